Background: an optimization exercise with open tools, aiming at small area. Do not read the settings as production practice. At most, simulation tests tie the RTL to the original design; equivalence was not proved. Runs are listed by start time; runs that overlapped did not see each other's results, and the first one shown may already differ from the original design. Some runs may be left out. An edit can pass the tests and still lose a function that they never use. No functional check of the RTL was part of run 3. In runs 9 and 11 the design's own scripts or RTL, not TritonCTS, make the clock network. The clock port is modelled as an ideal driver, which makes a skipped or thinned clock tree look cheaper than it is; a real chip needs a root buffer or a tree. Power figures rest on the tool's default switching activity, not on a simulated workload.

File: flow/design.v
`timescale 1ns / 1ps
module Zmija(
input clk50, reset, up, down, left, right,
output [9:0] yCount,
output [9:0] xCount,
output VGA_hSync,
output VGA_vSync,
output VGA_R,
output VGA_G,
output VGA_B
 );
    parameter H_DISPLAY = 640;
    parameter H_FRONT_PORCH = 27;
    parameter H_SYNC_WIDTH = 96;
    parameter H_BACK_PORCH = 37;
    parameter H_TOTAL = 800;
    parameter V_DISPLAY = 485;
    parameter V_FRONT_PORCH = 8;
    parameter V_SYNC_WIDTH = 2;
    parameter V_BACK_PORCH = 26;
    parameter V_TOTAL = 521;
    parameter TIMER_MAX = 61799;
    reg [9:0] hCount, vCount;
    reg [5:0] k_s;
    reg [4:0] k_r;
    reg [9:0] hCount_next, vCount_next;
    reg hSync, vSync;
    reg hSync_next, vSync_next;
    reg red_value, green_value;
    wire blue_value = 1'b0;
    reg [5:0] x1, x2, x3, x4;
    reg [4:0] y1, y2, y3, y4;
    reg [5:0] apple_x1,apple_x2;
    reg [4:0] apple_y1,apple_y2;
    reg game_over;
    reg [31:0] timer_1;
    reg b;
    reg [1:0] direction;
    reg [1:0] controll;
    reg clk25;
    wire pix_en = ~clk25;
    always @(posedge clk50 or posedge reset) begin
        if (reset)
            clk25 <= 1'b0;
        else
            clk25 <= ~clk25;
    end
    always @(posedge clk50 or posedge reset) begin
        if(reset) begin
            vCount <= 0;
            hCount <= 0;
            vSync <= 1'b0;
            hSync <= 1'b0;
        end
        else begin
            vCount <= vCount_next;
            hCount <= hCount_next;
            vSync <= vSync_next;
            hSync <= hSync_next;
        end
    end
    always @(posedge clk50 or posedge reset) begin
        if(reset)
            hCount_next <= 0;
        else if (pix_en) begin
            if (hCount == H_TOTAL - 1)
                hCount_next <= 0;
            else
                hCount_next <= hCount + 1;
        end
    end
    always @(posedge clk50 or posedge reset) begin
        if(reset)
            vCount_next <= 0;
        else if (pix_en) begin
            if (hCount == H_TOTAL - 1) begin
                if(vCount == V_TOTAL - 1)
                    vCount_next <= 0;
                else
                    vCount_next <= vCount + 1;
            end
        end
    end
    always @(posedge clk50 or posedge reset) begin
        if(reset)
            controll<=0;
        else if (pix_en) begin
            if(up) begin
                if(direction != 1)
                    controll <= 3;
            end
            else if(left) begin
                if(direction != 0)
                    controll <= 2;
            end
            else if(down) begin
                if(direction != 3)
                    controll <= 1;
            end
            else if(right) begin
                if(direction != 2)
                    controll <= 0;
            end
        end
    end
    always @(posedge clk50) begin
      if (pix_en) begin
        k_s <= hCount [9:4];
        k_r <= vCount [9:4];
        if (reset)
        begin
            x1 <= 4;
            x2 <= 3;
            x3 <= 2;
            x4 <= 1;
            y1 <= 1;
            y2 <= 1;
            y3 <= 1;
            y4 <= 1;
            game_over<=0;
            apple_x1 <=32;
            apple_y1 <= 3;
            apple_x2 <=5 ;
            apple_y2 <= 25;
            direction <=0;
            red_value <= 0;
            green_value <= 0;
            timer_1 <= 0;
            b <= 0;
        end
        else
        begin
        if(x1==0 || x1 == 37 || y1==0 || y1==29 || game_over==1)
        begin
            game_over<=1;
            red_value<=0;
            green_value<=0;
        end
        else
        begin
        if(k_r < 30 && hCount [3:0]==0)
        begin 
                green_value <= 0;
                red_value<=0;
        end
        else if(k_s < 38 && vCount [3:0]==0)  
        begin
                green_value <= 0;
                red_value<=0;
        end
        else if((k_r == y1)&&(k_s==x1))
        begin
                green_value<=1;
                red_value<=0;
        end
        else if(k_r == y2 && k_s==x2)
        begin
                green_value<=1;
                red_value<=0;
        end
        else if(k_r == y3 && k_s==x3)
        begin
                green_value<=1;
                red_value<=0;
        end
        else if(k_r == y4 && k_s==x4)
        begin
                green_value<=1;
                red_value<=0;
        end
        else if(k_r== apple_y1 && k_s == apple_x1)
                red_value<=1;
        else if(k_r== apple_y2 && k_s == apple_x2)
                red_value<=1;
        else
        begin
                green_value<=0;
                red_value<=0;
        end
        end
        if(x1 == apple_x1 && y1==apple_y1)
                apple_x1<=45;
        if(x1 == apple_x2 && y1==apple_y2)
                apple_x2<=45;
        case(direction)
            0: begin
                if(b)
                begin
                    x1<=x1+1;
                    x2<=x1;
                    y2<=y1;
                    x3<=x2;
                    y3<=y2;
                    x4<=x3;
                    y4<=y3;
                end
            end
            1:begin
                if(b)
                begin
                    y1<=y1+1;
                    x2<=x1;
                    y2<=y1;
                    x3<=x2;
                    y3<=y2;
                    x4<=x3;
                    y4<=y3;
                end
            end
            2:begin
                if(b)
                begin
                    x1<=x1-1;
                    x2<=x1;
                    y2<=y1;
                    x3<=x2;
                    y3<=y2;
                    x4<=x3;
                    y4<=y3;
                end
            end
            3:begin
                if(b)
                begin
                    y1<=y1-1;
                    x2<=x1;
                    y2<=y1;
                    x3<=x2;
                    y3<=y2;
                    x4<=x3;
                    y4<=y3;
                end
            end
        endcase
            if(k_s== 0 && k_r<30)
                red_value <= 1;
            else if(k_s== 37 && k_r<30)
                red_value <= 1;
            else if(k_s<40 && k_r==0)
                red_value <= 1;
            else if(k_s<40 && k_r==29)
                red_value <= 1;
        if(timer_1==TIMER_MAX)
        begin
            timer_1 <= 0;
            b <= 1;
            direction<=controll;
        end
        else begin
            timer_1 <= timer_1+1;
            b <= 0;
        end
        end
      end
    end
    always @(posedge clk50) begin
      if (pix_en) begin
        hSync_next <= (hCount >= (H_DISPLAY + H_FRONT_PORCH) && hCount <= (H_DISPLAY + H_FRONT_PORCH + H_SYNC_WIDTH - 1));
        vSync_next <= (vCount >= (V_DISPLAY + V_FRONT_PORCH) && vCount <= (V_DISPLAY + V_FRONT_PORCH + V_SYNC_WIDTH - 1));
      end
    end
    assign xCount = hCount;
    assign yCount = vCount;
    assign VGA_hSync = ~hSync;
    assign VGA_vSync = ~vSync;
    assign VGA_R = red_value;
    assign VGA_B = blue_value;
    assign VGA_G = green_value;
endmodule
File: flow/run.sh
#!/bin/bash
# synth_recipe.tcl (not shown) runs the flow's synth.tcl, then flattens the netlist and writes it again
# the make line also repeats each setting of config.mk as NAME=value (left out here)
make -C /OpenROAD-flow-scripts/flow DESIGN_CONFIG=/design/flow/config.mk WORK_HOME=/design/flow/orfs CLKGATE_MAP_FILE= SYNTH_SCRIPT=/design/flow/synth_recipe.tcl finish
File: flow/config.mk
export PLATFORM = sky130hd
export DESIGN_NAME = Zmija
export DESIGN_NICKNAME = Zmija
export VERILOG_FILES = /design/flow/design.v
export SDC_FILE = /design/flow/constraint.sdc
export NUM_CORES = 4
export LEC_CHECK = 0
export CAP_MARGIN = 20
export CORE_MARGIN = 2
export CORE_UTILIZATION = 40
export SLEW_MARGIN = 20
File: flow/constraint.sdc
create_clock -name core_clock -period 20.0 [get_ports {clk50}]
set_input_delay 4.0000 -clock core_clock [delete_from_list [all_inputs] [get_ports {clk50}]]
set_output_delay 4.0000 -clock core_clock [all_outputs]
set_load 0.01 [all_outputs]
==> out/results.tsv, run 1 <==
stage	metric	value	unit
detailed_routing	drt_iter0_markers	280	
floorplan	coreArea	17400	µm²
floorplan	start_util	0.411	
critical_path	reg2reg_depth	5	
clock_tree	clock_latency	0.42	ns
clock_tree	hold_buffers	0	
grt	grt_max_degree	56	
logic_synthesis	synth_xor_area_frac	0.118	
floorplan	num_rows	48	
power_and_ir_drop	p_per_area	79.9	nW/µm²
detailed_routing	routedWlPerCell	15.8	µm
detailed_routing	drc_errors	0	
floorplan	die_y	138	µm
hold_path	holdCritStartpoint	vSync_next	
logic_synthesis	ys_types	51	
logic_synthesis	synthMuxAreaShare	0.00438	
finish	design_area	8220	µm²
logic_synthesis	ys_top_cells_by_count	edfxtp_1 (97), xnor2_1 (73), nor2_1 (60)	
logic_synthesis	synth_compound_area_frac	0.0524	
critical_path	crit_required	20.12	ns
grt	track_usage	0.164	
sta	finalMaxSlewViolations	0	
logic_synthesis	synth_ff_type	edfxtp_1	
grt	antenna_found_initial	0	
critical_path	crit_path_end_kind	flop	
logic_synthesis	ys_ff_latch	142	
logic_synthesis	synth_top_family_by_area	simple AND/OR/NAND/NOR gates	
floorplan	ios	31	
sta	hold_viol_final	0	
power_and_ir_drop	peakVddDrop	0.0773	mV
logic_synthesis	ys_warn_count	1	
placed_design	dpl_cell_area	7630	µm²
floorplan	die_w	138	µm
detailed_routing	vias	4676	
logic_synthesis	synth.area.top_cells	edfxtp_1 (41%), dfrtp_1 (16%), xnor2_1 (9.0%), nor2_1 (3.2%), xor2_1 (2.8%)	
sta	rsz0062_at_grt	false	
clock_tree	clockBufferDepth	2	
critical_path	cp_cell_sequence	clkdlybuf4s50_1 -> buf_4 -> o21ai_0 -> inv_1 -> buf_16	
logic_synthesis	syn_inst	641	
critical_path	arrival	5.92	ns
logic_synthesis	seq_area_frac_synth	0.566	
grt	grt_pass1_vias	4764	
sta	tightest_slew	0.856	ns
critical_path	worstPathMaxFanout	48	
sta	finalSetupViolations	0	
sta	fin_tns_setup	0	ns
status	status	complete, no violations	
critical_path	r2r_start	timer_1[26]	
finish	antenna_cells	0	
clock_tree	clk_pin_slew	0.06	ns
detailed_routing	vias_per_cell	5.18	
logic_synthesis	syn-num-nets	665	
sta	period_share	0.290	
sta	clock_skew	0.00990	ns
placed_design	dp_hpwl	9.82	mm
clock_tree	cts_tree	done	
sta	fin_crit	5.80	ns
critical_path	r2r_slack	16.92	ns
logic_synthesis	async_flop_share	0.317	
critical_path	path_class	in2reg	
hold_path	hold_class	reg2reg	
critical_path	crit_buf_inv	4	
critical_path	cpMaxStageDelayCell	inv_1	
flow_run	maxCapViolations	0	
placed_design	place_congestion	0.839	
sta	fin_hold_ws	0.350	ns
critical_path	critPathLaunchType	input pin	
floorplan	die-area	18900	µm²
detailed_routing	drt-pass1-iter-count	7	
sta	slew_headroom	0.430	
logic_synthesis	synth_top_cell_area_share	0.408	
critical_path	crit_path_max_incr_delay	0.53	ns
critical_path	crit_family	buffers and inverters	
placed_design	io_buffer_count	29	
logic_synthesis	synth.cell_area	7140	µm²
hold_path	hold_end	vSync	
clock_tree	clockRootBuffer	clkbuf_16	
detailed_routing	ant_nets	0	
clock_tree	cts_resized	0	
logic_synthesis	synth-simple-area-share	0.189	
clock_tree	cts_sinks	142	
logic_synthesis	synth_edf_count	97	
logic_synthesis	synth_adder_area_share	0.0336	
finish	syn_to_final_growth	15.0	%
critical_path	r2r-end	direction[0]	
clock_tree	htreeDepth	4	
logic_synthesis	yosysMostFrequentCell	edfxtp_1	
power_and_ir_drop	leakage	0.00304	µW
logic_synthesis	synth_top_cell_by_area	edfxtp_1	
logic_synthesis	synth.avg_cell_area	11.1	µm²
hold_path	worstHoldPathCells	0	
grt	grt-ovfl-total	0	
finish	layout-drive-gt1-share	0.0678	
finish	post-route-util	0.473	
clock_tree	post_cts.repair.setup_buffers	0	
detailed_routing	routed_wl	14.3	mm
clock_tree	cts_buffers	17	
sta	fmax	172	MHz
finish	nets	689	
grt	grt_first_pass_wirelength	23.9	mm
[how the worst max path moves through the flow]
stage | start | to | cells after the start
5_1_grt | reset | y4[2] | 5
3_3_place_gp | reset | x4[0] | 4
4_1_cts | reset | direction[0] | 4
2_1_floorplan | reset | x1[0] | 3
3_5_place_dp | reset | direction[0] | 4
6_report | reset | y4[1] | 5
[layout make-up]
| type | count | area (µm²) |
|---|---|---|
| repair buffers | 34 | 348 |
| multi-input cells | 439 | 2840 |
| fillers | 1573 | 9140 |
| well taps | 225 | 282 |
| inverters | 31 | 116 |
| clock buffers | 22 | 518 |
| clock inverters | 10 | 70.1 |
| flip-flops and latches | 142 | 4040 |
[sequential cells by signal, summed over array words and instances, names as in the netlist, 2 cells and up]
name and flops:
controll 2, direction 2, hCount 10, hCount_next 10
k_r 5, k_s 6, timer_1 32, vCount 10
vCount_next 10, x1 6, x2 6, x3 6
x4 6, y1 5, y2 5, y3 5
y4 5
[where the power goes]
group / switching (µW) / total, µW / internal [µW]
Clock: 122 / 307 / 185
Sequential: 5.70 / 325 / 320
Combinational: 13.5 / 24.1 / 10.6
[kinds of logic (layout without fill, tap and decap cells)]
| family | count (synthesis) | in the layout |
|---|---|---|
| multiplexers | 3 | 3 |
| XOR/XNOR | 96 | 96 |
| other | 1 | 1 |
| AO/OA/AOI/OAI | 60 | 60 |
| flip-flops | 142 | 142 |
| adder cells (fa/ha/maj) | 18 | 18 |
| AND/OR/NAND/NOR | 261 | 261 |
| buffers and inverters | 60 | 97 |
[cells in the final DEF, fill, tap and decap left out, drive strengths merged, types with 3 or more instances in the layout]
cell type,netlist,routed
o31ai,5,5
nor2b,29,29
or4,7,7
nand2,45,45
nand4,21,21
nor4b,3,3
edfxtp,97,97
xor2,23,23
or3,6,6
nor4,15,15
inv,30,35
clkdlybuf4s50,0,29
ha,16,16
clkbuf,20,22
clkinv,1,4
nor2,60,60
nand3,24,24
xnor2,73,73
o21ai,20,20
nor3,19,19
or2,8,8
and3,7,7
and2,7,7
a21oi,14,14
dfrtp,45,45
and4,4,4
a21o,6,6
a31oi,4,4
buf,9,5
[metrics by stage]
step / setup WS (ns) / power [µW] / std cells
after floorplan: 13.41 / 349 / 641
final: 14.20 / 656 / 903
after global placement: 13.55 / 354 / 870
after CTS: 14.00 / 662 / 903
after global routing: 14.03 / 679 / 903
after detailed placement: 13.56 / 356 / 871
[routing by layer]
metal / vias to the layer above / part of all wire / wire, µm / global-route usage
met3: 17 / 0.031 / 445 / 0.0353
met5: - / 0 / 0 / 0
met2: 76 / 0.49 / 6970 / 0.262
li1: 2311 / - / - / -
met1: 2272 / 0.47 / 6640 / 0.218
met4: 0 / 0.015 / 217 / 0.0682
==> run 2, diff against run 1 <==
==> flow/design.v (replaced) <==
`timescale 1ns / 1ps
module Zmija(
input clk50, reset, up, down, left, right,
output [9:0] yCount,
output [9:0] xCount,
output VGA_hSync,
output VGA_vSync,
output VGA_R,
output VGA_G,
output VGA_B
 );
    reg        ph;           
    reg  [9:0] h, v;         
    reg  [6:0] lc;           
    reg  [1:0] tp;           
    reg        b;            
    reg  [5:0] x1;           
    reg  [4:0] y1;
    reg  [1:0] m1, m2, m3;   
    reg  [1:0] direction, controll;
    reg        game_over, e1, e2;
    reg        red_value, green_value;
    wire en   = ~ph;
    wire hend = h[9] & h[8] & (&h[4:0]);           
    wire vend = v[9] & v[3];                       
    wire hadv = ph & hend;                         
    wire lc77 = lc[6] & lc[3] & lc[2] & lc[0];      
    wire fire = lc77 & (&h[2:0]) & ~h[5] &
                (h[9] == tp[1]) & (h[4] == tp[1]) & (h[7] == ~tp[1]) &
                (h[8] == tp[0]) & (h[3] == tp[0]) & (h[6] == ~tp[0]);
    always @(posedge clk50 or posedge reset) begin
        if (reset) begin
            ph <= 1'b0;
            h  <= 10'd0;
            v  <= 10'd0;
            lc <= 7'd0;
            tp <= 2'd0;
            b  <= 1'b0;
        end else begin
            ph <= ~ph;
            h  <= hadv ? 10'd0 : h + {9'd0, ph};
            v  <= (hadv & vend) ? 10'd0 : v + {9'd0, hadv};
            lc <= (ph & fire) ? 7'd0 : lc + {6'd0, hadv};
            tp <= tp + {1'b0, ph & fire};
            b  <= ph & fire;
        end
    end
    always @(posedge clk50 or posedge reset) begin
        if (reset)
            controll <= 2'd0;
        else if (en) begin
            if (up) begin
                if (direction != 2'd1) controll <= 2'd3;
            end else if (left) begin
                if (direction != 2'd0) controll <= 2'd2;
            end else if (down) begin
                if (direction != 2'd3) controll <= 2'd1;
            end else if (right) begin
                if (direction != 2'd2) controll <= 2'd0;
            end
        end
    end
    wire [5:0] cs = h[9:4];        
    wire [4:0] cr = v[8:4];        
    wire       h0 = (h[3:0] == 4'd0);
    wire       hz = h0 & (h[9:4] == 6'd0);
    wire on_border = (x1 == 6'd0) | (x1 == 6'd37) | (y1 == 5'd0) | (y1 == 5'd29);
    wire active    = ~game_over & ~on_border;
    wire [5:0] dx = cs - x1;
    wire [4:0] dy = cr - y1;
    wire head  = (dx == 6'd0) & (dy == 5'd0);
    wire near = (dx[5:2] == {4{dx[2]}}) & (dy[4:2] == {3{dy[2]}});
    function [2:0] bx; input [1:0] d; bx = (d == 2'd0) ? 3'b111 : (d == 2'd2) ? 3'b001 : 3'b000; endfunction
    function [2:0] by; input [1:0] d; by = (d == 2'd1) ? 3'b111 : (d == 2'd3) ? 3'b001 : 3'b000; endfunction
    wire [2:0] ox2 = bx(m1),        oy2 = by(m1);
    wire [2:0] ox3 = ox2 + bx(m2),  oy3 = oy2 + by(m2);
    wire [2:0] ox4 = ox3 + bx(m3),  oy4 = oy3 + by(m3);
    wire seg2 = (dx[2:0] == ox2) & (dy[2:0] == oy2);
    wire seg3 = (dx[2:0] == ox3) & (dy[2:0] == oy3);
    wire seg4 = (dx[2:0] == ox4) & (dy[2:0] == oy4);
    wire snake = head | (near & (seg2 | seg3 | seg4));
    wire apple = ((cr == 5'd3)  & (cs == (e1 ? 6'd45 : 6'd32))) |
                 ((cr == 5'd25) & (cs == (e2 ? 6'd45 : 6'd5)));
    wire r2 = (cs < 6'd38) & (v[3:0] == 4'd0);
    wire rows = (cr < 5'd30);
    wire rowe = (cr == 5'd0) | (cr == 5'd29);
    wire bord  = (rows & ((cs == 6'd0) | (cs == 6'd37))) | ((cs < 6'd40) & rowe);
    wire bordl = (rows & ((cs == 6'd1) | (cs == 6'd38))) | ((cs < 6'd41) & rowe);
    wire paint = active & ~r2;
    wire green_n = ~h0 & paint & (snake | (apple & green_value));
    wire red_n   = h0 ? (hz ? ((lc == 7'd0) & ~b) : bordl)
                      : (bord | (paint & ~snake & apple));
    always @(posedge clk50 or posedge reset) begin
        if (reset) begin
            x1 <= 6'd4;
            y1 <= 5'd1;
            m1 <= 2'd0;
            m2 <= 2'd0;
            m3 <= 2'd0;
            direction <= 2'd0;
            game_over <= 1'b0;
            e1 <= 1'b0;
            e2 <= 1'b0;
            red_value <= 1'b0;
            green_value <= 1'b0;
        end else begin
            if (en) begin
                red_value <= red_n;
                green_value <= green_n;
                if (on_border) game_over <= 1'b1;
                if (x1 == 6'd32 && y1 == 5'd3) e1 <= 1'b1;
                if (x1 == 6'd5 && y1 == 5'd25) e2 <= 1'b1;
                if (fire) direction <= controll;
            end
            if (b) begin
                case (direction)
                    2'd0: x1 <= x1 + 6'd1;
                    2'd1: y1 <= y1 + 5'd1;
                    2'd2: x1 <= x1 - 6'd1;
                    2'd3: y1 <= y1 - 5'd1;
                endcase
                m1 <= direction;
                m2 <= m1;
                m3 <= m2;
            end
        end
    end
    assign xCount = h;
    assign yCount = v;
    assign VGA_hSync = ~((h >= 10'd668) & (h <= 10'd763));
    assign VGA_vSync = ~(hz ? ((v == 10'd494) | (v == 10'd495)) : ((v == 10'd493) | (v == 10'd494)));
    assign VGA_R = red_value;
    assign VGA_G = green_value;
    assign VGA_B = 1'b0;
endmodule
==> run 2 against run 1 <==
Count of clock-buffer cells in the layout shrank 11. Synthesized area shrank 42%. Final cell count shrank 30%. Design area shrank 42%. Largest cell class is now multi-input combinational cells. Highest routed layer unchanged.
==> out/results.tsv, run 2 <==
stage	metric	value	unit	change
status	status	complete, no violations		
floorplan	start_util	0.408		-0.00337
sta	fmax	157	MHz	-8.6%
grt	grt-ovfl-total	0		unchanged
floorplan	ios	31		unchanged
logic_synthesis	yosysMostFrequentCell	dfrtp_1		
clock_tree	post_cts.repair.setup_buffers	0		unchanged
sta	fin_crit	6.35	ns	+0.546 ns
floorplan	num_rows	37		-23%
critical_path	crit_family	simple AND/OR/NAND/NOR gates		
flow_run	maxCapViolations	0		unchanged
finish	layout-drive-gt1-share	0.0771		+0.00923
grt	antenna_found_initial	0		unchanged
sta	fin_tns_setup	0	ns	unchanged
grt	track_usage	0.183		+0.0184
finish	layout_common_cells	dfrtp_1 (55), nor2_1 (48), nand2_1 (36), ha_1 (31), inv_1 (30)		
logic_synthesis	ys_types	64		+25%
critical_path	crit_path_end_kind	primary output		
detailed_routing	drt-pass1-iter-count	4		-3
detailed_routing	ant_nets	0		unchanged
logic_synthesis	synth_top_cell_by_area	dfrtp_1		
floorplan	coreArea	10200	µm²	-41%
critical_path	path_class	reg2out		
logic_synthesis	async_flop_share	1.00		+0.683
hold_path	hold_class	reg2reg		
placed_design	dp_hpwl	7.03	mm	-28%
logic_synthesis	synth.area.top_cells	dfrtp_1 (33%), ha_1 (9.3%), xor2_1 (5.7%), xnor2_1 (5.5%), nor2_1 (4.3%)		
sta	slew_headroom	0.375		-0.0546
logic_synthesis	synth_edf_count	0		-100%
logic_synthesis	synth_top_cell_area_share	0.331		-0.0767
grt	grt_first_pass_wirelength	16.5	mm	-31%
critical_path	crit_path_max_incr_delay	0.61	ns	+0.08 ns
critical_path	crit_buf_inv	1		-3
finish	fillers	1018		-35%
clock_tree	cts_resized	0		unchanged
logic_synthesis	ys_top_cells_by_count	dfrtp_1 (55), nor2_1 (48), nand2_1 (36)		
placed_design	place_ws	14.00	ns	+0.446 ns
placed_design	io_buffer_count	29		unchanged
clock_tree	cts_buffers	9		-8
critical_path	cpMaxStageDelayCell	or4_1		
grt	grt_max_degree	58		+3.6%
critical_path	worstPathMaxFanout	8		-83%
sta	tightest_slew	0.930	ns	+0.0747 ns
sta	clock_skew	0.00948	ns	-0.000424 ns
clock_tree	clockBufferDepth	2		unchanged
sta	finalMaxSlewViolations	0		unchanged
finish	layout_commonest_cell	dfrtp_1		
grt	grt_pass1_vias	3390		-29%
floorplan	die_w	106	µm	-23%
sta	rsz0062_at_grt	false		
floorplan	die_y	106	µm	-23%
sta	hold_viol_final	0		unchanged
finish	syn_to_final_growth	15.1	%	about the same
clock_tree	hold_buffers	0		unchanged
sta	fin_ws	13.65	ns	-0.546 ns
sta	finalSetupViolations	0		unchanged
critical_path	cp_cell_sequence	or4_1 -> o21ai_0 -> xnor2_1 -> nand3_1 -> clkdlybuf4s50_1		
clock_tree	cts_sinks	57		-60%
clock_tree	clock_latency	0.33	ns	-0.09 ns
logic_synthesis	syn_inst	464		-28%
critical_path	arrival	2.35	ns	-3.57 ns
critical_path	critPathLaunchType	flop		
detailed_routing	drt_iter0_markers	148		-47%
detailed_routing	drc_errors	0		unchanged
logic_synthesis	ys_ff_latch	57		-60%
logic_synthesis	synth.cell_area	4160	µm²	-42%
clock_tree	cts_tree	done		
clock_tree	clk_pin_slew	0.07	ns	about the same
clock_tree	htreeDepth	3		-1
finish	nets	531		-23%
critical_path	crit_required	16.00	ns	-4.12 ns
logic_synthesis	seq_area_frac_synth	0.344		-0.222
detailed_routing	vias	3334		-29%
sta	period_share	0.317		+0.0273
placed_design	place_congestion	0.840		+0.14%
logic_synthesis	ys_warn_count	1		unchanged
detailed_routing	routed_wl	9.39	mm	-34%
floorplan	die-area	11200	µm²	-41%
finish	antenna_cells	0		unchanged
detailed_routing	routedWlPerCell	14.9	µm	-5.5%
logic_synthesis	synth.avg_cell_area	8.96	µm²	-20%
detailed_routing	vias_per_cell	5.30		+2.4%
logic_synthesis	syn-num-nets	507		-24%
logic_synthesis	synth_ff_type	dfrtp_1		
clock_tree	clockRootBuffer	clkbuf_8		
finish	top_regs	h: 10 flops, v: 10 flops, lc: 7 flops		
-- run 2: through the flow --
stage / area (µm²) / hold WS [ns] / cells / utilization
detailed placement: 4550 / 0.474 / 613 / 0.447
global route: 4780 / 0.515 / 629 / 0.470
floorplan: 4160 / 0.429 / 464 / -
CTS: 4780 / 0.489 / 629 / 0.470
global placement: 4550 / 0.477 / 613 / 0.447
finish: 4780 / 0.489 / 629 / 0.470
-- run 2: cells by family after synthesis --
| logic type | Yosys count | share of synthesized area |
|---|---|---|
| buffers and inverters | 50 | 0.0491 |
| AND/OR/NAND/NOR | 184 | 0.228 |
| XOR/XNOR | 56 | 0.123 |
| multiplexers | 5 | 0.0144 |
| adder cells (fa/ha/maj) | 37 | 0.122 |
| flip-flops | 57 | 0.344 |
| other | 1 | 0.000902 |
| AO/OA/AOI/OAI | 74 | 0.118 |
-- run 2: path summary, 6_finish.rpt --
| kind | depth (start not counted) | end | slack [ns] | from |
|---|---|---|---|---|
| min | 1 | game_over | 0.49 | game_over |
| max in group asynchronous | 3 | red_value | 15.32 | reset |
| min in group asynchronous | 3 | x1[3] | 4.20 | reset |
| max reg2reg | 13 | green_value | 16.48 | m1[0] |
| max | 5 | VGA_vSync | 13.65 | h[1] |
| min reg2reg | 1 | game_over | 0.49 | game_over |
-- run 2: worst register-to-register path, stage by stage (launching register included) --
cell and delay, ns:
dfrtp_1 0.52, nor2b_4 0.28, xnor2_2 0.11, ha_1 0.33
inv_1 0.07, fa_1 0.50, xnor2_1 0.14, nor4_1 0.33
nor2b_1 0.24, nand2_1 0.07, nor2_1 0.19, a211oi_4 0.08
o41ai_2 0.38, a2bb2oi_1 0.21
-- run 2: final cells by class --
type / instances / area (µm²) / share of cell area
inverter: 32 / 120 / 0.0251
clock buffer: 11 / 151 / 0.0317
multi-input combinational: 357 / 2530 / 0.529
sequential: 57 / 1430 / 0.299
timing repair buffer: 31 / 305 / 0.0638
tap: 136 / 170 / 0.0356
clock inverter: 5 / 77.6 / 0.0162
-- run 2: layer usage --
| layer | vias up | part of all wire | GRT usage |
|---|---|---|---|
| met1 | 1608 | 0.49 | 0.252 |
| met4 | 0 | 0.018 | 0.0611 |
| met3 | 14 | 0.022 | 0.0258 |
| met2 | 44 | 0.47 | 0.296 |
| li1 | 1668 | - | - |
| met5 | - | 0 | 0 |
Power of run 2 is not shown: the default activity estimate is doubtful for this run.
==> run 3, diff against run 2 <==
--- a/flow/design.v
+++ b/flow/design.v
@@ -30,3 +30,3 @@
                 (h[8] == tp[0]) & (h[3] == tp[0]) & (h[6] == ~tp[0]);
-    always @(posedge clk50 or posedge reset) begin
+    always @(posedge clk50) begin
         if (reset) begin
@@ -47,3 +47,3 @@
     end
-    always @(posedge clk50 or posedge reset) begin
+    always @(posedge clk50) begin
         if (reset)
@@ -92,3 +92,3 @@
                       : (bord | (paint & ~snake & apple));
-    always @(posedge clk50 or posedge reset) begin
+    always @(posedge clk50) begin
         if (reset) begin
--- a/flow/config.mk
+++ b/flow/config.mk
@@ -7,5 +7,7 @@
 export LEC_CHECK = 0
+export ABC_AREA = 1
 export CAP_MARGIN = 20
 export CORE_MARGIN = 2
-export CORE_UTILIZATION = 40
+export CORE_UTILIZATION = 60
+export CTS_BUF_LIST = sky130_fd_sc_hd__clkbuf_4
 export SLEW_MARGIN = 20
==> run 3 against run 2 <==
Core utilization is 23 points higher. Die area is 34% lower. Non-clock buffer count down 2. Critical endpoint unchanged. First-iteration DRC count up 91%. Register-to-register slack improved by 0.62 ns. Clock skew increased by 0.017 ns. Largest cell class unchanged. Global-route usage is 9.9 points higher. Sequential share of layout area shrank 4.6 points. Routed wire length rose by 4.3%. Synthesized cell count up 27%. Via count grew 18%. Highest routed layer unchanged. Still clean.
==> out/results.tsv, run 3 <==
stage	metric	value	unit	change
status	status	complete, no violations		
grt	grt_max_degree	20		-66%
placed_design	io_buffer_count	29		unchanged
sta	fmax	153	MHz	-3.1%
sta	clock_skew	0.0267	ns	+0.0172 ns
floorplan	start_util	0.630		+0.222
grt	track_usage	0.282		+0.0993
clock_tree	clock_latency	0.41	ns	+0.08 ns
detailed_routing	drt-pass1-iter-count	5		+1
clock_tree	clockRootBuffer	clkbuf_4		
detailed_routing	wl_met1	4.54	mm	-0.66%
flow_run	maxCapViolations	0		unchanged
sta	tightest_slew	0.761	ns	-0.170 ns
clock_tree	cts_buffers	9		unchanged
logic_synthesis	synth_top_cell_area_share	0.282		-0.0490
finish	nets	660		+24%
sta	fin_ws	13.45	ns	-0.201 ns
detailed_routing	wl_met2	4.49	mm	+0.88%
detailed_routing	drt_iter0_markers	283		+91%
logic_synthesis	seq_area_frac_synth	0.282		-0.0617
floorplan	ios	31		unchanged
power_and_ir_drop	p_sw	51.8	µW	
power_and_ir_drop	p_total	209	µW	
placed_design	place_congestion	0.929		+11%
logic_synthesis	async_flop_share	0		-1.00
placed_design	dp_hpwl	7.57	mm	+7.7%
logic_synthesis	synth.cell_area	4050	µm²	-2.7%
critical_path	cp_cell_sequence	nor4_1 -> a21oi_1 -> or2_2 -> nand3_1 -> clkdlybuf4s50_1		
clock_tree	hold_buffers	0		unchanged
detailed_routing	vias_per_cell	5.61		+5.9%
finish	layout_commonest_cell	nand2_1		
power_and_ir_drop	swShare	0.248		
hold_path	worstHoldPathCells	2		+1
power_and_ir_drop	pwr-share-clk	0.400		
clock_tree	post_cts.repair.setup_buffers	0		unchanged
finish	antenna_cells	0		unchanged
sta	rsz0062_at_grt	false		
clock_tree	clockBufferDepth	2		unchanged
logic_synthesis	ys_ff_latch	57		unchanged
sta	slew_headroom	0.488		+0.113
grt	grt_pass1_vias	3555		+4.9%
power_and_ir_drop	peakVddDrop	0.0386	mV	
finish	syn_to_final_growth	11.7	%	
sta	period_share	0.328		+0.0101
critical_path	crit_path_end_kind	primary output		
power_and_ir_drop	p_seq_frac	0.555		
logic_synthesis	yosysMostFrequentCell	nand2_1		
logic_synthesis	synth_edf_count	0		unchanged
logic_synthesis	synth_top_cell_by_area	dfxtp_1		
finish	final_cells	699		+11%
clock_tree	cts_resized	0		unchanged
sta	hold_viol_final	0		unchanged
floorplan	die_y	86.1	µm	-19%
finish	layout-drive-gt1-share	0.0482		-0.0288
power_and_ir_drop	p_int	157	µW	
power_and_ir_drop	leakage	0.00204	µW	
hold_path	hold_class	reg2reg		
critical_path	reg2reg_depth	20		+7
logic_synthesis	synth.avg_cell_area	6.88	µm²	-23%
critical_path	cpMaxStageDelayCell	nor4_1		
detailed_routing	ant_nets	0		unchanged
detailed_routing	routedWlPerCell	14.0	µm	-6.1%
clock_tree	clk_pin_slew	0.10	ns	+0.03 ns
clock_tree	cts_tree	done		
logic_synthesis	ys_top_cells_by_count	nand2_1 (92), inv_1 (90), nor2_1 (77)		
critical_path	crit_required	16.00	ns	about the same
detailed_routing	wl_met3	542	µm	+160%
floorplan	die-area	7410	µm²	-34%
grt	antenna_found_initial	0		unchanged
critical_path	path_class	reg2out		
grt	grt_first_pass_wirelength	16.6	mm	+0.75%
logic_synthesis	syn_inst	588		+27%
logic_synthesis	syn-num-nets	631		+24%
critical_path	critPathLaunchType	flop		
logic_synthesis	synth_ff_type	dfxtp_1		
detailed_routing	routed_wl	9.80	mm	+4.3%
logic_synthesis	ys_types	43		-33%
critical_path	arrival	2.55	ns	+0.20 ns
finish	top_regs	h: 10 flops, v: 10 flops, lc: 7 flops		
placed_design	post-place-cells	683		+11%
floorplan	coreArea	6420	µm²	-37%
placed_design	place_ws	13.62	ns	-0.383 ns
power_and_ir_drop	p_per_area	46.3	nW/µm²	
logic_synthesis	ys_warn_count	1		unchanged
clock_tree	cts_sinks	57		unchanged
grt	grt-ovfl-total	0		unchanged
sta	fin_crit	6.55	ns	+0.201 ns
sta	fin_tns_setup	0	ns	unchanged
sta	finalMaxSlewViolations	0		unchanged
critical_path	crit_family	simple AND/OR/NAND/NOR gates		
floorplan	die_w	86.1	µm	-19%
critical_path	crit_path_max_incr_delay	0.66	ns	+0.05 ns
detailed_routing	drc_errors	0		unchanged
finish	layout_common_cells	nand2_1 (92), inv_1 (90), nor2_1 (77), dfxtp_1 (57), a21oi_1 (37)		
critical_path	worstPathMaxFanout	7		-1
logic_synthesis	synth.area.top_cells	dfxtp_1 (28%), ha_1 (9.6%), nand2_1 (8.5%), inv_1 (8.4%), nor2_1 (7.1%)		
power_and_ir_drop	combPwrFrac	0.045		
critical_path	worst-path-stages	5		unchanged
critical_path	crit_buf_inv	1		unchanged
floorplan	num_rows	29		-22%
clock_tree	htreeDepth	3		unchanged
sta	finalSetupViolations	0		unchanged
detailed_routing	vias	3923		+18%
finish	fillers	585		-43%
detailed_routing	routed.top_layer	met4		
## run 3: cell types whose count changed in the layout (fill, tap and decap cells not counted), moves of 13 or more
cell | previous run | this run
xnor2_1 | 26 | 13
nand2_1 | 36 | 92
nor2_1 | 48 | 77
dfrtp_1 | 55 | 0
a21oi_1 | 17 | 37
dfxtp_1 | 0 | 57
inv_1 | 30 | 90
## run 3: power groups by stage
stage	registers [µW]	clock network, µW	logic, µW
finish	116	83.7	9.40
global route	116	90.2	10.5
CTS	116	84.1	9.44
detailed placement	119	0	9.42
global placement	118	0	9.30
floorplan	118	0	5.46
## run 3: logic make-up (layout without fill, tap and decap cells)
logic type | Yosys count | in the layout | synth area share
flops | 57 | 57 | 0.282
buf+inv | 108 | 142 | 0.102
compound gates | 99 | 99 | 0.140
fa+ha+maj | 37 | 37 | 0.126
xor+xnor | 37 | 37 | 0.0820
simple gates | 249 | 249 | 0.268
other cells | 1 | 1 | 0.000927
## run 3: layout make-up
type,instances,area (µm²),share of cell area
well taps,77,96.3,0.0213
clock inverters,6,58.8,0.0130
flip-flops and latches,57,1140,0.253
clock buffers,10,75.1,0.0166
inverters,97,364,0.0806
multi-input cells,423,2490,0.552
repair buffers,29,290,0.0643
## run 3: worst register-to-register path, stage by stage, from the launching register on
cell	delay, ns
dfxtp_1	0.43
inv_2	0.13
nor2_4	0.14
nand2_2	0.09
nand2_2	0.08
inv_1	0.04
ha_1	0.29
inv_1	0.06
fa_1	0.55
xor2_1	0.15
nand2_1	0.07
nor3_1	0.17
nand2_1	0.08
nor2_1	0.09
nand2_1	0.06
nand2_1	0.07
nand2_1	0.07
nand3_1	0.07
nand2_1	0.05
nand2_1	0.07
a21oi_2	0.05
## run 3: worst paths after layout
kind                            startpoint         to  slack [ns]
worst max-delay path                  h[3]  VGA_vSync       13.45
worst min-delay path             game_over  game_over        0.49
worst max register to register       m1[0]  red_value       17.10
worst min register to register   game_over  game_over        0.49
## run 3: per-stage QoR
step	util	area, µm²	hold WS, ns
floorplan	-	4050	0.444
global placement	0.682	4380	0.477
detailed placement	0.682	4380	0.484
CTS	0.703	4520	0.501
global route	0.703	4520	0.549
finish	0.703	4520	0.494
## run 3: metal layers
layer	global-route usage	vias up
met3	0.0510	21
met2	0.462	131
met4	0.0952	0
met5	0	-
li1	-	1986
met1	0.374	1785
==> run 4, diff against run 3 <==
--- a/flow/design.v
+++ b/flow/design.v
@@ -72,11 +72,14 @@
     wire near = (dx[5:2] == {4{dx[2]}}) & (dy[4:2] == {3{dy[2]}});
-    function [2:0] bx; input [1:0] d; bx = (d == 2'd0) ? 3'b111 : (d == 2'd2) ? 3'b001 : 3'b000; endfunction
-    function [2:0] by; input [1:0] d; by = (d == 2'd1) ? 3'b111 : (d == 2'd3) ? 3'b001 : 3'b000; endfunction
-    wire [2:0] ox2 = bx(m1),        oy2 = by(m1);
-    wire [2:0] ox3 = ox2 + bx(m2),  oy3 = oy2 + by(m2);
-    wire [2:0] ox4 = ox3 + bx(m3),  oy4 = oy3 + by(m3);
-    wire seg2 = (dx[2:0] == ox2) & (dy[2:0] == oy2);
-    wire seg3 = (dx[2:0] == ox3) & (dy[2:0] == oy3);
-    wire seg4 = (dx[2:0] == ox4) & (dy[2:0] == oy4);
-    wire snake = head | (near & (seg2 | seg3 | seg4));
+    wire [6:0] X1, Y1;
+    genvar i;
+    generate for (i = 0; i < 7; i = i + 1) begin : dec
+        assign X1[i] = (dx[2:0] == ((i + 5) % 8));
+        assign Y1[i] = (dy[2:0] == ((i + 5) % 8));
+    end endgenerate
+    function [6:0] shx; input [6:0] X; input [1:0] d; shx = (d == 2'd0) ? {X[5:0],1'b0} : (d == 2'd2) ? {1'b0,X[6:1]} : X; endfunction
+    function [6:0] shy; input [6:0] X; input [1:0] d; shy = (d == 2'd1) ? {X[5:0],1'b0} : (d == 2'd3) ? {1'b0,X[6:1]} : X; endfunction
+    wire [6:0] X2 = shx(X1, m1), Y2 = shy(Y1, m1);
+    wire [6:0] X3 = shx(X2, m2), Y3 = shy(Y2, m2);
+    wire [6:0] X4 = shx(X3, m3), Y4 = shy(Y3, m3);
+    wire snake = head | (near & ((X2[3]&Y2[3]) | (X3[3]&Y3[3]) | (X4[3]&Y4[3])));
     wire apple = ((cr == 5'd3)  & (cs == (e1 ? 6'd45 : 6'd32))) |
==> run 4 against run 3 <==
Highest routed layer unchanged. Sequential share of layout area increased by 0.59 points. Critical endpoint unchanged. Die area decreased by 2.8%. Sequential cell count unchanged. Power increased by 8.2%. Combinational power increased by about 40%. Clock power increased by 15%. Synthesized area decreased by 3.0%. Routed wire length decreased by 1.7%. Worst setup slack improved by 0.11 ns. Sequential power about the same. Via count increased by 1.0%.
==> out/results.tsv, run 4 <==
stage	metric	value	unit	change
finish	layout_common_cells	nand2_1 (128), inv_1 (89), nor2_1 (82), dfxtp_1 (57), a21oi_1 (46)		
floorplan	die_y	84.9	µm	-1.4%
placed_design	place_ws	14.05	ns	+0.431 ns
floorplan	ios	31		unchanged
grt	grt_use_met1	0.393		+0.0195
sta	fin_crit	6.44	ns	-0.111 ns
finish	antenna_cells	0		unchanged
logic_synthesis	synth_ff_type	dfxtp_1		
grt	grt_pass1_vias	3782		+6.4%
power_and_ir_drop	peakVddDrop	0.0359	mV	-7.0%
sta	period_share	0.322		-0.00553
critical_path	crit_required	16.00	ns	about the same
sta	finalMaxSlewViolations	0		unchanged
finish	layout-drive-gt1-share	0.0427		-0.00558
hold_path	holdCritStartpoint	e1		
grt	track_usage	0.290		+0.00799
flow_run	maxCapViolations	0		unchanged
hold_path	hold_end	e1		
critical_path	r2r_slack	16.98	ns	-0.12 ns
critical_path	critPathLaunchType	flop		
floorplan	die_w	84.9	µm	-1.4%
critical_path	cp-startpoint	h[1]		
logic_synthesis	async_flop_share	0		unchanged
logic_synthesis	synth_top_cell_by_area	dfxtp_1		
finish	layout_commonest_cell	nand2_1		
detailed_routing	vias	3963		+1.0%
logic_synthesis	yosysMostFrequentCell	nand2_1		
power_and_ir_drop	leakage	0.00201	µW	-1.6%
finish	fillers	600		+2.6%
finish	final-seq-area	1140	µm²	unchanged
clock_tree	clockBufferDepth	2		unchanged
logic_synthesis	ys_ff_latch	57		unchanged
sta	finalSetupViolations	0		unchanged
placed_design	post-place-cells	694		+1.6%
sta	fin_tns_setup	0	ns	unchanged
detailed_routing	routedWlPerCell	13.6	µm	-3.2%
clock_tree	clk_pin_slew	0.10	ns	about the same
detailed_routing	vias_per_cell	5.58		-0.55%
status	status	complete, no violations		
finish	top_regs	h: 10 flops, v: 10 flops, lc: 7 flops		
clock_tree	cts_sinks	57		unchanged
clock_tree	clock_latency	0.42	ns	about the same
clock_tree	cts_tree	done		
clock_tree	hold_buffers	0		unchanged
hold_path	hold_class	reg2reg		
sta	hold_viol_final	0		unchanged
critical_path	reg2reg_depth	17		-15%
critical_path	path_class	reg2out		
detailed_routing	drt-pass1-iter-count	4		-1
finish	multiInputGateArea	2390	µm²	-4.2%
placed_design	io_buffer_count	29		unchanged
clock_tree	htreeDepth	3		unchanged
finish	final_cells	710		+1.6%
sta	clock_skew	0.0232	ns	-0.00355 ns
logic_synthesis	ys_top_cells_by_count	nand2_1 (128), inv_1 (89), nor2_1 (82)		
detailed_routing	drt_iter0_markers	220		-22%
clock_tree	cts_buffers	9		unchanged
logic_synthesis	synth_edf_count	0		unchanged
logic_synthesis	synth.area.top_cells	dfxtp_1 (29%), nand2_1 (12%), inv_1 (8.5%), ha_1 (8.0%), nor2_1 (7.8%)		
logic_synthesis	syn_inst	597		+1.5%
grt	antenna_found_initial	0		unchanged
sta	fin_hold_ws	0.486	ns	-0.00823 ns
grt	grt_first_pass_wirelength	17.1	mm	+2.8%
clock_tree	cts_resized	0		unchanged
critical_path	arrival	2.44	ns	-0.11 ns
floorplan	num_rows	29		unchanged
grt	top_usage_layer	met2		
sta	slew_headroom	0.411		-0.0775
logic_synthesis	syn-num-nets	632		+0.16%
logic_synthesis	synth_top_cell_area_share	0.291		+0.00863
logic_synthesis	ys_types	45		+4.7%
critical_path	worstPathMaxFanout	5		-2
placed_design	dp_hpwl	7.59	mm	+0.25%
grt	met3_usage	0.0506		-0.000427
detailed_routing	drc_errors	0		unchanged
finish	nets	663		+0.45%
floorplan	start_util	0.618		-0.0117
grt	grt_use_met2	0.476		+0.0137
hold_path	worstHoldPathCells	2		unchanged
grt	grt-ovfl-total	0		unchanged
critical_path	r2r-end	green_value		
placed_design	place_congestion	0.908		-2.2%
power_and_ir_drop	p_per_area	51.2	nW/µm²	+11%
floorplan	coreArea	6350	µm²	-1.1%
logic_synthesis	seq_area_frac_synth	0.291		+0.00863
logic_synthesis	synth.avg_cell_area	6.57	µm²	-4.4%
sta	fmax	155	MHz	+1.7%
clock_tree	post_cts.repair.setup_buffers	0		unchanged
sta	fin_ws	13.56	ns	+0.111 ns
logic_synthesis	ys_warn_count	1		unchanged
clock_tree	clockRootBuffer	clkbuf_4		
detailed_routing	routed_wl	9.63	mm	-1.7%
logic_synthesis	synth.cell_area	3930	µm²	-3.0%
detailed_routing	ant_nets	0		unchanged
finish	syn_to_final_growth	12.5	%	
critical_path	r2r_start	h[4]		
sta	tightest_slew	0.876	ns	+0.115 ns
critical_path	crit_path_end_kind	primary output		
floorplan	die-area	7200	µm²	-2.8%
finish	post-route-util	0.695		-0.00812
grt	grt_max_degree	18		-10%
sta	rsz0062_at_grt	false		
-- run 4: cell types whose count changed in the layout (fill, tap and decap cells not counted), sizes merged, moves of 3 or more --
cell and change:
ha -6, a21oi +7, nand3 +9, xnor2 -7, nand2 +34, a31oi -3, inv -4, xor2 -11
nor3 -7, nor2 +3, o21ai -8
-- run 4: per-stage QoR --
stage,total power [µW],instance area [µm²]
after floorplan,128,3930
after global placement,132,4260
after detailed placement,132,4260
after CTS,227,4410
after global routing,234,4410
final,226,4410
-- run 4: how the worst max path moves through the flow --
stage,to,cells after the start,slack (ns)
2_1_floorplan,VGA_vSync,7,14.72
3_3_place_gp,v[8],4,14.08
3_5_place_dp,VGA_vSync,7,14.05
4_1_cts,VGA_vSync,7,13.57
5_1_grt,VGA_vSync,7,13.43
6_report,VGA_vSync,7,13.56
-- run 4: cells by family after synthesis --
family          Yosys count  share of synthesized area
buf+inv                 100                      0.101
simple gates            292                      0.318
other cells               1                   0.000955
flops                    57                      0.291
fa+ha+maj                29                      0.100
xor+xnor                 19                     0.0443
mux                       1                    0.00255
compound gates           98                      0.142
-- run 4: critical path, cell delays in order, from the launching register on --
cell and delay, ns:
dfxtp_1 0.37, nor4_1 0.57, inv_1 0.12, nor2_1 0.20, inv_1 0.08, nand3_1 0.07, nand4_1 0.11, clkdlybuf4s50_1 0.52
-- run 4: routing by layer --
metal	up-vias	wire [µm]
met4	0	138
met3	15	603
li1	2021	-
met1	1790	4540
met2	137	4350
met5	-	0
-- run 4: final cells by class --
cell class | instances | share of cell area
flip-flops and latches | 57 | 0.259
clock buffers | 10 | 0.0170
clock inverters | 6 | 0.0187
inverters | 91 | 0.0774
repair buffers | 29 | 0.0658
multi-input cells | 440 | 0.541
well taps | 77 | 0.0218
-- run 4: power by group --
group | leakage, µW | total [µW] | switching, µW | internal, µW
Combinational | 0.00146 | 13.2 | 7.80 | 5.42
Sequential | 0.000461 | 116 | 1.59 | 115
Clock | 0.0000862 | 96.5 | 45.0 | 51.5
==> run 5, diff against run 4 <==
==> flow/flow/run.sh (new file) <==
#!/bin/bash
# Standard ORFS layout, with the port buffers made from the smallest buffer cell.
set -euo pipefail
bash standard.sh synth > synth.log 2>&1
bash standard.sh BUFFER_PORTS_ARGS="-buffer_cell sky130_fd_sc_hd__buf_1" finish > layout.log 2>&1
==> flow/standard.sh (new file) <==
#!/bin/bash
# synth_recipe.tcl (not shown) runs the flow's synth.tcl, then flattens the netlist and writes it again
# the make line also repeats each setting of config.mk as NAME=value (left out here)
make -C /OpenROAD-flow-scripts/flow DESIGN_CONFIG=/design/flow/config.mk WORK_HOME=/design/flow/orfs CLKGATE_MAP_FILE= SYNTH_SCRIPT=/design/flow/synth_recipe.tcl "${@:-finish}"
removed: flow/run.sh
==> run 5 against run 4 <==
Critical path depth did not move. Synthesized cell count unchanged. Global-route usage down 0.35 points. Highest routed layer unchanged. Sequential share of layout area up 1.4 points. Routed wire length is 3.5% higher. Still clean. Worst setup slack better by 0.36 ns. Design area down 5.0%. Count of clock-buffer cells in the layout stayed put.
==> out/results.tsv, run 5 <==
stage	metric	value	unit	change
status	status	complete, no violations		
logic_synthesis	synth_compound_area_frac	0.142		unchanged
detailed_routing	routedWlPerCell	14.0	µm	+3.4%
sta	fin_tns_setup	0	ns	unchanged
placed_design	dpl_cell_area	4080	µm²	-4.1%
critical_path	cpMaxStageDelayCell	nor4_1		
logic_synthesis	synth_top_cell_by_area	dfxtp_1		
grt	track_usage	0.287		-0.00349
flow_run	maxCapViolations	0		unchanged
power_and_ir_drop	peakVddDrop	0.0383	mV	+6.6%
grt	grt_pass1_vias	3588		-5.1%
floorplan	die-area	7200	µm²	unchanged
clock_tree	post_cts.repair.setup_buffers	0		unchanged
clock_tree	hold_buffers	0		unchanged
floorplan	start_util	0.618		unchanged
detailed_routing	drt_iter0_markers	364		+65%
critical_path	cp_cell_sequence	nor4_1 -> inv_1 -> nor2_1 -> inv_1 -> nand3_1 -> nand4_1 -> buf_1		
grt	grt_use_met1	0.404		+0.0110
placed_design	io_buffer_count	29		unchanged
power_and_ir_drop	p_seq_frac	0.579		+0.064
sta	tightest_slew	0.971	ns	+0.0955 ns
detailed_routing	ant_nets	0		unchanged
power_and_ir_drop	p_int	145	µW	-16%
finish	syn_to_final_growth	6.82	%	
detailed_routing	drt-pass1-iter-count	5		+1
sta	hold_viol_final	0		unchanged
grt	grt_use_met2	0.442		-0.0336
sta	slew_headroom	0.346		-0.0643
power_and_ir_drop	leakage	0.00191	µW	-4.8%
clock_tree	clockBufferDepth	2		unchanged
logic_synthesis	async_flop_share	0		unchanged
logic_synthesis	ys_types	45		unchanged
floorplan	die_y	84.9	µm	unchanged
clock_tree	htreeDepth	3		unchanged
floorplan	coreArea	6350	µm²	unchanged
finish	post-route-util	0.660		-0.0349
logic_synthesis	synth-simple-area-share	0.318		unchanged
sta	finalMaxSlewViolations	0		unchanged
logic_synthesis	syn-num-nets	632		unchanged
clock_tree	clockRootBuffer	clkbuf_4		
logic_synthesis	syn_inst	597		unchanged
critical_path	path_class	reg2out		
floorplan	ios	31		unchanged
floorplan	die_w	84.9	µm	unchanged
power_and_ir_drop	combPwrFrac	0.060		+0.002
logic_synthesis	synth_edf_count	0		unchanged
critical_path	crit_family	simple AND/OR/NAND/NOR gates		
critical_path	crit_path_max_incr_delay	0.54	ns	-0.03 ns
logic_synthesis	synth_top_cell_area_share	0.291		unchanged
grt	met3_usage	0.0535		+0.00292
grt	antenna_found_initial	0		unchanged
finish	fillers	630		+5.0%
critical_path	crit_top_cell	inv_1		
logic_synthesis	synth_top_family_by_area	simple AND/OR/NAND/NOR gates		
finish	design_area	4190	µm²	-5.0%
sta	clock_skew	0.0166	ns	-0.00655 ns
sta	period_share	0.304		-0.0178
grt	grt_max_degree	18		unchanged
finish	layout_commonest_cell	nand2_1		
power_and_ir_drop	pwr-share-clk	0.361		-0.066
placed_design	place_congestion	0.888		-2.3%
finish	antenna_cells	0		unchanged
sta	rsz0062_at_grt	false		
grt	grt-ovfl-total	0		unchanged
power_and_ir_drop	swShare	0.280		+0.0391
detailed_routing	vias	4010		+1.2%
sta	finalSetupViolations	0		unchanged
finish	layout_common_cells	nand2_1 (128), inv_1 (89), nor2_1 (82), dfxtp_1 (57), a21oi_1 (46)		
clock_tree	cts_buffers	9		unchanged
detailed_routing	routed_wl	9.97	mm	+3.5%
finish	nets	664		+0.15%
grt	top_usage_layer	met2		
placed_design	dp_hpwl	7.66	mm	+0.95%
power_and_ir_drop	p_per_area	47.9	nW/µm²	-6.5%
grt	grt_first_pass_wirelength	16.6	mm	-2.9%
logic_synthesis	synth_xor_area_frac	0.0443		unchanged
critical_path	crit_required	16.00	ns	about the same
logic_synthesis	ys_top_cells_by_count	nand2_1 (128), inv_1 (89), nor2_1 (82)		
logic_synthesis	synth_adder_area_share	0.100		unchanged
logic_synthesis	synth.area.top_cells	dfxtp_1 (29%), nand2_1 (12%), inv_1 (8.5%), ha_1 (8.0%), nor2_1 (7.8%)		
clock_tree	cts_resized	0		unchanged
clock_tree	clk_pin_slew	0.10	ns	about the same
sta	fmax	164	MHz	+5.9%
logic_synthesis	synth.cell_area	3930	µm²	unchanged
power_and_ir_drop	p_sw	56.2	µW	+3.3%
floorplan	num_rows	29		unchanged
clock_tree	clock_latency	0.43	ns	about the same
sta	fin_crit	6.08	ns	-0.357 ns
logic_synthesis	synthMuxAreaShare	0.00255		unchanged
critical_path	crit_buf_inv	3		unchanged
critical_path	worstPathMaxFanout	5		unchanged
logic_synthesis	yosysMostFrequentCell	nand2_1		
logic_synthesis	ys_warn_count	1		unchanged
logic_synthesis	synth.avg_cell_area	6.57	µm²	unchanged
detailed_routing	vias_per_cell	5.64		+1.0%
critical_path	arrival	2.08	ns	-0.36 ns
detailed_routing	drc_errors	0		unchanged
critical_path	critPathLaunchType	flop		
logic_synthesis	seq_area_frac_synth	0.291		unchanged
logic_synthesis	synth_ff_type	dfxtp_1		
clock_tree	cts_tree	done		
finish	top_regs	h: 10 flops, v: 10 flops, lc: 7 flops		
critical_path	crit_path_end_kind	primary output		
hold_path	hold_class	reg2reg		
logic_synthesis	ys_ff_latch	57		unchanged
power_and_ir_drop	p_total	201	µW	-11%
finish	layout-drive-gt1-share	0.0394		-0.00322
clock_tree	cts_sinks	57		unchanged
[run 5: cell counts after synthesis]
Identical to the previous run, type by type.
[run 5: cells by family (layout without fill, tap and decap cells)]
| kind of cell | after synthesis | in the layout |
|---|---|---|
| buffers and inverters | 100 | 137 |
| xor gates and xnor gates | 19 | 19 |
| and+or+nand+nor | 292 | 292 |
| AOI/OAI and AO/OA | 98 | 98 |
| DFF | 57 | 57 |
| adders and majority gates | 29 | 29 |
| other | 1 | 1 |
| muxes | 1 | 1 |
[run 5: metal layers]
metal  share of wire  up-vias
met5               0        -
met4           0.021        0
met3           0.067       22
met2            0.44      151
met1            0.47     1804
li1                -     2033
[run 5: through the flow]
step | hold WS (ns) | setup WS, ns | cells
2_1_floorplan | 0.444 | 14.72 | 597
3_3_place_gp | 0.471 | 14.45 | 695
3_5_place_dp | 0.470 | 14.45 | 695
4_1_cts | 0.485 | 13.97 | 711
5_1_grt | 0.524 | 13.83 | 711
6_report | 0.483 | 13.92 | 711
[run 5: worst min-delay path, delay by kind of cell, from the launching register on]
family / cells / cell delay (ns)
flops: 1 / 0.33
compound gates: 1 / 0.05
simple gates: 1 / 0.05
[run 5: power by group through the flow]
| stage | clock network [µW] | logic (µW) | registers, µW |
|---|---|---|---|
| after floorplan | 0 | 8.93 | 119 |
| after global placement | 0 | 11.7 | 119 |
| after detailed placement | 0 | 11.8 | 119 |
| after CTS | 73.7 | 11.9 | 116 |
| after global routing | 78.5 | 13.4 | 117 |
| final | 72.6 | 12.0 | 116 |
[run 5: cell type report]
class | count | area [µm²] | area share
Sequential cell | 57 | 1140 | 0.272
Clock inverter | 6 | 35.0 | 0.00836
Inverter | 91 | 342 | 0.0815
Timing Repair Buffer | 30 | 116 | 0.0278
Tap cell | 77 | 96.3 | 0.0230
Clock buffer | 10 | 75.1 | 0.0179
Multi-Input combinational cell | 440 | 2390 | 0.569
[run 5: final timing paths]
| path | from | to | cells past startpoint | slack [ns] |
|---|---|---|---|---|
| min | green_value | green_value | 2 | 0.48 |
| min reg2reg | green_value | green_value | 2 | 0.48 |
| max reg2reg | ph | v[8] | 10 | 17.03 |
| max | h[1] | VGA_vSync | 7 | 13.92 |
==> run 6, diff against run 5 <==
==> flow/flow/run.sh (replaced) <==
#!/bin/bash
# Layout flow: the standard synthesis, then a stronger area re-optimisation of the
# combinational logic only (every flip-flop instance is kept as it is, with its name and
# cell type), then the standard ORFS layout with the port buffers made from buf_1.
set -euo pipefail
HERE=$(pwd)
F=$HERE/flow
R=$HERE/orfs/results/$FLOW_PLATFORM/Zmija/base
LIB=$FLOW_HOME/platforms/$FLOW_PLATFORM/lib/sky130_fd_sc_hd__tt_025C_1v80.lib
YOSYS=$FLOW_HOME/../tools/install/yosys/bin/yosys
[[ -x $YOSYS ]] || YOSYS=$(command -v yosys)

bash standard.sh synth > synth.log 2>&1

cp $R/1_2_yosys.v std_synth.v
DU=""
for c in $(cat $F/dont_use.txt); do DU="$DU -dont_use $c"; done
printf 'set_driving_cell sky130_fd_sc_hd__buf_1\nset_load 5\n' > abc.constr
cat > resyn.ys <<EOS
read_liberty -ignore_miss_func $LIB
read_verilog std_synth.v
hierarchy -top $FLOW_TOP
blackbox sky130_fd_sc_hd__dfxtp_1 sky130_fd_sc_hd__dfrtp_1 sky130_fd_sc_hd__dfstp_2 sky130_fd_sc_hd__conb_1
flatten
rename -hide w:*.*
opt -purge
abc -script $F/resyn.abc -liberty $LIB $DU -constr abc.constr -D 20000
opt_clean -purge
hilomap -singleton -hicell sky130_fd_sc_hd__conb_1 HI -locell sky130_fd_sc_hd__conb_1 LO
splitnets
opt_clean -purge
tee -o resyn_stat.txt stat -liberty $LIB
write_verilog -noattr -nohex -nodec resyn_raw.v
EOS
$YOSYS -l resyn.log -s resyn.ys > /dev/null 2>&1
python3 $F/fixassign.py resyn_raw.v resyn.v > fixassign.log 2>&1

# equivalence of the re-optimised netlist with the standard one (same registers)
cat > equiv.ys <<EOS
read_liberty -ignore_miss_func $LIB
read_verilog std_synth.v
rename $FLOW_TOP gold
read_verilog resyn.v
rename $FLOW_TOP gate
flatten gold gate
opt_clean
equiv_make gold gate equiv
hierarchy -top equiv
equiv_simple -seq 2
equiv_induct
equiv_status -assert
EOS
if $YOSYS -l equiv.log -s equiv.ys > /dev/null 2>&1; then
  cp resyn.v $R/1_2_yosys.v
  touch $R/1_2_yosys.v
  echo "resynthesis used" > resyn_result.txt
else
  echo "resynthesis not proven equivalent; standard netlist kept" > resyn_result.txt
fi
rm -f $R/1_synth.odb $R/1_synth.sdc

bash standard.sh BUFFER_PORTS_ARGS="-buffer_cell sky130_fd_sc_hd__buf_1" finish > layout.log 2>&1
==> flow/flow/dont_use.txt (new file) <==
sky130_fd_sc_hd__probe_p_8 sky130_fd_sc_hd__probec_p_8 sky130_fd_sc_hd__lpflow_bleeder_1 sky130_fd_sc_hd__lpflow_clkbufkapwr_1 sky130_fd_sc_hd__lpflow_clkbufkapwr_16 sky130_fd_sc_hd__lpflow_clkbufkapwr_2 sky130_fd_sc_hd__lpflow_clkbufkapwr_4 sky130_fd_sc_hd__lpflow_clkbufkapwr_8 sky130_fd_sc_hd__lpflow_clkinvkapwr_1 sky130_fd_sc_hd__lpflow_clkinvkapwr_16 sky130_fd_sc_hd__lpflow_clkinvkapwr_2 sky130_fd_sc_hd__lpflow_clkinvkapwr_4 sky130_fd_sc_hd__lpflow_clkinvkapwr_8 sky130_fd_sc_hd__lpflow_decapkapwr_12 sky130_fd_sc_hd__lpflow_decapkapwr_3 sky130_fd_sc_hd__lpflow_decapkapwr_4 sky130_fd_sc_hd__lpflow_decapkapwr_6 sky130_fd_sc_hd__lpflow_decapkapwr_8 sky130_fd_sc_hd__lpflow_inputiso0n_1 sky130_fd_sc_hd__lpflow_inputiso0p_1 sky130_fd_sc_hd__lpflow_inputiso1n_1 sky130_fd_sc_hd__lpflow_inputiso1p_1 sky130_fd_sc_hd__lpflow_inputisolatch_1 sky130_fd_sc_hd__lpflow_isobufsrc_1 sky130_fd_sc_hd__lpflow_isobufsrc_16 sky130_fd_sc_hd__lpflow_isobufsrc_2 sky130_fd_sc_hd__lpflow_isobufsrc_4 sky130_fd_sc_hd__lpflow_isobufsrc_8 sky130_fd_sc_hd__lpflow_isobufsrckapwr_16 sky130_fd_sc_hd__lpflow_lsbuf_lh_hl_isowell_tap_1 sky130_fd_sc_hd__lpflow_lsbuf_lh_hl_isowell_tap_2 sky130_fd_sc_hd__lpflow_lsbuf_lh_hl_isowell_tap_4 sky130_fd_sc_hd__lpflow_lsbuf_lh_isowell_4 sky130_fd_sc_hd__lpflow_lsbuf_lh_isowell_tap_1 sky130_fd_sc_hd__lpflow_lsbuf_lh_isowell_tap_2 sky130_fd_sc_hd__lpflow_lsbuf_lh_isowell_tap_4
==> flow/flow/fixassign.py (new file) <==
import re, sys
# Replace "assign {p1, p2} = {n1, n2};" aliases by renaming the internal nets to the port bits.
src = open(sys.argv[1]).read()
pairs = []
def take(m):
    lhs = [x.strip() for x in m.group(1).strip('{} ').split(',')]
    rhs = [x.strip() for x in m.group(2).strip('{} ').split(',')]
    assert len(lhs) == len(rhs), m.group(0)
    pairs.extend(zip(lhs, rhs))
    return ''
src = re.sub(r'^\s*assign\s+(.+?)\s*=\s*(.+?);\s*$\n', take, src, flags=re.M)
for port, net in pairs:
    assert re.fullmatch(r'_\d+_', net), (port, net)
    src = re.sub(r'^\s*wire\s+%s;\s*\n' % re.escape(net), '', src, flags=re.M)
    src = re.sub(r'(?<![\w\\$])%s(?![\w$])' % re.escape(net), port, src)
open(sys.argv[2], 'w').write(src)
print('aliases replaced:', len(pairs))
==> flow/flow/resyn.abc (new file) <==
strash
&get -n
&deepsyn -I 1 -J 100
&put
dch -f
amap
topo
==> run 6 against run 5 <==
Highest routed layer unchanged. Synthesized area shrank 21%. Sequential share of layout area grew 6.2 points. Largest power group unchanged. Clock power grew 2%. Worst setup slack lost 0.10 ns.
==> out/results.tsv, run 6 <==
stage	metric	value	unit	change
status	status	complete, no violations		
detailed_routing	routedWlPerCell	14.9	µm	+6.1%
finish	fillers	482		-23%
detailed_routing	vias_per_cell	5.99		+6.1%
sta	fin_crit	6.19	ns	+0.103 ns
logic_synthesis	syn-num-nets	452		-28%
power_and_ir_drop	p_total	197	µW	-2.0%
finish	multiInputGateArea	1700	µm²	-29%
sta	finalMaxSlewViolations	0		unchanged
finish	layout_commonest_cell	nor2_1		
critical_path	crit_required	16.00	ns	about the same
placed_design	place_congestion	0.974		+9.7%
clock_tree	hold_buffers	0		unchanged
logic_synthesis	syn_inst	446		-25%
finish	antenna_cells	0		unchanged
critical_path	worstPathMaxFanout	4		-1
logic_synthesis	synth.cell_area	3100	µm²	-21%
placed_design	place_ws	14.22	ns	-0.231 ns
clock_tree	cts_tree	done		
hold_path	hold_class	reg2reg		
finish	layout_common_cells	nor2_1 (94), clkinv_1 (67), dfxtp_1 (57), nand2_1 (36), nor3_1 (32)		
clock_tree	cts_sinks	57		unchanged
detailed_routing	drc_errors	0		unchanged
clock_tree	clk_pin_slew	0.10	ns	about the same
floorplan	coreArea	5040	µm²	-21%
finish	final-seq-area	1140	µm²	unchanged
floorplan	start_util	0.614		-0.00423
clock_tree	htreeDepth	3		unchanged
power_and_ir_drop	p_per_area	57.6	nW/µm²	+20%
logic_synthesis	ys_warn_count	1		unchanged
finish	nets	493		-26%
clock_tree	clock_latency	0.42	ns	about the same
sta	fin_ws	13.81	ns	-0.103 ns
sta	clock_skew	0.0119	ns	-0.00469 ns
grt	grt_max_degree	22		+4
finish	layout-drive-gt1-share	0.0346		-0.00488
floorplan	die-area	5750	µm²	-20%
floorplan	die_y	75.8	µm	-11%
clock_tree	clockBufferDepth	2		unchanged
critical_path	critPathLaunchType	flop		
grt	grt_first_pass_wirelength	13.4	mm	-19%
floorplan	die_w	75.8	µm	-11%
flow_run	maxCapViolations	0		unchanged
sta	rsz0062_at_grt	false		
sta	tightest_slew	0.722	ns	-0.249 ns
floorplan	ios	31		unchanged
floorplan	num_rows	26		-10%
grt	grt_use_met1	0.446		+0.0412
placed_design	dp_hpwl	6.37	mm	-17%
grt	track_usage	0.310		+0.0230
grt	grt_pass1_vias	2893		-19%
sta	fmax	162	MHz	-1.7%
placed_design	io_buffer_count	29		unchanged
critical_path	path_class	reg2out		
power_and_ir_drop	leakage	0.00113	µW	-41%
power_and_ir_drop	peakVddDrop	0.0424	mV	+11%
sta	fin_tns_setup	0	ns	unchanged
detailed_routing	drt-pass1-iter-count	5		unchanged
finish	top_regs	h: 10 flops, v: 10 flops, lc: 7 flops		
grt	grt-ovfl-total	0		unchanged
clock_tree	post_cts.repair.setup_buffers	0		unchanged
critical_path	arrival	2.19	ns	+0.11 ns
grt	grt_use_met2	0.452		+0.00973
detailed_routing	routed_wl	8.36	mm	-16%
critical_path	crit_path_end_kind	primary output		
clock_tree	cts_buffers	9		unchanged
grt	top_usage_layer	met2		
grt	antenna_found_initial	0		unchanged
clock_tree	clockRootBuffer	clkbuf_4		
detailed_routing	drt_iter0_markers	302		-17%
sta	period_share	0.309		+0.00514
sta	finalSetupViolations	0		unchanged
detailed_routing	ant_nets	0		unchanged
grt	met3_usage	0.0648		+0.0113
finish	syn_to_final_growth	10.3	%	
sta	hold_viol_final	0		unchanged
logic_synthesis	synth.avg_cell_area	6.94	µm²	+5.6%
sta	slew_headroom	0.514		+0.168
detailed_routing	vias	3364		-16%
clock_tree	cts_resized	0		unchanged
run 6: cell count changes in the layout (fill, tap and decap cells not counted), sizes merged, moves of 7 or more:
| cell | delta |
|---|---|
| xnor2 | -7 |
| nand3 | -39 |
| clkinv | +65 |
| nor2 | +11 |
| ha | -25 |
| o22ai | +16 |
| a21oi | -24 |
| nand2 | -93 |
| inv | -91 |
| nor3 | +23 |
| xor2 | -12 |
run 6: path summary, 6_finish.rpt:
path                            slack, ns  cells past startpoint  startpoint        end
worst max-delay path                13.81                      7        h[0]  VGA_vSync
worst min-delay path                 0.48                      2   game_over  game_over
worst max register to register      16.63                     13       x1[0]  red_value
worst min register to register       0.48                      2   game_over  game_over
run 6: routing by layer:
metal / vias up / wire length (µm)
li1: 1702 / -
met1: 1516 / 4060
met2: 129 / 3600
met3: 17 / 550
met4: 0 / 150
met5: - / 0
run 6: worst max-delay path, stage by stage, from the launching register on:
cell      delay [ns]
dfxtp_1         0.35
nor4_1          0.66
clkinv_1        0.18
nor2_1          0.17
nor2_1          0.07
a21oi_1         0.12
o21ai_0         0.09
buf_1           0.13
run 6: final cells by class:
class | count | share of cell area
Clock buffer | 11 | 0.0242
Clock inverter | 5 | 0.00953
Inverter | 67 | 0.0737
Multi-Input combinational cell | 322 | 0.499
Sequential cell | 57 | 0.334
Tap cell | 70 | 0.0257
Timing Repair Buffer | 30 | 0.0341
run 6: where the power goes:
group | switching [µW] | leakage (µW) | internal [µW] | total (µW)
Sequential | 1.03 | 0.000461 | 114 | 115
Clock | 46.1 | 0.0000589 | 27.8 | 73.9
Combinational | 5.22 | 0.000612 | 2.17 | 7.39
Total | 52.4 | 0.00113 | 144 | 197
run 6: metrics by stage:
stage,instances,util,hold slack (ns),area (µm²)
after floorplan,446,-,0.429,3100
after global placement,546,0.654,0.446,3300
after detailed placement,546,0.654,0.452,3300
after CTS,562,0.677,0.477,3410
after global routing,562,0.677,0.508,3410
final,562,0.677,0.475,3410
==> run 7, diff against run 6 <==
--- a/flow/config.mk
+++ b/flow/config.mk
@@ -11,3 +11,5 @@
 export CORE_UTILIZATION = 60
-export CTS_BUF_LIST = sky130_fd_sc_hd__clkbuf_4
+export CTS_BUF_LIST = sky130_fd_sc_hd__clkbuf_8
+export CTS_CLUSTER_DIAMETER = 300
+export CTS_CLUSTER_SIZE = 64
 export SLEW_MARGIN = 20
==> run 7 against run 6 <==
Still clean on timing, DRC and antenna. Maximum frequency grew 0.72%. Clock skew shrank 0.0033 ns. First-iteration DRC count grew 2.0%. Non-clock buffer count is the same. Register-to-register slack lost 0.02 ns. Via count shrank 0.33%. Synthesized area is the same. Power grew 9.2%. Sequential cell count is the same. Routed wire length grew 1.2%. Die area is the same. Critical endpoint unchanged.
==> out/results.tsv, run 7 <==
stage	metric	value	unit	change
sta	fin_tns_setup	0	ns	unchanged
detailed_routing	vias	3353		-0.33%
grt	grt-ovfl-total	0		unchanged
critical_path	crit_path_max_incr_delay	0.70	ns	+0.04 ns
critical_path	cp_cell_sequence	nor4_1 -> clkinv_1 -> nor2_1 -> nor2_1 -> a21oi_1 -> o21ai_0 -> buf_1		
critical_path	cpMaxStageDelayCell	nor4_1		
clock_tree	post_cts.repair.setup_buffers	0		unchanged
critical_path	critPathLaunchType	flop		
finish	final_cells	562		unchanged
clock_tree	clockBufferDepth	2		unchanged
grt	grt_max_degree	22		unchanged
critical_path	arrival	2.14	ns	-0.05 ns
finish	nets	493		unchanged
floorplan	num_rows	26		unchanged
clock_tree	hold_buffers	0		unchanged
logic_synthesis	ys_warn_count	1		unchanged
sta	finalSetupViolations	0		unchanged
power_and_ir_drop	pwr-share-clk	0.427		+0.051
critical_path	path_class	reg2out		
detailed_routing	vias_per_cell	5.97		-0.33%
power_and_ir_drop	leakage	0.00116	µW	+2.2%
sta	fin_crit	6.14	ns	-0.0440 ns
clock_tree	clock_latency	0.34	ns	-0.08 ns
detailed_routing	drt-pass1-iter-count	5		unchanged
logic_synthesis	synth.avg_cell_area	6.94	µm²	unchanged
critical_path	worstPathMaxFanout	4		unchanged
placed_design	place_congestion	0.974		unchanged
sta	period_share	0.307		-0.00220
finish	antenna_cells	0		unchanged
floorplan	die_y	75.8	µm	unchanged
floorplan	ios	31		unchanged
power_and_ir_drop	p_int	160	µW	+11%
critical_path	crit_path_end_kind	primary output		
placed_design	post-place-cells	546		unchanged
sta	clock_skew	0.00858	ns	-0.00334 ns
finish	design_area	3460	µm²	+1.4%
logic_synthesis	synth.cell_area	3100	µm²	unchanged
sta	slew_headroom	0.478		-0.0357
finish	syn_to_final_growth	11.9	%	
detailed_routing	drt_iter0_markers	308		+2.0%
grt	antenna_found_initial	0		unchanged
sta	tightest_slew	0.775	ns	+0.0531 ns
sta	fin_hold_ws	0.482	ns	+0.00642 ns
clock_tree	cts_tree	done		
detailed_routing	drc_errors	0		unchanged
clock_tree	cts_resized	0		unchanged
placed_design	dpl_cell_area	3300	µm²	unchanged
placed_design	io_buffer_count	29		unchanged
logic_synthesis	syn-num-nets	452		unchanged
finish	fillers	473		-1.9%
power_and_ir_drop	p_per_area	62.0	nW/µm²	+7.6%
finish	top_regs	h: 10 flops, v: 10 flops, lc: 7 flops		
status	status	complete, no violations		
grt	met3_usage	0.0820		+0.0172
critical_path	crit_top_cell	nor2_1		
floorplan	start_util	0.614		unchanged
clock_tree	clk_pin_slew	0.07	ns	-0.03 ns
power_and_ir_drop	p_sw	54.7	µW	+4.4%
clock_tree	htreeDepth	3		unchanged
grt	grt_pass1_vias	2909		+0.55%
grt	track_usage	0.308		-0.00192
clock_tree	cts_buffers	9		unchanged
detailed_routing	routed_wl	8.46	mm	+1.2%
placed_design	dp_hpwl	6.37	mm	unchanged
grt	grt_use_met2	0.449		-0.00287
finish	layout_commonest_cell	nor2_1		
power_and_ir_drop	p_total	215	µW	+9.2%
sta	finalMaxSlewViolations	0		unchanged
finish	layout_common_cells	nor2_1 (94), clkinv_1 (67), dfxtp_1 (57), nand2_1 (36), nor3_1 (32)		
power_and_ir_drop	p_seq_frac	0.538		-0.049
power_and_ir_drop	combPwrFrac	0.035		-0.003
power_and_ir_drop	peakVddDrop	0.0600	mV	+41%
grt	grt_first_pass_wirelength	13.4	mm	about the same
floorplan	coreArea	5040	µm²	unchanged
flow_run	maxCapViolations	0		unchanged
sta	fmax	163	MHz	+0.72%
logic_synthesis	syn_inst	446		unchanged
floorplan	die_w	75.8	µm	unchanged
detailed_routing	routedWlPerCell	15.1	µm	+1.2%
clock_tree	cts_sinks	57		unchanged
sta	hold_viol_final	0		unchanged
finish	layout-drive-gt1-share	0.0305		-0.00407
floorplan	die-area	5750	µm²	unchanged
critical_path	crit_required	16.00	ns	about the same
clock_tree	clockRootBuffer	clkbuf_8		
hold_path	hold_class	reg2reg		
detailed_routing	ant_nets	0		unchanged
grt	top_usage_layer	met2		
grt	grt_use_met1	0.442		-0.00409
power_and_ir_drop	swShare	0.255		-0.0116
sta	rsz0062_at_grt	false		
-- run 7: critical path: cells and delay by family, from the launching register on --
kind | cells | cell delay, ns
simple gates | 3 | 0.94
buf+inv | 2 | 0.32
flops | 1 | 0.34
compound gates | 2 | 0.21
-- run 7: final timing paths --
kind	from	cells after the start	slack (ns)	to
worst min register to register	game_over	2	0.48	game_over
worst max-delay path	h[0]	7	13.86	VGA_vSync
worst min-delay path	game_over	2	0.48	game_over
worst max register to register	x1[0]	13	16.61	red_value
-- run 7: power by group through the flow --
stage | registers [µW] | clock network (µW) | logic, µW
4_1_cts | 116 | 92.0 | 7.34
2_1_floorplan | 118 | 0 | 4.19
6_report | 116 | 91.8 | 7.46
5_1_grt | 116 | 97.0 | 8.33
3_5_place_dp | 118 | 0 | 7.31
3_3_place_gp | 118 | 0 | 7.13
-- run 7: routing by layer --
layer  share of wire  wire length (µm)  up-vias
li1                -                 -     1696
met1            0.49              4140     1524
met2            0.44              3700      123
met3           0.062               527       10
met4           0.011                93        0
met5               0                 0        -
-- run 7: through the flow --
stage                      util  worst slack [ns]
final                     0.687             13.86
after global routing      0.687             13.63
after CTS                 0.687             13.91
after detailed placement  0.654             14.22
after global placement    0.654             14.26
after floorplan               -             14.52
-- run 7: final cells by class --
type | instances | area (µm²) | area share
clock inverters | 7 | 40.0 | 0.0116
inverters | 67 | 251 | 0.0726
repair buffers | 30 | 116 | 0.0336
clock buffers | 9 | 124 | 0.0358
multi-input cells | 322 | 1700 | 0.492
flip-flops and latches | 57 | 1140 | 0.329
well taps | 70 | 87.6 | 0.0253
==> run 8, diff against run 7 <==
--- a/flow/design.v
+++ b/flow/design.v
@@ -72,14 +72,8 @@
     wire near = (dx[5:2] == {4{dx[2]}}) & (dy[4:2] == {3{dy[2]}});
-    wire [6:0] X1, Y1;
-    genvar i;
-    generate for (i = 0; i < 7; i = i + 1) begin : dec
-        assign X1[i] = (dx[2:0] == ((i + 5) % 8));
-        assign Y1[i] = (dy[2:0] == ((i + 5) % 8));
-    end endgenerate
-    function [6:0] shx; input [6:0] X; input [1:0] d; shx = (d == 2'd0) ? {X[5:0],1'b0} : (d == 2'd2) ? {1'b0,X[6:1]} : X; endfunction
-    function [6:0] shy; input [6:0] X; input [1:0] d; shy = (d == 2'd1) ? {X[5:0],1'b0} : (d == 2'd3) ? {1'b0,X[6:1]} : X; endfunction
-    wire [6:0] X2 = shx(X1, m1), Y2 = shy(Y1, m1);
-    wire [6:0] X3 = shx(X2, m2), Y3 = shy(Y2, m2);
-    wire [6:0] X4 = shx(X3, m3), Y4 = shy(Y3, m3);
-    wire snake = head | (near & ((X2[3]&Y2[3]) | (X3[3]&Y3[3]) | (X4[3]&Y4[3])));
+    function [2:0] sx; input [2:0] x; input [1:0] d; sx = (d == 2'd0) ? x + 3'd1 : (d == 2'd2) ? x - 3'd1 : x; endfunction
+    function [2:0] sy; input [2:0] y; input [1:0] d; sy = (d == 2'd1) ? y + 3'd1 : (d == 2'd3) ? y - 3'd1 : y; endfunction
+    wire [2:0] qx2 = sx(dx[2:0], m1), qy2 = sy(dy[2:0], m1);
+    wire [2:0] qx3 = sx(qx2, m2),     qy3 = sy(qy2, m2);
+    wire [2:0] qx4 = sx(qx3, m3),     qy4 = sy(qy3, m3);
+    wire snake = head | (near & (~|{qx2, qy2} | ~|{qx3, qy3} | ~|{qx4, qy4}));
     wire apple = ((cr == 5'd3)  & (cs == (e1 ? 6'd45 : 6'd32))) |
@@ -133,3 +127,3 @@
     assign VGA_hSync = ~((h >= 10'd668) & (h <= 10'd763));
-    assign VGA_vSync = ~(hz ? ((v == 10'd494) | (v == 10'd495)) : ((v == 10'd493) | (v == 10'd494)));
+    assign VGA_vSync = ~(hz ? ((v[8:0] == 9'd494) | (v[8:0] == 9'd495)) : ((v[8:0] == 9'd493) | (v[8:0] == 9'd494)));
     assign VGA_R = red_value;
--- a/flow/flow/run.sh
+++ b/flow/flow/run.sh
@@ -3,3 +3,4 @@
 # combinational logic only (every flip-flop instance is kept as it is, with its name and
-# cell type), then the standard ORFS layout with the port buffers made from buf_1.
+# cell type), then the standard ORFS layout with the port buffers made from buf_1 and a
+# four-buffer clock distribution (flow/pre_cts.tcl).
 set -euo pipefail
@@ -34,4 +35,5 @@
 EOS
-$YOSYS -l resyn.log -s resyn.ys > /dev/null 2>&1
-python3 $F/fixassign.py resyn_raw.v resyn.v > fixassign.log 2>&1
+resyn_ok=1
+$YOSYS -l resyn.log -s resyn.ys > /dev/null 2>&1 || resyn_ok=0
+if [[ $resyn_ok == 1 ]]; then python3 $F/fixassign.py resyn_raw.v resyn.v > fixassign.log 2>&1 || resyn_ok=0; fi
 
@@ -52,3 +54,3 @@
 EOS
-if $YOSYS -l equiv.log -s equiv.ys > /dev/null 2>&1; then
+if [[ $resyn_ok == 1 ]] && $YOSYS -l equiv.log -s equiv.ys > /dev/null 2>&1; then
   cp resyn.v $R/1_2_yosys.v
==> flow/flow/fixassign.py (replaced) <==
import re, sys
# yosys may leave "assign {port bits} = {internal nets};" aliases for output ports driven
# straight by flip-flops. Rename each internal net to its port bit and drop the assign.
src = open(sys.argv[1]).read()

def bits(expr):
    out = []
    for x in expr.strip().strip('{}').split(','):
        x = x.strip()
        m = re.fullmatch(r'(\S+)\[(\d+):(\d+)\]', x)
        if m:
            a, b = int(m.group(2)), int(m.group(3))
            step = -1 if a >= b else 1
            out += ['%s[%d]' % (m.group(1), i) for i in range(a, b + step, step)]
        else:
            out.append(x)
    return out

pairs = []
def take(m):
    lhs, rhs = bits(m.group(1)), bits(m.group(2))
    assert len(lhs) == len(rhs), m.group(0)
    pairs.extend(zip(lhs, rhs))
    return ''
src = re.sub(r'^\s*assign\s+(.+?)\s*=\s*(.+?);\s*$\n', take, src, flags=re.M)
for port, net in pairs:
    assert re.fullmatch(r'_\d+_', net), (port, net)
    src = re.sub(r'^\s*wire\s+%s;\s*\n' % re.escape(net), '', src, flags=re.M)
    src = re.sub(r'(?<![\w\\$])%s(?![\w$])' % re.escape(net), lambda _: port, src)
assert 'assign' not in src
open(sys.argv[2], 'w').write(src)
print('aliases replaced:', len(pairs))
==> flow/flow/resyn.abc (replaced) <==
strash
&get -n
&deepsyn -I 1 -J 300
&put
dch -f
amap
topo
--- a/flow/config.mk
+++ b/flow/config.mk
@@ -11,5 +11,3 @@
 export CORE_UTILIZATION = 60
-export CTS_BUF_LIST = sky130_fd_sc_hd__clkbuf_8
-export CTS_CLUSTER_DIAMETER = 300
-export CTS_CLUSTER_SIZE = 64
+export CTS_BUF_LIST = sky130_fd_sc_hd__clkbuf_4
 export SLEW_MARGIN = 20
==> run 8 against run 7 <==
Still clean. Sequential cell count did not move. Worst setup slack worse by 0.40 ns. Power fell by 11%. Design area decreased by 4.2%. Combinational power fell by 8.6%. Critical endpoint unchanged. Largest power group unchanged. Highest routed layer unchanged.
==> out/results.tsv, run 8 <==
stage	metric	value	unit	change
critical_path	cpMaxStageDelayCell	nor4_1		
logic_synthesis	synth.cell_area	3010	µm²	-2.7%
critical_path	crit_required	16.00	ns	about the same
status	status	complete, no violations		
finish	layout_commonest_cell	nor2_1		
critical_path	crit_path_max_incr_delay	0.62	ns	-0.08 ns
logic_synthesis	ys_warn_count	1		unchanged
logic_synthesis	synth.avg_cell_area	7.04	µm²	+1.4%
sta	fmax	153	MHz	-6.1%
floorplan	die-area	5600	µm²	-2.5%
grt	grt_max_degree	23		+4.5%
clock_tree	clockBufferDepth	2		unchanged
sta	finalSetupViolations	0		unchanged
detailed_routing	routedWlPerCell	14.8	µm	-1.9%
critical_path	r2r_start	ph		
detailed_routing	vias	3271		-2.4%
placed_design	dp_hpwl	6.10	mm	-4.3%
hold_path	hold_class	reg2reg		
clock_tree	cts_buffers	9		unchanged
floorplan	ios	31		unchanged
power_and_ir_drop	p_per_area	57.4	nW/µm²	-7.5%
critical_path	cp_cell_sequence	nor4_1 -> nand2_1 -> nor2_1 -> nor2_1 -> a2111oi_0 -> o21ai_0 -> buf_1		
grt	grt_first_pass_wirelength	13.0	mm	-2.9%
critical_path	critPathLaunchType	flop		
hold_path	holdCritStartpoint	controll[1]		
clock_tree	cts_sinks	57		unchanged
finish	layout_common_cells	nor2_1 (95), clkinv_1 (65), dfxtp_1 (57), nand2_1 (31), nor3_1 (31)		
critical_path	worstPathMaxFanout	6		+2
critical_path	reg2reg_depth	18		+5
sta	hold_viol_final	0		unchanged
grt	grt_pass1_vias	2856		-1.8%
critical_path	crit_path_end_kind	primary output		
finish	syn_to_final_growth	10.1	%	
flow_run	maxCapViolations	0		unchanged
clock_tree	clock_latency	0.40	ns	+0.06 ns
clock_tree	clk_pin_slew	0.10	ns	+0.03 ns
sta	rsz0062_at_grt	false		
floorplan	num_rows	25		-3.8%
hold_path	worstHoldPathCells	2		unchanged
floorplan	coreArea	4790	µm²	-5.1%
placed_design	dpl_cell_area	3210	µm²	-2.6%
floorplan	die_w	74.9	µm	-1.3%
detailed_routing	drt_iter0_markers	265		-14%
finish	top_regs	h: 10 flops, v: 10 flops, lc: 7 flops		
critical_path	crit_top_cell	nor2_1		
placed_design	place_ws	13.95	ns	-0.264 ns
floorplan	die_y	74.9	µm	-1.3%
clock_tree	htreeDepth	3		unchanged
clock_tree	post_cts.repair.setup_buffers	0		unchanged
finish	antenna_cells	0		unchanged
sta	fin_tns_setup	0	ns	unchanged
sta	finalMaxSlewViolations	0		unchanged
grt	grt-ovfl-total	0		unchanged
grt	track_usage	0.302		-0.00604
detailed_routing	ant_nets	0		unchanged
sta	slew_headroom	0.545		+0.0666
critical_path	path_class	reg2out		
finish	nets	475		-3.7%
detailed_routing	routed_wl	7.99	mm	-5.5%
placed_design	io_buffer_count	29		unchanged
detailed_routing	drc_errors	0		unchanged
critical_path	r2r-end	v[8]		
hold_path	hold_end	direction[1]		
sta	fin_crit	6.54	ns	+0.401 ns
detailed_routing	drt-pass1-iter-count	8		+3
finish	layout-drive-gt1-share	0.0316		+0.00116
clock_tree	cts_tree	done		
critical_path	r2r_slack	16.77	ns	+0.16 ns
sta	fin_ws	13.46	ns	-0.401 ns
logic_synthesis	syn_inst	428		-4.0%
grt	antenna_found_initial	0		unchanged
placed_design	place_congestion	0.936		-3.9%
detailed_routing	vias_per_cell	6.05		+1.3%
critical_path	arrival	2.54	ns	+0.40 ns
sta	clock_skew	0.0116	ns	+0.00297 ns
sta	tightest_slew	0.676	ns	-0.0989 ns
logic_synthesis	syn-num-nets	434		-4.0%
clock_tree	cts_resized	0		unchanged
clock_tree	hold_buffers	0		unchanged
sta	period_share	0.327		+0.0201
power_and_ir_drop	peakVddDrop	0.0409	mV	-32%
finish	design_area	3320	µm²	-4.2%
floorplan	start_util	0.630		+0.0156
clock_tree	clockRootBuffer	clkbuf_4		
power_and_ir_drop	leakage	0.00106	µW	-8.2%
finish	post-route-util	0.693		+0.00648
## run 8: changes by cell type in the layout (fill, tap and decap cells not counted), moves of 4 or more
cell,before,now
a211oi_1,13,21
clkbuf_8,9,0
o221ai_1,7,3
nand3_1,5,9
a22oi_1,7,2
o221a_1,4,0
clkbuf_4,0,11
nand2_1,36,31
a21oi_1,22,13
o211ai_1,0,4
## run 8: cell type report
type | instances | area [µm²]
fillers | 429 | 1470
multi-input cells | 308 | 1640
clock inverters | 5 | 22.5
repair buffers | 30 | 116
well taps | 67 | 83.8
inverters | 63 | 236
clock buffers | 11 | 82.6
flip-flops and latches | 57 | 1140
## run 8: where the power goes
group	internal (µW)	leakage (µW)	switching [µW]	total [µW]
Sequential	114	0.000460	0.890	115
Combinational	1.86	0.000536	4.96	6.82
Clock	26.9	0.0000655	41.3	68.3
## run 8: worst max path at each step
stage / end / slack (ns) / from
2_1_floorplan: VGA_vSync / 14.28 / h[1]
3_3_place_gp: VGA_vSync / 14.06 / h[3]
3_5_place_dp: VGA_vSync / 13.95 / h[1]
4_1_cts: VGA_vSync / 13.49 / h[1]
5_1_grt: VGA_vSync / 13.20 / h[1]
6_report: VGA_vSync / 13.46 / h[3]
## run 8: critical path, delay by kind of cell, from the launching register on
family	cells	cell delay, ns
and+or+nand+nor	4	1.07
AOI/OAI and AO/OA	2	0.53
DFF	1	0.38
buffers and inverters	1	0.16
## run 8: stage by stage
| stage | hold WS, ns | total power (µW) | cells |
|---|---|---|---|
| after global routing | 0.489 | 197 | 541 |
| after CTS | 0.471 | 192 | 541 |
| final | 0.469 | 190 | 541 |
| after floorplan | 0.430 | 122 | 428 |
| after detailed placement | 0.458 | 125 | 525 |
| after global placement | 0.455 | 124 | 525 |
## run 8: layer usage
| layer | vias up | GRT usage | part of all wire |
|---|---|---|---|
| met3 | 20 | 0.0549 | 0.071 |
| li1 | 1638 | - | - |
| met5 | - | 0 | 0 |
| met4 | 0 | 0.131 | 0.024 |
| met2 | 137 | 0.462 | 0.44 |
| met1 | 1476 | 0.416 | 0.47 |
==> run 9, diff against run 8 <==
--- a/flow/flow/run.sh
+++ b/flow/flow/run.sh
@@ -63,2 +63,2 @@
 
-bash standard.sh BUFFER_PORTS_ARGS="-buffer_cell sky130_fd_sc_hd__buf_1" finish > layout.log 2>&1
+bash standard.sh BUFFER_PORTS_ARGS="-buffer_cell sky130_fd_sc_hd__buf_1" PRE_CTS_TCL=$F/pre_cts.tcl finish > layout.log 2>&1
==> flow/flow/clock_leaves.tcl (new file) <==
# Clock distribution for a small design: the clock port drives K leaf buffers directly,
# each leaf buffer drives the flip-flops of one placement cluster (k-means on x, y).
proc my_clock_leaves {master_name k} {
  set block [ord::get_db_block]
  set master [[ord::get_db] findMaster $master_name]
  set clk [$block findNet clk50]
  set sinks {}
  foreach it [$clk getITerms] { lappend sinks $it }
  set pts {}
  foreach it $sinks { set b [[$it getInst] getBBox]; lappend pts [list [expr {([$b xMin] + [$b xMax]) / 2}] [expr {([$b yMin] + [$b yMax]) / 2}]] }
  set n [llength $sinks]
  # initial centres: spread over the sinks sorted by x then y
  set order [lsort -integer -index 0 [lmap p $pts i [lsearch -all $pts *] {list [lindex $p 0] $i}]]
  set cs {}
  for {set j 0} {$j < $k} {incr j} { lappend cs [lindex $pts [lindex [lindex $order [expr {($j * $n) / $k + $n / (2 * $k)}]] 1]] }
  for {set iter 0} {$iter < 50} {incr iter} {
    set asg {}
    foreach p $pts {
      set best 0; set bd -1
      for {set j 0} {$j < $k} {incr j} {
        set c [lindex $cs $j]
        set d [expr {abs([lindex $p 0] - [lindex $c 0]) + abs([lindex $p 1] - [lindex $c 1])}]
        if {$bd < 0 || $d < $bd} { set bd $d; set best $j }
      }
      lappend asg $best
    }
    set ncs {}
    for {set j 0} {$j < $k} {incr j} {
      set sx 0; set sy 0; set m 0
      foreach p $pts a $asg { if {$a == $j} { incr sx [lindex $p 0]; incr sy [lindex $p 1]; incr m } }
      if {$m == 0} { lappend ncs [lindex $cs $j] } else { lappend ncs [list [expr {$sx / $m}] [expr {$sy / $m}]] }
    }
    set cs $ncs
  }
  for {set j 0} {$j < $k} {incr j} {
    set net [odb::dbNet_create $block clk50_leaf$j]
    $net setSigType CLOCK
    set buf [odb::dbInst_create $block $master clkbuf_leaf$j]
    [$buf findITerm A] connect $clk
    [$buf findITerm X] connect $net
    set c [lindex $cs $j]
    $buf setLocation [lindex $c 0] [lindex $c 1]
    $buf setPlacementStatus PLACED
    set m 0
    foreach it $sinks a $asg { if {$a == $j} { $it disconnect; $it connect $net; incr m } }
    puts "clock leaf $j: $m sinks"
  }
}
==> flow/flow/pre_cts.tcl (new file) <==
# Runs before ORFS's CTS step (PRE_CTS_TCL). The design has only 57 flip-flops, so instead of
# TritonCTS's H-tree (9 to 11 buffers) the clock port drives four leaf buffers directly, each
# feeding one placement cluster of flip-flops; the rest of the CTS step (placement legalisation,
# timing repair) runs unchanged.
source [file join [file dirname [info script]] clock_leaves.tcl]
my_clock_leaves sky130_fd_sc_hd__clkbuf_8 4
proc clock_tree_synthesis {args} { puts "clock_tree_synthesis skipped: leaf clock buffers inserted by pre_cts.tcl" }
==> run 9 against run 8 <==
Routed wire length fell by 1.4%. Hold slack improved by 0.00051 ns. Combinational power barely moved. Still clean. Maximum frequency rose by 3.9%. Synthesized area did not move. Register-to-register slack barely moved. Design area fell by 1.5%.
==> out/results.tsv, run 9 <==
stage	metric	value	unit	change
finish	layout_common_cells	nor2_1 (95), clkinv_1 (63), dfxtp_1 (57), nand2_1 (31), nor3_1 (31)		
logic_synthesis	ys_warn_count	1		unchanged
critical_path	r2r_slack	16.76	ns	about the same
hold_path	holdCritStartpoint	controll[1]		
detailed_routing	drc_errors	0		unchanged
sta	finalSetupViolations	0		unchanged
critical_path	arrival	2.30	ns	-0.24 ns
sta	clock_skew	0.0163	ns	+0.00477 ns
finish	layout-drive-gt1-share	0.0108		-0.0208
finish	antenna_cells	0		unchanged
clock_tree	hold_buffers	0		unchanged
critical_path	path_class	reg2out		
logic_synthesis	synth.cell_area	3010	µm²	unchanged
critical_path	critPathLaunchType	flop		
sta	fin_crit	6.30	ns	-0.243 ns
floorplan	coreArea	4790	µm²	unchanged
detailed_routing	drt-pass1-iter-count	5		-3
sta	fmax	159	MHz	+3.9%
placed_design	dp_hpwl	6.10	mm	unchanged
detailed_routing	ant_nets	0		unchanged
grt	grt_pass1_vias	2795		-2.1%
hold_path	hold_class	reg2reg		
sta	slew_headroom	0.531		-0.0142
detailed_routing	routed_wl	7.89	mm	-1.4%
sta	hold_viol_final	0		unchanged
power_and_ir_drop	p_per_area	51.8	nW/µm²	-9.7%
grt	grt-ovfl-total	0		unchanged
critical_path	crit_path_end_kind	primary output		
detailed_routing	vias	3240		-0.95%
sta	period_share	0.315		-0.0122
floorplan	num_rows	25		unchanged
logic_synthesis	syn_inst	428		unchanged
grt	track_usage	0.284		-0.0176
grt	grt_first_pass_wirelength	12.9	mm	-0.95%
placed_design	dpl_cell_area	3210	µm²	unchanged
finish	design_area	3270	µm²	-1.5%
power_and_ir_drop	leakage	0.00102	µW	-3.5%
floorplan	ios	31		unchanged
floorplan	die_w	74.9	µm	unchanged
sta	tightest_slew	0.698	ns	+0.0211 ns
sta	finalMaxSlewViolations	0		unchanged
critical_path	r2r-end	v[8]		
critical_path	reg2reg_depth	18		unchanged
placed_design	io_buffer_count	29		unchanged
status	status	complete, no violations		
detailed_routing	routedWlPerCell	14.9	µm	+0.89%
placed_design	place_congestion	0.936		unchanged
finish	layout_commonest_cell	nor2_1		
clock_tree	clock_latency	0.15	ns	-0.25 ns
floorplan	start_util	0.630		unchanged
finish	syn_to_final_growth	8.47	%	
finish	nets	470		-1.1%
critical_path	worstPathMaxFanout	6		unchanged
grt	grt_max_degree	23		unchanged
grt	antenna_found_initial	0		unchanged
critical_path	crit_required	16.00	ns	about the same
detailed_routing	vias_per_cell	6.12		+1.3%
hold_path	worstHoldPathCells	2		unchanged
floorplan	die-area	5600	µm²	unchanged
clock_tree	post_cts.repair.setup_buffers	0		unchanged
detailed_routing	drt_iter0_markers	263		-0.75%
logic_synthesis	synth.avg_cell_area	7.04	µm²	unchanged
clock_tree	cts_resized	0		unchanged
finish	top_regs	h: 10 flops, v: 10 flops, lc: 7 flops		
hold_path	hold_end	direction[1]		
power_and_ir_drop	peakVddDrop	0.0510	mV	+25%
logic_synthesis	syn-num-nets	434		unchanged
flow_run	maxCapViolations	0		unchanged
floorplan	die_y	74.9	µm	unchanged
critical_path	r2r_start	ph		
clock_tree	clk_pin_slew	0.10	ns	about the same
finish	post-route-util	0.683		-0.0105
sta	rsz0062_at_grt	false		
sta	fin_tns_setup	0	ns	unchanged
run 9: cell count changes in the layout (fill, tap and decap cells not counted):
cell      delta
clkbuf_4    -11
clkbuf_8     +4
clkinv_2     -3
clkinv_1     -2
run 9: metrics by stage:
step           instances  hold WS [ns]  setup slack, ns  total power, µW
6_report             529         0.470            13.70              169
5_1_grt              529         0.491            13.46              175
4_1_cts              529         0.456            13.95              160
3_5_place_dp         525         0.458            13.95              125
3_3_place_gp         525         0.455            14.06              124
2_1_floorplan        428         0.430            14.28              122
run 9: worst max-delay path by stage:
| stage | startpoint | slack [ns] | endpoint |
|---|---|---|---|
| 5_1_grt | h[1] | 13.46 | VGA_vSync |
| 4_1_cts | h[3] | 13.95 | VGA_vSync |
| 3_5_place_dp | h[1] | 13.95 | VGA_vSync |
| 2_1_floorplan | h[1] | 14.28 | VGA_vSync |
| 3_3_place_gp | h[3] | 14.06 | VGA_vSync |
| 6_report | h[1] | 13.70 | VGA_vSync |
run 9: cell type report:
class | instances | area [µm²]
buffer | 4 | 55.1
inverter | 63 | 236
sequential | 57 | 1140
multi-input combinational | 308 | 1640
tap | 67 | 83.8
fill | 429 | 1520
timing repair buffer | 30 | 116
run 9: report_power, final:
part / total (µW) / switching (µW) / internal [µW]
combinational: 6.81 / 4.95 / 1.86
sequential: 115 / 0.883 / 114
clock: 47.2 / 28.8 / 18.5
total: 169 / 34.6 / 135
run 9: layer usage:
metal / routed length, µm / global-route usage / vias up
met4: 104 / 0.0456 / 0
li1: - / - / 1616
met5: 0 / 0 / -
met1: 3670 / 0.408 / 1483
met3: 520 / 0.0308 / 14
met2: 3590 / 0.470 / 127
run 9: worst max-delay path, cell delays in order (launching register included):
cell and delay [ns]:
dfxtp_1 0.36, nor4_1 0.65, nand2_1 0.20, nor2_1 0.19, nor2_1 0.07, a2111oi_0 0.36
o21ai_0 0.17, buf_1 0.16
==> run 10, diff against run 9 <==
--- a/flow/design.v
+++ b/flow/design.v
@@ -66,3 +66,3 @@
     wire       hz = h0 & (h[9:4] == 6'd0);
-    wire on_border = (x1 == 6'd0) | (x1 == 6'd37) | (y1 == 5'd0) | (y1 == 5'd29);
+    wire on_border = (x1 == 6'd0) | (x1[5] & x1[2] & x1[0]) | (y1 == 5'd0) | (y1[4] & y1[3] & y1[2] & y1[0]);
     wire active    = ~game_over & ~on_border;
@@ -78,4 +78,7 @@
     wire snake = head | (near & (~|{qx2, qy2} | ~|{qx3, qy3} | ~|{qx4, qy4}));
-    wire apple = ((cr == 5'd3)  & (cs == (e1 ? 6'd45 : 6'd32))) |
-                 ((cr == 5'd25) & (cs == (e2 ? 6'd45 : 6'd5)));
+    wire cs37 = cs[5] & ~cs[3] & cs[2] & ~cs[1] & cs[0];
+    wire cs38 = cs[5] & ~cs[3] & cs[2] & cs[1] & ~cs[0];
+    wire cs45 = cs[5] & cs[3] & cs[2] & ~cs[1] & cs[0];
+    wire apple = ((cr == 5'd3)  & (e1 ? cs45 : (cs == 6'd32))) |
+                 ((cr == 5'd25) & (e2 ? cs45 : (cs == 6'd5)));
     wire r2 = (cs < 6'd38) & (v[3:0] == 4'd0);
@@ -83,4 +86,4 @@
     wire rowe = (cr == 5'd0) | (cr == 5'd29);
-    wire bord  = (rows & ((cs == 6'd0) | (cs == 6'd37))) | ((cs < 6'd40) & rowe);
-    wire bordl = (rows & ((cs == 6'd1) | (cs == 6'd38))) | ((cs < 6'd41) & rowe);
+    wire bord  = (rows & ((cs == 6'd0) | cs37)) | ((cs < 6'd40) & rowe);
+    wire bordl = (rows & ((cs == 6'd1) | cs38)) | ((cs < 6'd41) & rowe);
     wire paint = active & ~r2;
--- a/flow/config.mk
+++ b/flow/config.mk
@@ -10,3 +10,3 @@
 export CORE_MARGIN = 2
-export CORE_UTILIZATION = 60
+export CORE_UTILIZATION = 80
 export CTS_BUF_LIST = sky130_fd_sc_hd__clkbuf_4
==> run 10 against run 9 <==
Synthesized cell count fell by 2.8%. The run now fails in global placement. Synthesized area fell by 0.37%.
==> out/results.tsv, run 10 <==
stage	metric	value	unit	change
floorplan	start_util	0.826		+0.197
floorplan	die_y	65.3	µm	-13%
logic_synthesis	synth.cell_area	3000	µm²	-0.37%
placed_design	io_buffer_count	29		unchanged
status	haltStage	global placement		
logic_synthesis	synth.avg_cell_area	7.22	µm²	+2.5%
logic_synthesis	ys_warn_count	1		unchanged
floorplan	ios	31		unchanged
logic_synthesis	syn-num-nets	422		-2.8%
status	error_line	[ERROR GPL-0301] Utilization 101.111 % exceeds 100%.		
floorplan	num_rows	22		-12%
status	status	aborted with a tool error		
floorplan	die_w	65.3	µm	-13%
logic_synthesis	syn_inst	416		-2.8%
==> run 11, diff against run 10 <==
--- a/flow/config.mk
+++ b/flow/config.mk
@@ -10,3 +10,3 @@
 export CORE_MARGIN = 2
-export CORE_UTILIZATION = 80
+export CORE_UTILIZATION = 60
 export CTS_BUF_LIST = sky130_fd_sc_hd__clkbuf_4
==> run 11 against run 10 <==
Synthesized cell count unchanged. Synthesized area unchanged. Now clean on timing, DRC and antenna.
==> out/results.tsv, run 11 <==
stage	metric	value	unit	change
critical_path	worstPathMaxFanout	6		
sta	fin_tns_setup	0	ns	
finish	design_area	3260	µm²	
floorplan	coreArea	4790	µm²	
grt	antenna_found_initial	0		
critical_path	crit_required	16.00	ns	
grt	grt_max_degree	24		
detailed_routing	ant_nets	0		
sta	rsz0062_at_grt	false		
sta	period_share	0.295		
finish	layout-drive-gt1-share	0.0111		
power_and_ir_drop	p_per_area	52.1	nW/µm²	
placed_design	dp_hpwl	5.84	mm	
logic_synthesis	ys_warn_count	1		unchanged
detailed_routing	drt_iter0_markers	194		
clock_tree	cts_resized	0		
power_and_ir_drop	leakage	0.00102	µW	
detailed_routing	drc_errors	0		
placed_design	post-place-cells	513		
detailed_routing	routedWlPerCell	14.7	µm	
critical_path	crit_path_end_kind	primary output		
grt	track_usage	0.278		
floorplan	die_y	74.7	µm	+15%
grt	grt-ovfl-total	0		
critical_path	arrival	1.89	ns	
status	status	complete, no violations		
clock_tree	clock_latency	0.16	ns	
detailed_routing	drt-pass1-iter-count	4		
sta	clock_skew	0.0271	ns	
finish	antenna_cells	0		
placed_design	place_congestion	0.956		
sta	finalSetupViolations	0		
sta	finalMaxSlewViolations	0		
finish	post-route-util	0.681		
floorplan	die-area	5580	µm²	
placed_design	dpl_cell_area	3200	µm²	
floorplan	start_util	0.627		-0.199
flow_run	maxCapViolations	0		
detailed_routing	vias	3162		
finish	nets	458		
logic_synthesis	syn_inst	416		unchanged
finish	multiInputGateArea	1670	µm²	
floorplan	die_w	74.7	µm	+15%
placed_design	io_buffer_count	29		unchanged
grt	grt_first_pass_wirelength	12.6	mm	
detailed_routing	vias_per_cell	6.12		
sta	hold_viol_final	0		
logic_synthesis	syn-num-nets	422		unchanged
clock_tree	hold_buffers	0		
finish	syn_to_final_growth	8.50	%	
clock_tree	clk_pin_slew	0.09	ns	
sta	slew_headroom	0.560		
logic_synthesis	synth.avg_cell_area	7.22	µm²	unchanged
finish	final_cells	517		
power_and_ir_drop	peakVddDrop	0.0534	mV	
detailed_routing	routed_wl	7.61	mm	
clock_tree	post_cts.repair.setup_buffers	0		
hold_path	hold_class	reg2reg		
finish	final-seq-area	1140	µm²	
finish	layout_commonest_cell	nor2_1		
critical_path	path_class	reg2out		
power_and_ir_drop	p_total	170	µW	
floorplan	num_rows	25		+14%
finish	layout_common_cells	nor2_1 (88), dfxtp_1 (57), clkinv_1 (52), nand2_1 (31)		
finish	top_regs	h: 10 flops, v: 10 flops, lc: 7 flops		
sta	fin_crit	5.89	ns	
sta	tightest_slew	0.655	ns	
grt	grt_pass1_vias	2866		
sta	fmax	170	MHz	
critical_path	critPathLaunchType	flop		
floorplan	ios	31		unchanged
logic_synthesis	synth.cell_area	3000	µm²	unchanged
finish	fillers	467		
-- run 11: worst paths after layout --
check,slack [ns],to,startpoint,cells past startpoint
max,14.11,VGA_vSync,h[2],8
min,0.47,game_over,game_over,2
min reg2reg,0.47,game_over,game_over,2
max reg2reg,16.63,red_value,v[4],13
-- run 11: layout make-up --
cell class	instances	share of cell area
Multi-Input combinational cell	307	0.511
Sequential cell	57	0.350
Inverter	52	0.0599
Timing Repair Buffer	30	0.0357
Tap cell	67	0.0257
Buffer	4	0.0169
-- run 11: through the flow --
| step | hold WS [ns] | worst slack [ns] |
|---|---|---|
| after global routing | 0.519 | 13.94 |
| after floorplan | 0.417 | 14.67 |
| after global placement | 0.436 | 14.33 |
| final | 0.466 | 14.11 |
| after detailed placement | 0.457 | 14.29 |
| after CTS | 0.456 | 14.28 |
-- run 11: where the power goes --
group          total [µW]  leakage (µW)  internal, µW  switching, µW
sequential            115      0.000461           114          0.807
clock                46.2     0.0000288          18.4           27.7
combinational        8.04      0.000526          2.65           5.39
-- run 11: worst max-delay path, stage by stage, from the launching register on --
cell and delay, ns:
dfxtp_1 0.36, nor4_1 0.52, nand2_1 0.16, clkinv_1 0.09, nand4_1 0.15, nand2_1 0.13, nand2_1 0.06, o211ai_1 0.08
buf_1 0.18
-- run 11: routing by layer --
metal  GRT usage  wire length, µm  vias to the layer above
li1            -                -                     1605
met1       0.382             3630                     1458
met2       0.482             3520                       83
met3      0.0187              307                       16
met4      0.0655              160                        0
met5           0                0                        -

## what the ideal ports hide
How much do the figures lean on ideal ports? The routed layouts below were timed once more, with nothing changed but the port constraints. Step 1: set_driving_cell puts a clkbuf_16 on clk50 and a buf_2 on each other input, an assumption about the parent block. Step 2 moves the port delays by t, midway between the first and last clock arrival at a register: inputs arrive t later, outputs are due t later. That takes back most of the time a late clock gives input paths. Three values: ideal, step 1, step 2; two values: the first two.
| run | t (ns) | setup slack, ns | hold slack, ns | cell pins on the clock port's net |
|---|---|---|---|---|
| run 1 | 0.459 | 14.196 / 14.220 / 13.761 | 0.350 / 0.350 / 0.350 | 1 |
| run 2 | 0.360 | 13.651 / 13.618 / 13.978 | 0.489 / 0.489 / 0.489 | 1 |
| run 3 | 0.429 | 13.450 / 13.420 / 13.596 | 0.494 / 0.494 / 0.494 | 1 |
| run 4 | 0.435 | 13.560 / 13.532 / 13.967 | 0.486 / 0.486 / 0.486 | 1 |
| run 5 | 0.454 | 13.917 / 13.886 / 14.340 | 0.483 / 0.483 / 0.483 | 1 |
| run 6 | 0.445 | 13.814 / 13.786 / 14.218 | 0.475 / 0.475 / 0.475 | 1 |
| run 7 | 0.363 | 13.858 / 13.828 / 14.191 | 0.482 / 0.482 / 0.482 | 1 |
| run 8 | 0.421 | 13.457 / 13.430 / 13.851 | 0.469 / 0.469 / 0.469 | 1 |
| run 9 | 0.208 | 13.700 / 13.638 / 13.846 | 0.470 / 0.470 / 0.470 | 4 |
| run 11 | 0.209 | 14.107 / 14.044 / 14.253 | 0.466 / 0.466 / 0.466 | 4 |
After both steps setup and hold are still met in every run listed. For run 1, which loses most, drivers alone change the setup slack by +0.024 ns; drivers and shift together by -0.435 ns.
